This is an optimization exercise on Yosys and OpenROAD, whose aim is small area, not a production implementation.
Function was checked by simulation only, so behaviour that the tests miss may differ from the original.
Order is by start time. A run may have started before the one above it ended, and the first run may already hold edits.
Some runs may be left out. An edit can pass the tests and still lose a function that they never use.

==> design/flow/design.v <==
module gwct_uart #(
    parameter CLK_HZ  = 50_000_000,
    parameter BAUD    = 115_200
)(
    input            clk,
    input            rstn,
    input            rx,
    output reg       tx,
    output reg [7:0] rx_data,
    output reg       rx_valid,
    input      [7:0] tx_data,
    input            tx_valid,
    output           tx_ready
);
    localparam integer DIVISOR = CLK_HZ / BAUD;           
    localparam integer HALF    = DIVISOR / 2;
    reg rx_s0, rx_s1, rx_s2;
    always @(posedge clk) begin
        rx_s0 <= rx;
        rx_s1 <= rx_s0;
        rx_s2 <= rx_s1;
    end
    wire rx_in = rx_s2;
    localparam RX_IDLE  = 2'd0,
               RX_START = 2'd1,
               RX_DATA  = 2'd2,
               RX_STOP  = 2'd3;
    reg [1:0]  rx_state;
    reg [15:0] rx_cnt;
    reg [2:0]  rx_bit;
    reg [7:0]  rx_shift;
    always @(posedge clk or negedge rstn) begin
        if (!rstn) begin
            rx_state <= RX_IDLE;
            rx_cnt   <= 0;
            rx_bit   <= 0;
            rx_shift <= 0;
            rx_data  <= 0;
            rx_valid <= 0;
        end else begin
            rx_valid <= 0;
            case (rx_state)
                RX_IDLE: begin
                    if (!rx_in) begin
                        rx_state <= RX_START;
                        rx_cnt   <= HALF;
                    end
                end
                RX_START: begin
                    if (rx_cnt == 0) begin
                        rx_cnt   <= DIVISOR - 1;
                        rx_state <= RX_DATA;
                        rx_bit   <= 0;
                    end else begin
                        rx_cnt <= rx_cnt - 1;
                    end
                end
                RX_DATA: begin
                    if (rx_cnt == 0) begin
                        rx_shift <= {rx_in, rx_shift[7:1]};
                        rx_cnt   <= DIVISOR - 1;
                        if (rx_bit == 7)
                            rx_state <= RX_STOP;
                        else
                            rx_bit <= rx_bit + 1;
                    end else begin
                        rx_cnt <= rx_cnt - 1;
                    end
                end
                RX_STOP: begin
                    if (rx_cnt == 0) begin
                        if (rx_in) begin
                            rx_data  <= rx_shift;
                            rx_valid <= 1;
                        end
                        rx_state <= RX_IDLE;
                    end else begin
                        rx_cnt <= rx_cnt - 1;
                    end
                end
            endcase
        end
    end
    localparam TX_IDLE  = 2'd0,
               TX_START = 2'd1,
               TX_DATA  = 2'd2,
               TX_STOP  = 2'd3;
    reg [1:0]  tx_state;
    reg [15:0] tx_cnt;
    reg [2:0]  tx_bit;
    reg [7:0]  tx_shift;
    assign tx_ready = (tx_state == TX_IDLE);
    always @(posedge clk or negedge rstn) begin
        if (!rstn) begin
            tx_state <= TX_IDLE;
            tx_cnt   <= 0;
            tx_bit   <= 0;
            tx_shift <= 0;
            tx       <= 1'b1;
        end else begin
            case (tx_state)
                TX_IDLE: begin
                    tx <= 1'b1;
                    if (tx_valid) begin
                        tx_shift <= tx_data;
                        tx_state <= TX_START;
                        tx_cnt   <= DIVISOR - 1;
                        tx       <= 1'b0;
                    end
                end
                TX_START: begin
                    if (tx_cnt == 0) begin
                        tx       <= tx_shift[0];
                        tx_shift <= {1'b1, tx_shift[7:1]};
                        tx_bit   <= 0;
                        tx_cnt   <= DIVISOR - 1;
                        tx_state <= TX_DATA;
                    end else begin
                        tx_cnt <= tx_cnt - 1;
                    end
                end
                TX_DATA: begin
                    if (tx_cnt == 0) begin
                        if (tx_bit == 7) begin
                            tx       <= 1'b1;
                            tx_state <= TX_STOP;
                            tx_cnt   <= DIVISOR - 1;
                        end else begin
                            tx_bit   <= tx_bit + 1;
                            tx       <= tx_shift[0];
                            tx_shift <= {1'b1, tx_shift[7:1]};
                            tx_cnt   <= DIVISOR - 1;
                        end
                    end else begin
                        tx_cnt <= tx_cnt - 1;
                    end
                end
                TX_STOP: begin
                    if (tx_cnt == 0)
                        tx_state <= TX_IDLE;
                    else
                        tx_cnt <= tx_cnt - 1;
                end
            endcase
        end
    end
endmodule
module gwct_packet (
    input            clk,
    input            rstn,
    input      [7:0] rx_data,
    input            rx_valid,
    output reg [7:0] tx_data,
    output reg       tx_valid,
    input            tx_ready,
    output reg [31:0] cmd_addr,
    output reg [31:0] cmd_wdata,
    output reg        cmd_write,
    output reg        cmd_valid,
    input             cmd_ready,
    input      [31:0] cmd_rdata,
    input             cmd_error
);
    localparam RX_MAGIC  = 4'd0,
               RX_CMD    = 4'd1,
               RX_ADDR0  = 4'd2,
               RX_ADDR1  = 4'd3,
               RX_ADDR2  = 4'd4,
               RX_ADDR3  = 4'd5,
               RX_DATA0  = 4'd6,
               RX_DATA1  = 4'd7,
               RX_DATA2  = 4'd8,
               RX_DATA3  = 4'd9,
               RX_CHK    = 4'd10,
               RX_WAIT   = 4'd11;
    reg [3:0]  rx_state;
    reg [7:0]  rx_cmd;
    reg [31:0] rx_addr;
    reg [31:0] rx_wdata;
    reg [7:0]  rx_chk_acc;
    always @(posedge clk or negedge rstn) begin
        if (!rstn) begin
            rx_state   <= RX_MAGIC;
            rx_cmd     <= 0;
            rx_addr    <= 0;
            rx_wdata   <= 0;
            rx_chk_acc <= 0;
            cmd_addr   <= 0;
            cmd_wdata  <= 0;
            cmd_write  <= 0;
            cmd_valid  <= 0;
        end else begin
            cmd_valid <= 0;
            if (rx_state == RX_WAIT) begin
                if (tx_done)
                    rx_state <= RX_MAGIC;
            end else if (rx_valid) begin
                case (rx_state)
                    RX_MAGIC: begin
                        if (rx_data == 8'h47) begin
                            rx_chk_acc <= 8'h47;
                            rx_state   <= RX_CMD;
                        end
                    end
                    RX_CMD: begin
                        rx_cmd     <= rx_data;
                        rx_chk_acc <= rx_chk_acc ^ rx_data;
                        if (rx_data == 8'h01 || rx_data == 8'h02)
                            rx_state <= RX_ADDR0;
                        else
                            rx_state <= RX_MAGIC;
                    end
                    RX_ADDR0: begin rx_addr[ 7: 0] <= rx_data; rx_chk_acc <= rx_chk_acc ^ rx_data; rx_state <= RX_ADDR1; end
                    RX_ADDR1: begin rx_addr[15: 8] <= rx_data; rx_chk_acc <= rx_chk_acc ^ rx_data; rx_state <= RX_ADDR2; end
                    RX_ADDR2: begin rx_addr[23:16] <= rx_data; rx_chk_acc <= rx_chk_acc ^ rx_data; rx_state <= RX_ADDR3; end
                    RX_ADDR3: begin rx_addr[31:24] <= rx_data; rx_chk_acc <= rx_chk_acc ^ rx_data; rx_state <= RX_DATA0; end
                    RX_DATA0: begin rx_wdata[ 7: 0] <= rx_data; rx_chk_acc <= rx_chk_acc ^ rx_data; rx_state <= RX_DATA1; end
                    RX_DATA1: begin rx_wdata[15: 8] <= rx_data; rx_chk_acc <= rx_chk_acc ^ rx_data; rx_state <= RX_DATA2; end
                    RX_DATA2: begin rx_wdata[23:16] <= rx_data; rx_chk_acc <= rx_chk_acc ^ rx_data; rx_state <= RX_DATA3; end
                    RX_DATA3: begin rx_wdata[31:24] <= rx_data; rx_chk_acc <= rx_chk_acc ^ rx_data; rx_state <= RX_CHK;   end
                    RX_CHK: begin
                        if ((rx_chk_acc ^ rx_data) == 8'h00) begin
                            cmd_addr  <= rx_addr;
                            cmd_wdata <= rx_wdata;
                            cmd_write <= (rx_cmd == 8'h02);
                            cmd_valid <= 1;
                            rx_state  <= RX_WAIT;
                        end else begin
                            rx_state <= RX_MAGIC;
                        end
                    end
                    default: rx_state <= RX_MAGIC;
                endcase
            end
        end
    end
    localparam TX_IDLE = 3'd0,
               TX_LOAD = 3'd1,
               TX_SEND = 3'd2,
               TX_WAIT = 3'd3,    
               TX_DONE = 3'd4;
    reg [2:0]  tx_state;
    reg [2:0]  tx_idx;
    reg        tx_done;
    reg [7:0]  tx_buf0, tx_buf1, tx_buf2, tx_buf3;
    reg [7:0]  tx_buf4, tx_buf5, tx_buf6;
    reg [31:0] tx_rdata;
    reg        tx_error;
    reg [7:0]  tx_cmd;
    always @(posedge clk or negedge rstn) begin
        if (!rstn) begin
            tx_state <= TX_IDLE;
            tx_valid <= 0;
            tx_data  <= 0;
            tx_idx   <= 0;
            tx_done  <= 0;
            tx_rdata <= 0;
            tx_error <= 0;
            tx_cmd   <= 0;
            tx_buf0  <= 0; tx_buf1 <= 0; tx_buf2 <= 0; tx_buf3 <= 0;
            tx_buf4  <= 0; tx_buf5 <= 0; tx_buf6 <= 0;
        end else begin
            tx_valid <= 0;
            tx_done  <= 0;
            case (tx_state)
                TX_IDLE: begin
                    if (cmd_ready) begin
                        tx_rdata <= cmd_rdata;
                        tx_error <= cmd_error;
                        tx_cmd   <= rx_cmd;
                        tx_state <= TX_LOAD;
                    end
                end
                TX_LOAD: begin
                    tx_buf0 <= 8'h47;
                    tx_buf1 <= tx_error ? 8'hFF : tx_cmd;
                    tx_buf2 <= tx_error ? 8'h00 : tx_rdata[ 7: 0];
                    tx_buf3 <= tx_error ? 8'h00 : tx_rdata[15: 8];
                    tx_buf4 <= tx_error ? 8'h00 : tx_rdata[23:16];
                    tx_buf5 <= tx_error ? 8'h00 : tx_rdata[31:24];
                    tx_buf6 <= 8'h47
                               ^ (tx_error ? 8'hFF : tx_cmd)
                               ^ (tx_error ? 8'h00 : tx_rdata[ 7: 0])
                               ^ (tx_error ? 8'h00 : tx_rdata[15: 8])
                               ^ (tx_error ? 8'h00 : tx_rdata[23:16])
                               ^ (tx_error ? 8'h00 : tx_rdata[31:24]);
                    tx_idx   <= 0;
                    tx_state <= TX_SEND;
                end
                TX_SEND: begin
                    if (tx_ready) begin
                        case (tx_idx)
                            3'd0: tx_data <= tx_buf0;
                            3'd1: tx_data <= tx_buf1;
                            3'd2: tx_data <= tx_buf2;
                            3'd3: tx_data <= tx_buf3;
                            3'd4: tx_data <= tx_buf4;
                            3'd5: tx_data <= tx_buf5;
                            3'd6: tx_data <= tx_buf6;
                            default: tx_data <= 8'h00;
                        endcase
                        tx_valid <= 1;
                        tx_state <= TX_WAIT;
                    end
                end
                TX_WAIT: begin
                    if (!tx_ready) begin
                        if (tx_idx == 3'd6)
                            tx_state <= TX_DONE;
                        else begin
                            tx_idx   <= tx_idx + 3'd1;
                            tx_state <= TX_SEND;
                        end
                    end
                end
                TX_DONE: begin
                    tx_done  <= 1;
                    tx_state <= TX_IDLE;
                end
            endcase
        end
    end
endmodule
module gwct_apb_master (
    input            clk,
    input            rstn,
    input  [31:0]    cmd_addr,
    input  [31:0]    cmd_wdata,
    input            cmd_write,
    input            cmd_valid,      
    output reg       cmd_ready,      
    output reg [31:0] cmd_rdata,     
    output reg       cmd_error,      
    output reg [31:0] PADDR,
    output reg        PSEL,
    output reg        PENABLE,
    output reg        PWRITE,
    output reg [31:0] PWDATA,
    output reg [3:0]  PSTRB,
    output reg [2:0]  PPROT,
    input  [31:0]    PRDATA,
    input            PREADY,
    input            PSLVERR
);
    localparam ST_IDLE   = 2'd0,
               ST_SETUP  = 2'd1,    
               ST_ACCESS = 2'd2,    
               ST_DONE   = 2'd3;    
    reg [1:0] state;
    always @(posedge clk or negedge rstn) begin
        if (!rstn) begin
            state      <= ST_IDLE;
            PADDR      <= 0;
            PSEL       <= 0;
            PENABLE    <= 0;
            PWRITE     <= 0;
            PWDATA     <= 0;
            PSTRB      <= 4'hF;      
            PPROT      <= 3'b000;    
            cmd_ready  <= 0;
            cmd_rdata  <= 0;
            cmd_error  <= 0;
        end else begin
            cmd_ready <= 0;
            case (state)
                ST_IDLE: begin
                    PSEL    <= 0;
                    PENABLE <= 0;
                    if (cmd_valid) begin
                        PADDR   <= cmd_addr;
                        PWRITE  <= cmd_write;
                        PWDATA  <= cmd_wdata;
                        PSTRB   <= 4'hF;
                        PSEL    <= 1;
                        PENABLE <= 0;
                        state   <= ST_SETUP;
                    end
                end
                ST_SETUP: begin
                    PENABLE <= 1;
                    state   <= ST_ACCESS;
                end
                ST_ACCESS: begin
                    if (PREADY) begin
                        cmd_rdata <= PRDATA;
                        cmd_error <= PSLVERR;
                        PSEL      <= 0;
                        PENABLE   <= 0;
                        state     <= ST_DONE;
                    end
                end
                ST_DONE: begin
                    cmd_ready <= 1;
                    state     <= ST_IDLE;
                end
            endcase
        end
    end
endmodule
module gwct_top #(
    parameter CLK_HZ = 50_000_000,
    parameter BAUD   = 115_200
)(
    input        clk,
    input        rstn,
    input        gwct_rx,
    output       gwct_tx,
    output [31:0] PADDR,
    output        PSEL,
    output        PENABLE,
    output        PWRITE,
    output [31:0] PWDATA,
    output [3:0]  PSTRB,
    output [2:0]  PPROT,
    input  [31:0] PRDATA,
    input         PREADY,
    input         PSLVERR
);
    wire [7:0] uart_rx_data;
    wire       uart_rx_valid;
    wire [7:0] uart_tx_data;
    wire       uart_tx_valid;
    wire       uart_tx_ready;
    wire [31:0] cmd_addr;
    wire [31:0] cmd_wdata;
    wire        cmd_write;
    wire        cmd_valid;
    wire        cmd_ready;
    wire [31:0] cmd_rdata;
    wire        cmd_error;
    gwct_uart #(
        .CLK_HZ (CLK_HZ),
        .BAUD   (BAUD)
    ) u_uart (
        .clk      (clk),
        .rstn     (rstn),
        .rx       (gwct_rx),
        .tx       (gwct_tx),
        .rx_data  (uart_rx_data),
        .rx_valid (uart_rx_valid),
        .tx_data  (uart_tx_data),
        .tx_valid (uart_tx_valid),
        .tx_ready (uart_tx_ready)
    );
    gwct_packet u_packet (
        .clk       (clk),
        .rstn      (rstn),
        .rx_data   (uart_rx_data),
        .rx_valid  (uart_rx_valid),
        .tx_data   (uart_tx_data),
        .tx_valid  (uart_tx_valid),
        .tx_ready  (uart_tx_ready),
        .cmd_addr  (cmd_addr),
        .cmd_wdata (cmd_wdata),
        .cmd_write (cmd_write),
        .cmd_valid (cmd_valid),
        .cmd_ready (cmd_ready),
        .cmd_rdata (cmd_rdata),
        .cmd_error (cmd_error)
    );
    gwct_apb_master u_apb (
        .clk       (clk),
        .rstn      (rstn),
        .cmd_addr  (cmd_addr),
        .cmd_wdata (cmd_wdata),
        .cmd_write (cmd_write),
        .cmd_valid (cmd_valid),
        .cmd_ready (cmd_ready),
        .cmd_rdata (cmd_rdata),
        .cmd_error (cmd_error),
        .PADDR     (PADDR),
        .PSEL      (PSEL),
        .PENABLE   (PENABLE),
        .PWRITE    (PWRITE),
        .PWDATA    (PWDATA),
        .PSTRB     (PSTRB),
        .PPROT     (PPROT),
        .PRDATA    (PRDATA),
        .PREADY    (PREADY),
        .PSLVERR   (PSLVERR)
    );
endmodule
==> design/flow/run.sh <==
#!/bin/bash
# synth_recipe.tcl (not shown) runs the flow's synth.tcl, then flattens the netlist and writes it again
# the make line also repeats each setting of config.mk as NAME=value (left out here)
make -C /OpenROAD-flow-scripts/flow DESIGN_CONFIG=/design/flow/config.mk WORK_HOME=/design/flow/orfs CLKGATE_MAP_FILE= SYNTH_SCRIPT=/design/flow/synth_recipe.tcl finish
==> design/flow/config.mk <==
export PLATFORM = sky130hd
export DESIGN_NAME = gwct_top
export DESIGN_NICKNAME = gwct_top
export VERILOG_FILES = /design/flow/design.v
export SDC_FILE = /design/flow/constraint.sdc
export NUM_CORES = 4
export LEC_CHECK = 0
export CAP_MARGIN = 20
export CORE_MARGIN = 2
export CORE_UTILIZATION = 40
export SLEW_MARGIN = 20
==> design/flow/constraint.sdc <==
create_clock -name core_clock -period 20.0 [get_ports {clk}]
set_input_delay 4.0000 -clock core_clock [delete_from_list [all_inputs] [get_ports {clk}]]
set_output_delay 4.0000 -clock core_clock [all_outputs]
set_load 0.01 [all_outputs]
==> impl_metrics.yaml, run 1 <==
outcome:
  status: "no timing/DRC/antenna violations"
setup_path:
  critPathMaxFanout: 169
  endpoint_kind: "async pin"
  startpoint: "rstn"
  path_buf_inv: 3
  crit_arrival_ns: 6.36
  startpoint_type: "input port"
  r2r_cells: 7
  cp.depth: 3
  required_ns: 20.56
  crit_family: "buffers and inverters"
  cpPeakStageDelay_ns: 0.88
  slowest_stage: "buf_4"
  crit_chain: "buf_8 -> buf_12 -> buf_4"
  crit_type: "input port to async pin"
  r2r-start: "u_uart.tx_cnt[0]"
floorplanning:
  die_x_um: 218.6
  top_level_ports: 112
  die_area_um2: 47790
  die_y_um: 218.6
  coreArea_um2: 45380
  start_util_pct: 40.59
  std_cell_rows: 78
sta:
  final-hold-violation-count: 0
  relSlewSlack_pct: 35.04
  setup_viol: 0
  max_clock_freq_ghz: 0.1724
  worst_pin_slew_ns: 0.9745
  report.final.slew_viol_count: 0
  fin_skew_ns: 0.01700
  grt_setup_unrepaired: "no"
  period_minus_slack_ns: 5.799
  fin_crit_sh_pct: 28.99
  worst_slack_ns: 14.20
  tns_ns: 0
synth:
  yosys-top-cells-area: "dfrtp_1 58%, mux2_2 19%, o21ai_0 2.6%"
  synth_area_um2: 18420
  synth_top_area_share_pct: 57.87
  synth-adder-area-share_pct: 1.630
  synth_edf_count: 0
  avgSynthCellArea_um2: 12.77
  yosys.area.top_type: "dfrtp_1"
  synthMuxAreaShare_pct: 19.66
  synthFlopType: "dfrtp_1"
  ys_types: 66
  yosys.area_share.simple_pct: 7.872
  synth_top_family_by_area: "multiplexers"
  async_flop_share_pct: 99.30
  synth_cells: 1442
  yosysWarnings: 3
  synth-xor-area-share_pct: 2.377
  synth.yosys.seq_area_share_pct: 58.34
  synth_compound_area_share_pct: 7.621
  ys_seq_elements: 430
route:
  vias: 11310
  drt_pass1_iterations: 7
  final_antenna_net_count: 0
  drc: 0
  vias_per_cell: 5.233
  wire_per_inst_um: 18.02
  first_iter_violations: 609
  routed_wl_um: 38950
clock_network:
  numCtsBuffers: 46
  htreeDepth: 2
  post_cts_buffers: 0
  tritoncts: "yes"
  clkTransAtPathRegs_ns: 0.06
  clkSinkCount: 430
  hold_buffers: 0
  cts-root-buf: "clkbuf_16"
  clockBufferDepth: 3
  insertion_delay_ns: 0.59
  cts-resized-gates: 0
place:
  hpwlAfterDp_um: 24580
  place.gp.congestion: 0.8142
  pre_cts_slack_ns: 13.43
  io_buffers: 104
global_route:
  grt_pass1_vias: 11630
  met1_usage_pct: 23.12
  grt_overflow: 0
  use_met3_pct: 2.965
  top_usage_layer: "met2"
  antenna_found_initial: 0
  use_met2_pct: 27.05
  grt.total_usage_pct: 16.80
  grt_pass1_wl_um: 63770
  grt_start_max_net_pins: 170
worst_hold_path:
  whs_path_depth: 0
  hold_start: "u_uart.rx_s1"
  hp-class: "register to register"
run:
  cap_violations: 0
cells_and_area:
  finalNetCount: 1587
  diodes: 0
  fillers: 4052
  area_growth_pct: 17.06
  drive_gt1_share_pct: 26.44
-- per-layer routing --
| layer | share of wire (%) | wire length (um) |
|---|---|---|
| met4 | 2.2 | 838 |
| met2 | 48 | 18510 |
| met5 | 0 | 0 |
| met1 | 46 | 18070 |
| met3 | 3.9 | 1538 |
-- cell usage in the layout (no fill, tap or decap), types with 11 or more instances in the layout --
master           instances
clkbuf_16               46
ha_1                    24
nor3_1                  11
a21oi_1                 46
mux2_2                 307
a22o_1                  11
clkdlybuf4s50_1        103
xor2_1                  17
xnor2_1                 33
o21ai_0                 94
nand2_1                 81
inv_1                   25
clkbuf_8                11
nor2_1                  66
or4_1                   11
nand2b_1                46
dfrtp_1                426
-- final cells by class --
type	instances	area (um^2)	share of cell area [%]
Timing Repair Buffer	115	1141	5.292
Tap cell	600	750.7	3.481
Inverter	25	93.84	0.4352
Clock buffer	67	1340	6.214
Multi-Input combinational cell	908	7256	33.65
Sequential cell	430	10750	49.84
Clock inverter	17	235.2	1.091
-- state kept, by name, summed over array words and instances (netlist names), 16 cells and up --
signal / cells
u_packet.rx_addr: 32
u_packet.tx_rdata: 32
u_apb.cmd_rdata: 32
u_packet.cmd_addr: 32
u_packet.cmd_wdata: 32
u_apb.PWDATA: 32
u_uart.rx_cnt: 16
u_apb.PADDR: 32
u_uart.tx_cnt: 16
u_packet.rx_wdata: 32
-- worst paths after layout --
check,endpoint,slack (ns)
max,u_packet.rx_addr[8],14.20
min,u_uart.rx_s2,0.32
max reg2reg,u_uart.tx_shift[5],16.73
min reg2reg,u_uart.rx_s2,0.32
max in group core_clock,gwct_tx,14.37
min in group asynchronous,u_apb.cmd_rdata[18],3.45
-- logic make-up (layout without fill, tap and decap cells) --
| logic type | count (synthesis) | after routing |
|---|---|---|
| compound gates | 223 | 223 |
| xor+xnor | 50 | 50 |
| fa+ha+maj | 24 | 24 |
| buf+inv | 109 | 224 |
| flops | 430 | 430 |
| mux | 320 | 320 |
| other cells | 2 | 7 |
| simple gates | 284 | 284 |
-- synth_stat cells (4+ instances only) --
library cell	number
buf_2	5
buf_1	6
a222oi_1	7
nor2b_1	9
dfrtp_1	426
nor4_1	8
nor3b_1	5
clkbuf_1	64
or2_2	4
ha_1	24
mux2_2	307
xor2_1	17
a211oi_1	6
or3_1	10
nand2_1	82
a21oi_1	46
a22oi_1	6
o41ai_1	4
mux2i_1	6
xnor2_1	33
nor3_1	12
or4_1	11
o31ai_1	6
mux2_4	7
buf_4	8
a221oi_1	6
o21ai_0	94
inv_1	25
a22o_1	11
nor2_1	67
nand4_1	5
a31oi_1	4
nand3_1	10
nand2b_1	46
o22a_1	10
-- stage by stage --
step	area (um^2)	utilization (%)	hold slack [ns]	std cells
2_1_floorplan	18440	-	0.3096	1447
3_5_place_dp	19990	44.04	0.3121	2078
5_1_grt	21560	47.52	0.3313	2162
6_report	21560	47.52	0.3224	2162
4_1_cts	21560	47.52	0.3284	2162
3_3_place_gp	19990	44.04	0.3256	2078
Power of run 1 is not shown: the default activity estimate is doubtful for this run.
==> run 2, diff against run 1 <==
==> design/flow/design.v (replaced) <==
module gwct_top #(
    parameter CLK_HZ = 50_000_000,
    parameter BAUD   = 115_200
)(
    input         clk,
    input         rstn,
    input         gwct_rx,
    output        gwct_tx,
    output [31:0] PADDR,
    output        PSEL,
    output        PENABLE,
    output        PWRITE,
    output [31:0] PWDATA,
    output [3:0]  PSTRB,
    output [2:0]  PPROT,
    input  [31:0] PRDATA,
    input         PREADY,
    input         PSLVERR
);
    localparam integer DIV  = CLK_HZ / BAUD;
    localparam integer HALF = DIV / 2;
    reg s0, s1, s2;
    always @(posedge clk) begin
        s0 <= gwct_rx; s1 <= s0; s2 <= s1;
    end
    wire rxi = s2;
    reg [1:0] rst;             
    reg [8:0] rcnt;
    reg [2:0] rbit;
    reg [7:0] rsh;
    wire rz = (rcnt == 9'd0);
    wire byte_ok = (rst == 2'd3) & rz & rxi;
    always @(posedge clk or negedge rstn)
        if (!rstn) rst <= 2'd0;
        else case (rst)
            2'd0: if (!rxi) rst <= 2'd1;
            2'd1: if (rz) rst <= 2'd2;
            2'd2: if (rz && rbit == 3'd7) rst <= 2'd3;
            2'd3: if (rz) rst <= 2'd0;
        endcase
    always @(posedge clk) begin
        if (rst == 2'd0)   rcnt <= HALF;
        else if (rz)       rcnt <= DIV - 1;
        else               rcnt <= rcnt - 9'd1;
        if (rst == 2'd1)   rbit <= 3'd0;
        else if (rst == 2'd2 && rz) rbit <= rbit + 3'd1;
        if (rst == 2'd2 && rz) rsh <= {rxi, rsh[7:1]};
    end
    localparam M0 = 4'd0, M1 = 4'd1, M9 = 4'd9, M10 = 4'd10,
               V1 = 4'd11, V2 = 4'd12, SETUP = 4'd13, ACCESS = 4'd14, WAIT = 4'd15;
    reg [3:0] ms;
    reg [31:0] A, D;
    reg [7:0] acc;
    reg wr, err;
    localparam T_START = 4'd8, T_STOP = 4'd9;    
    reg [3:0] tph;
    reg [2:0] tby;
    reg [8:0] tcnt;
    wire tz = (tcnt == 9'd0);
    wire t_idle = (tph == T_STOP) && (tby == 3'd6);
    wire t_exit = (tby == 3'd6) && (tph == T_START) && (tcnt == DIV - 2);
    wire done_apb = (ms == ACCESS) && PREADY;
    wire t_shift = tz && (tph == 4'd7) && (tby >= 3'd2) && (tby <= 3'd5);
    always @(posedge clk or negedge rstn)
        if (!rstn) ms <= M0;
        else case (ms)
            M0:     if (byte_ok && rsh == 8'h47) ms <= M1;
            M1:     if (byte_ok) ms <= (rsh == 8'h01 || rsh == 8'h02) ? 4'd2 : M0;
            M10:    if (byte_ok) ms <= (acc == rsh) ? V1 : M0;
            V1:     ms <= V2;
            V2:     ms <= SETUP;
            SETUP:  ms <= ACCESS;
            ACCESS: if (PREADY) ms <= WAIT;
            WAIT:   if (t_exit) ms <= M0;
            default: if (byte_ok) ms <= ms + 4'd1;
        endcase
    wire store = byte_ok && ms >= 4'd2 && ms <= M9;
    always @(posedge clk) begin
        if (store || t_shift) begin
            A <= {D[7:0], A[31:8]};
            D <= {rsh, D[31:8]};
        end else if (done_apb)
            D <= PRDATA;
        if (done_apb) err <= PSLVERR;
        if (byte_ok && ms == M1) wr <= rsh[1];
        if (byte_ok && ms == M1)
            acc <= 8'h47 ^ rsh;
        else if (store)
            acc <= acc ^ rsh;
        else if (done_apb)
            acc <= wr ? 8'h45 : 8'h46;
        else if (t_shift)
            acc <= acc ^ D[7:0];
    end
    always @(posedge clk or negedge rstn)
        if (!rstn) begin
            tph <= T_STOP;
            tby <= 3'd6;
        end else if (done_apb) begin
            tph <= T_STOP;
            tby <= 3'd7;
        end else if (tz && !t_idle) begin
            if (tph == T_STOP) begin
                tph <= T_START;
                tby <= tby + 3'd1;
            end else if (tph == T_START)
                tph <= 4'd0;
            else if (tph == 4'd7)
                tph <= T_STOP;
            else
                tph <= tph + 4'd1;
        end
    always @(posedge clk)
        if (done_apb)
            tcnt <= 9'd4;
        else if (tz)
            tcnt <= (tph == 4'd7) ? DIV + 1 : DIV - 1;
        else
            tcnt <= tcnt - 9'd1;
    reg [7:0] tv;
    always @(*) begin
        case (tby)
            3'd0: tv = 8'h47;
            3'd1: tv = err ? 8'hFF : (wr ? 8'h02 : 8'h01);
            3'd6: tv = err ? 8'hB8 : acc;
            default: tv = err ? 8'h00 : D[7:0];
        endcase
    end
    assign gwct_tx = (tph == T_START) ? 1'b0 : (tph == T_STOP) ? 1'b1 : tv[tph[2:0]];
    assign PADDR   = A;
    assign PWDATA  = D;
    assign PWRITE  = wr;
    assign PSEL    = (ms == SETUP) || (ms == ACCESS);
    assign PENABLE = (ms == ACCESS);
    assign PSTRB   = 4'hF;
    assign PPROT   = 3'b000;
endmodule
==> run 2 against run 1 <==
  * Sequential cell count down 311
  * Non-clock buffer count down 7
  * Synthesized area down 67%
  * Design area down 64%
  * Utilization up 5.7 points
  * Critical path type is now register to output port
  * Critical endpoint is now gwct_tx
==> impl_metrics.yaml, run 2 <==
floorplanning:
  die_x_um: 126.8
  std_cell_rows: 44
  die_area_um2: 16080
  top_level_ports: 112
  start_util_pct: 41.20
  die_y_um: 126.8
  coreArea_um2: 14640
synth:
  synth_top_area_share_pct: 40.81
  synth.most_common_cell: "edfxtp_1"
  yosysWarnings: 1
  ys_types: 66
  synth_area_um2: 6033
  yosys-top-cells-area: "edfxtp_1 41%, dfxtp_1 8.0%, mux2_2 6.3%"
  async_flop_share_pct: 10.92
  ys_seq_elements: 119
  synthFlopType: "edfxtp_1"
  synth.yosys.seq_area_share_pct: 54.25
  avgSynthCellArea_um2: 11.56
  synth_common_cells: "82 x edfxtp_1, 34 x mux2_2, 32 x nor2_1, 28 x nand2_1, 26 x a21oi_1"
  synth_cells: 522
  synth_edf_count: 82
  yosys.area.top_type: "edfxtp_1"
setup_path:
  cp.depth: 8
  required_ns: 16.00
  crit_family: "compound AO/OA/AOI/OAI gates"
  crit_arrival_ns: 3.30
  critPathMaxFanout: 6
  r2r_cells: 8
  startpoint_type: "register"
  endpoint_kind: "output port"
  cpPeakStageDelay_ns: 0.56
  crit_type: "register to output port"
  slowest_stage: "dfstp_2"
  path_buf_inv: 2
  crit_chain: "inv_1 -> ha_1 -> or3_1 -> a21oi_1 -> a221oi_1 -> o311ai_0 -> o221a_2 -> clkdlybuf4s50_1"
route:
  vias_per_cell: 5.480
  wire_per_inst_um: 17.52
  final_antenna_net_count: 0
  routed_wl_um: 14390
  vias: 4499
  drt_pass1_iterations: 4
  first_iter_violations: 316
  drc: 0
clock_network:
  post_cts_buffers: 0
  cts-resized-gates: 0
  cts-root-buf: "clkbuf_16"
  tritoncts: "yes"
  htreeDepth: 4
  clockBufferDepth: 2
  clkSinkCount: 119
  numCtsBuffers: 17
  hold_buffers: 0
  clkTransAtPathRegs_ns: 0.05
  insertion_delay_ns: 0.42
place:
  place.gp.congestion: 0.8501
  postPlaceCellArea_um2: 7172
  io_buffers: 104
  hpwlAfterDp_um: 10180
sta:
  fin_skew_ns: 0.01074
  grt_setup_unrepaired: "no"
  period_minus_slack_ns: 7.300
  fin_crit_sh_pct: 36.50
  max_clock_freq_ghz: 0.1370
  tns_ns: 0
  setup_viol: 0
  worst_pin_slew_ns: 0.9029
  report.final.slew_viol_count: 0
  relSlewSlack_pct: 39.48
  final-hold-violation-count: 0
run:
  cap_violations: 0
cells_and_area:
  multi_input_comb_area_um2: 2511
  reg.largest.list: "A x32, D x32"
  regArea_um2: 3273
  area_growth_pct: 29.10
  fillers: 1258
  final_cell_mix: "104 x clkdlybuf4s50_1, 82 x edfxtp_1, 34 x mux2_2"
  diodes: 0
  finalNetCount: 683
  final_common_cell: "clkdlybuf4s50_1"
  fin_area_um2: 7789
  drive_gt1_share_pct: 13.81
global_route:
  grt.total_usage_pct: 18.17
  grt_pass1_wl_um: 22830
  antenna_found_initial: 0
  grt_overflow: 0
  grt_start_max_net_pins: 35
  grt_pass1_vias: 4393
outcome:
  status: "no timing/DRC/antenna violations"
worst_hold_path:
  hp-class: "register to register"
  whs_path_depth: 0
-- run 2: worst paths after layout --
check,from,endpoint,slack [ns]
max in group asynchronous,rstn,ms[3],15.54
worst min-delay path,s1,s2,0.32
min in group asynchronous,rstn,tph[1],4.01
worst min register to register,s1,s2,0.32
worst max-delay path,tby[1],gwct_tx,12.70
worst max register to register,ms[0],D[26],16.29
-- run 2: cell type report --
type | instances | share of cell area [%]
Multi-Input combinational cell | 353 | 32.24
Sequential cell | 119 | 42.02
Clock buffer | 19 | 5.558
Clock inverter | 13 | 2.008
Inverter | 25 | 1.205
Tap cell | 184 | 2.956
Timing Repair Buffer | 108 | 14.01
-- run 2: metrics by stage --
stage | instances | setup WS, ns | utilization (%) | hold slack, ns
detailed placement | 788 | 13.15 | 48.97 | 0.3132
finish | 821 | 12.70 | 53.19 | 0.3228
global placement | 788 | 13.19 | 48.97 | 0.3100
floorplan | 527 | 13.84 | - | 0.3096
global route | 821 | 12.47 | 53.19 | 0.3323
CTS | 820 | 12.69 | 53.00 | 0.3253
-- run 2: logic make-up after synthesis --
family | count (synthesis) | synth area share, %
flip-flops | 119 | 54.25
buffers and inverters | 55 | 4.500
AO/OA/AOI/OAI | 104 | 12.03
multiplexers | 43 | 7.881
adder cells (fa/ha/maj) | 22 | 4.562
XOR/XNOR | 20 | 2.903
AND/OR/NAND/NOR | 157 | 13.75
other | 2 | 0.1245
-- run 2: worst register-to-register path, cell delays in order (launching register included) --
cell and delay, ns:
dfrtp_1 0.43, inv_1 0.13, ha_1 0.33, nor3_1 0.13
o22ai_1 0.68, nand4_1 0.63, o21ai_4 0.43, nand2b_1 0.19
buf_4 0.39
-- run 2: per-layer routing --
metal / up-vias / routed length, um / track usage [%]
li1: 2144 / - / -
met1: 2168 / 6283 / 22.65
met2: 162 / 7043 / 30.08
met3: 25 / 766 / 4.597
met4: 0 / 291 / 7.757
met5: - / 0 / 0
Power of run 2 is not shown: the default activity estimate is doubtful for this run.
==> run 3, diff against run 2 <==
==> design/flow/design.v (replaced) <==
module gwct_top #(
    parameter CLK_HZ = 50_000_000,
    parameter BAUD   = 115_200
)(
    input         clk,
    input         rstn,
    input         gwct_rx,
    output        gwct_tx,
    output [31:0] PADDR,
    output        PSEL,
    output        PENABLE,
    output        PWRITE,
    output [31:0] PWDATA,
    output [3:0]  PSTRB,
    output [2:0]  PPROT,
    input  [31:0] PRDATA,
    input         PREADY,
    input         PSLVERR
);
    localparam integer DIV  = CLK_HZ / BAUD;
    localparam integer HALF = DIV / 2;
    function [8:0] lstep(input [8:0] c);
        lstep = {c[7:0], ~(c[8] ^ c[4])};
    endfunction
    function [8:0] LB(input integer n);
        integer i;
        reg [8:0] s;
        begin
            s = 9'd0;
            for (i = 0; i < n; i = i + 1)
                s = {~s[0] ^ s[5], s[8:1]};
            LB = s;
        end
    endfunction
    reg s0, s1, s2;
    always @(posedge clk) begin
        s0 <= gwct_rx; s1 <= s0; s2 <= s1;
    end
    wire rxi = s2;
    reg [3:0] rph;
    reg [8:0] rcnt;
    wire rz = (rcnt == 9'd0);
    wire sample = rph[3] & rz;
    wire [2:0] k = rph[2:0];
    wire byte_ok = (rph == 4'd2) & rz & rxi;
    always @(posedge clk or negedge rstn)
        if (!rstn) rph <= 4'd0;
        else if (rph == 4'd0) begin
            if (!rxi) rph <= 4'd1;
        end else if (rz) begin
            if (rph == 4'd1)       rph <= 4'd8;
            else if (rph == 4'd15) rph <= 4'd2;
            else if (rph == 4'd2)  rph <= 4'd0;
            else                   rph <= rph + 4'd1;
        end
    always @(posedge clk) begin
        if (rph == 4'd0)   rcnt <= LB(HALF);
        else if (rz)       rcnt <= LB(DIV - 1);
        else               rcnt <= lstep(rcnt);
    end
    localparam M0 = 4'd0, M1 = 4'd1, M9 = 4'd9, M10 = 4'd10,
               V1 = 4'd11, V2 = 4'd12, SETUP = 4'd13, ACCESS = 4'd14, WAIT = 4'd15;
    reg [3:0] ms;
    reg [31:0] A, D;
    reg [7:0] acc;
    reg wr, err, ok;
    reg [3:0] tph;
    reg [2:0] tb;
    reg [8:0] tcnt;
    wire tz = (tcnt == 9'd0);
    wire t_idle = (tph == 4'd0) && (tb == 3'd0);
    wire t_exit = (tb == 3'd0) && (tph == 4'd1) && (tcnt == LB(DIV - 2));
    wire done_apb = (ms == ACCESS) && PREADY;
    wire t_shift = tz && (tph == 4'd15) && (tb >= 3'd1) && (tb <= 3'd4);
    wire [7:0] magic = 8'h47;
    reg m;
    always @(*) begin
        if (ms == M1)
            m = (k == 3'd0) ? 1'b1 : (k == 3'd1) ? (rxi != wr) : !rxi;
        else if (ms == M10)
            m = (rxi == acc[k]);
        else
            m = (rxi == magic[k]);
    end
    always @(posedge clk or negedge rstn)
        if (!rstn) ms <= M0;
        else case (ms)
            M0:     if (byte_ok && ok) ms <= M1;
            M1:     if (byte_ok) ms <= ok ? 4'd2 : M0;
            M10:    if (byte_ok) ms <= ok ? V1 : M0;
            V1:     ms <= V2;
            V2:     ms <= SETUP;
            SETUP:  ms <= ACCESS;
            ACCESS: if (PREADY) ms <= WAIT;
            WAIT:   if (t_exit) ms <= M0;
            default: if (byte_ok) ms <= ms + 4'd1;
        endcase
    wire stor = (ms >= 4'd2) && (ms <= M9);
    always @(posedge clk) begin
        if (sample) ok <= (k == 3'd0 ? 1'b1 : ok) & m;
        if (sample && ms == M1 && k <= 3'd1) wr <= rxi;
        if ((byte_ok && stor && ms != M9) || t_shift) begin
            A <= {D[7:0], A[31:8]};
            D[23:0] <= D[31:8];
        end else if (done_apb)
            D[23:0] <= PRDATA[23:0];
        if (sample && stor)
            D[31:24] <= {rxi, D[31:25]};
        else if (done_apb)
            D[31:24] <= PRDATA[31:24];
        if (done_apb) err <= PSLVERR;
        if ((byte_ok && ms == M1) || done_apb)
            acc <= wr ? 8'h45 : 8'h46;
        else if (byte_ok && stor)
            acc <= acc ^ D[31:24];
        else if (t_shift)
            acc <= acc ^ D[7:0];
    end
    always @(posedge clk or negedge rstn)
        if (!rstn) begin
            tph <= 4'd0;
            tb  <= 3'd0;
        end else if (done_apb) begin
            tph <= 4'd0;
            tb  <= 3'd7;
        end else if (tz && !t_idle) begin
            if (tph == 4'd1) tph <= 4'd8;
            else             tph <= tph + 4'd1;
            if (tph == 4'd0) tb <= tb - 3'd1;
        end
    always @(posedge clk)
        if (done_apb)
            tcnt <= LB(4);
        else if (tz)
            tcnt <= (tph == 4'd15) ? LB(DIV + 1) : LB(DIV - 1);
        else
            tcnt <= lstep(tcnt);
    reg [7:0] tv;
    always @(*) begin
        case (tb)
            3'd6: tv = 8'h47;
            3'd5: tv = err ? 8'hFF : (wr ? 8'h02 : 8'h01);
            3'd0: tv = err ? 8'hB8 : acc;
            default: tv = err ? 8'h00 : D[7:0];
        endcase
    end
    assign gwct_tx = tph[3] ? tv[tph[2:0]] : ~tph[0];
    assign PADDR   = A;
    assign PWDATA  = D;
    assign PWRITE  = wr;
    assign PSEL    = (ms == SETUP) || (ms == ACCESS);
    assign PENABLE = (ms == ACCESS);
    assign PSTRB   = 4'hF;
    assign PPROT   = 3'b000;
endmodule
==> design/flow/flow/run.sh (new file) <==
#!/bin/bash
# Layout flow: the standard ORFS flow (standard.sh), with two changes to how
# the layout is built:
#  - port buffers use sky130_fd_sc_hd__buf_1 (every input and output port still
#    gets its own buffer, as in the standard flow);
#  - clock tree synthesis uses clkbuf_8 buffers, larger sink clusters and no
#    dummy load cells.
# The full output of the make run goes to flow_make.log in this folder; ORFS
# keeps each tool's own log under orfs/logs/.
set -euo pipefail
export BUFFER_PORTS_ARGS="-buffer_cell sky130_fd_sc_hd__buf_1"
export CTS_ARGS="-sink_clustering_enable -repair_clock_nets -dont_use_dummy_load -buf_list sky130_fd_sc_hd__clkbuf_8 -sink_clustering_size 60 -sink_clustering_max_diameter 200"
bash standard.sh > flow_make.log 2>&1
==> design/flow/standard.sh (new file) <==
#!/bin/bash
# synth_recipe.tcl (not shown) runs the flow's synth.tcl, then flattens the netlist and writes it again
# the make line also repeats each setting of config.mk as NAME=value (left out here)
make -C /OpenROAD-flow-scripts/flow DESIGN_CONFIG=/design/flow/config.mk WORK_HOME=/design/flow/orfs CLKGATE_MAP_FILE= SYNTH_SCRIPT=/design/flow/synth_recipe.tcl "${@:-finish}"
removed: design/flow/run.sh
==> run 3 against run 2 <==
  * Still clean
  * Maximum frequency rose by 13%
  * Utilization down 7.8 points
  * Global-route usage down 1.2 points
  * Synthesized area fell by 12%
  * Cell count fell by 12%
  * Clock skew grew 0.019 ns
  * Critical path depth down 3
  * Synthesized cell count shrank 13%
  * Setup slack improved by 0.83 ns
  * Register-to-register slack got worse by 0.47 ns
  * First-iteration DRC count up 40%
  * Die area decreased by 12%
  * Highest routed layer unchanged
==> impl_metrics.yaml, run 3 <==
place:
  place.gp.congestion: 0.8452
  dpl.cell_count: 710
  io_buffers: 104
  pre_cts_slack_ns: 13.95
  hpwlAfterDp_um: 8772
floorplanning:
  top_level_ports: 112
  die_area_um2: 14200
  coreArea_um2: 13090
  start_util_pct: 40.55
  die_x_um: 119.2
  std_cell_rows: 42
  die_y_um: 119.2
cells_and_area:
  final_common_cell: "buf_1"
  diodes: 0
  drive_gt1_share_pct: 10.68
  final_cell_mix: "104 x buf_1, 75 x edfxtp_1, 30 x mux2_2"
  reg.largest.list: "A x32, D x32"
  finalNetCount: 591
  finalNonFillerCells: 719
  area_growth_pct: 11.81
clock_network:
  clkSinkCount: 111
  clkTransAtPathRegs_ns: 0.09
  hold_buffers: 0
  cts-root-buf: "clkbuf_8"
  cts-resized-gates: 0
  htreeDepth: 3
  post_cts_buffers: 0
  insertion_delay_ns: 0.37
  clockBufferDepth: 2
  numCtsBuffers: 9
  tritoncts: "yes"
route:
  vias_per_cell: 5.449
  drc: 0
  first_iter_violations: 442
  final_antenna_net_count: 0
  drt_pass1_iterations: 5
  routed_wl_um: 11970
  wire_per_inst_um: 16.65
  vias: 3918
synth:
  yosys.area.top_type: "edfxtp_1"
  synth_top_area_share_pct: 42.44
  synth_cells: 455
  yosys-top-cells-area: "edfxtp_1 42%, dfxtp_1 7.9%, dfrtp_1 7.1%"
  ys_types: 67
  synth_common_cells: "75 x edfxtp_1, 30 x mux2_2, 28 x nor2_1, 26 x o21ai_0"
  synthFlopType: "edfxtp_1"
  yosysWarnings: 1
  synth.most_common_cell: "edfxtp_1"
  synth_area_um2: 5306
  async_flop_share_pct: 13.51
  synth_edf_count: 75
  synth.yosys.seq_area_share_pct: 57.44
  avgSynthCellArea_um2: 11.66
  ys_seq_elements: 111
sta:
  report.final.slew_viol_count: 0
  fin_crit_sh_pct: 32.36
  max_clock_freq_ghz: 0.1545
  worst_pin_slew_ns: 1.094
  hold-worst-slack_ns: 0.3207
  fin_skew_ns: 0.02981
  final-hold-violation-count: 0
  grt_setup_unrepaired: "no"
  period_minus_slack_ns: 6.473
  tns_ns: 0
  worst_slack_ns: 13.53
  setup_viol: 0
  relSlewSlack_pct: 27.06
global_route:
  grt_start_max_net_pins: 33
  grt_overflow: 0
  antenna_found_initial: 0
  grt_pass1_vias: 3729
  grt_pass1_wl_um: 19130
  grt.total_usage_pct: 17.01
setup_path:
  critPathMaxFanout: 16
  startpoint_type: "register"
  crit_arrival_ns: 2.47
  crit_type: "register to output port"
  endpoint_kind: "output port"
  required_ns: 16.00
outcome:
  status: "no timing/DRC/antenna violations"
worst_hold_path:
  hp-class: "register to register"
run:
  cap_violations: 0
-- run 3: cell types whose count changed in the layout (fill, tap and decap cells not counted), moves of 8 or more --
cell             delta
clkbuf_8            +9
buf_1             +104
clkbuf_16          -17
o21ai_0            +12
xnor2_1             -8
a21oi_1            -12
clkdlybuf4s50_1   -104
nor3_1             -10
ha_1               -13
-- run 3: area by class of cell --
cell class | count | area [um^2]
Fill cell | 1215 | 7152
Tap cell | 176 | 220.2
Inverter | 17 | 63.81
Clock buffer | 9 | 123.9
Timing Repair Buffer | 108 | 417.9
Multi-Input combinational cell | 298 | 2059
Sequential cell | 111 | 3048
-- run 3: cells by family (layout without fill, tap and decap cells) --
group | after synthesis | count (layout) | share of synthesized area [%]
mux | 41 | 41 | 8.984
fa+ha+maj | 9 | 9 | 2.122
flops | 111 | 111 | 57.44
buf+inv | 51 | 134 | 4.268
xor+xnor | 7 | 7 | 1.155
compound gates | 83 | 83 | 10.02
other cells | 2 | 7 | 0.1415
simple gates | 151 | 151 | 15.87
-- run 3: path summary, 6_finish.rpt --
| check | slack [ns] | endpoint | cells after the start | from |
|---|---|---|---|---|
| worst max-delay path | 13.53 | gwct_tx | 5 | tph[1] |
| worst min-delay path | 0.32 | s2 | 0 | s1 |
| worst max register to register | 15.82 | D[16] | 7 | ms[0] |
| worst min register to register | 0.32 | s2 | 0 | s1 |
| max in group asynchronous | 15.71 | ms[1] | 1 | rstn |
| min in group asynchronous | 3.73 | tph[2] | 1 | rstn |
-- run 3: layer usage --
| metal | GRT usage, % | up-vias | routed length [um] |
|---|---|---|---|
| li1 | - | 1851 | - |
| met1 | 22.65 | 1924 | 5272 |
| met2 | 28.27 | 131 | 5855 |
| met3 | 3.784 | 12 | 725 |
| met4 | 4.241 | 0 | 116 |
| met5 | 0 | - | 0 |
-- run 3: worst max-delay path, stage by stage, from the launching register on --
cell,delay (ns)
dfrtp_1,0.64
mux4_2,0.56
and4b_1,0.19
a2111oi_0,0.33
o221ai_1,0.21
buf_1,0.17
-- run 3: per-stage QoR --
step | utilization [%] | area [um^2]
3_5_place_dp | 44.36 | 5804
4_1_cts | 45.31 | 5928
6_report | 45.34 | 5933
5_1_grt | 45.34 | 5933
3_3_place_gp | 44.32 | 5799
2_1_floorplan | - | 5325
Power of run 3 is not shown: the default activity estimate is doubtful for this run.
==> run 4, diff against run 3 <==
--- a/design/flow/design.v
+++ b/design/flow/design.v
@@ -84,16 +84,12 @@
     end
+    wire stor = (ms >= 4'd2) && (ms <= M9);
+    wire ms_chk = (ms == M0) || (ms == M1) || (ms == M10);
+    wire ms_inc = (byte_ok && (stor || ok)) && (stor || ms_chk) ||
+                  (ms == V1) || (ms == V2) || (ms == SETUP) ||
+                  (ms == ACCESS && PREADY) || (ms == WAIT && t_exit);
+    wire ms_clr = byte_ok && !ok && ((ms == M1) || (ms == M10));
     always @(posedge clk or negedge rstn)
         if (!rstn) ms <= M0;
-        else case (ms)
-            M0:     if (byte_ok && ok) ms <= M1;
-            M1:     if (byte_ok) ms <= ok ? 4'd2 : M0;
-            M10:    if (byte_ok) ms <= ok ? V1 : M0;
-            V1:     ms <= V2;
-            V2:     ms <= SETUP;
-            SETUP:  ms <= ACCESS;
-            ACCESS: if (PREADY) ms <= WAIT;
-            WAIT:   if (t_exit) ms <= M0;
-            default: if (byte_ok) ms <= ms + 4'd1;
-        endcase
-    wire stor = (ms >= 4'd2) && (ms <= M9);
+        else if (ms_clr) ms <= M0;
+        else if (ms_inc) ms <= ms + 4'd1;
     always @(posedge clk) begin
@@ -137,12 +133,16 @@
             tcnt <= lstep(tcnt);
-    reg [7:0] tv;
+    wire [2:0] kt = tph[2:0];
+    wire [7:0] errchk = 8'hB8;
+    wire bd = D[kt];
+    wire ba = acc[kt];
+    reg tbit;
     always @(*) begin
         case (tb)
-            3'd6: tv = 8'h47;
-            3'd5: tv = err ? 8'hFF : (wr ? 8'h02 : 8'h01);
-            3'd0: tv = err ? 8'hB8 : acc;
-            default: tv = err ? 8'h00 : D[7:0];
+            3'd6: tbit = magic[kt];
+            3'd5: tbit = err | (wr ? (kt == 3'd1) : (kt == 3'd0));
+            3'd0: tbit = err ? errchk[kt] : ba;
+            default: tbit = ~err & bd;
         endcase
     end
-    assign gwct_tx = tph[3] ? tv[tph[2:0]] : ~tph[0];
+    assign gwct_tx = tph[3] ? tbit : ~tph[0];
     assign PADDR   = A;
==> design/flow/flow/run.sh (replaced) <==
#!/bin/bash
# Layout flow: the standard ORFS flow (standard.sh) with these changes to
# how the layout is made:
#  1. after the standard synthesis, its combinational logic is mapped again by
#     yosys/ABC with area-oriented scripts (flip-flops untouched: same
#     instances, names and cell types); the smallest result that a SAT
#     equivalence check proves equal to the standard netlist replaces it;
#  2. port buffers are sky130_fd_sc_hd__buf_1 (every port still gets one);
#  3. CTS uses clkbuf_8, larger sink clusters and no dummy loads;
#  4. non-critical gates are downsized after global routing (RECOVER_POWER).
# Each tool writes its full output to its own log file in this folder.
set -uo pipefail
HERE=$(pwd)
F=$HERE/flow
R=$HERE/orfs/results/$FLOW_PLATFORM/gwct_top/base
LIB=$FLOW_HOME/platforms/$FLOW_PLATFORM/lib/sky130_fd_sc_hd__tt_025C_1v80.lib
DONTUSE=$(grep -o 'sky130_fd_sc_hd__\(probe\|lpflow\)[a-z0-9_]*' $FLOW_HOME/platforms/$FLOW_PLATFORM/config.mk | sort -u | sed 's/^/-dont_use /' | tr '\n' ' ')

export BUFFER_PORTS_ARGS="-buffer_cell sky130_fd_sc_hd__buf_1"
export CTS_ARGS="-sink_clustering_enable -repair_clock_nets -dont_use_dummy_load -buf_list sky130_fd_sc_hd__clkbuf_8 -sink_clustering_size 60 -sink_clustering_max_diameter 200"
export RECOVER_POWER=100

bash standard.sh synth > flow_synth.log 2>&1 || exit 1

cp $R/1_2_yosys.v std_synth.v
python3 $F/mkcomb.py $LIB comb_cells.v > mkcomb.log 2>&1
python3 $F/cutff.py std_synth.v std_cut.v > cut_std.log 2>&1
best=""
bestarea=""
for s in a b c; do
  sed -e "s#@LIB@#$LIB#g" -e "s#@DONTUSE@#$DONTUSE#" -e "s#@SCRIPT@#$F/abc_$s.script#" \
      -e "s#@OUT@#resynth_$s.v#g" $F/resynth.ys > resynth_$s.ys
  timeout 900 yosys -s resynth_$s.ys > resynth_$s.log 2>&1 || continue
  python3 $F/cutff.py resynth_$s.v resynth_$s.cut.v > cut_$s.log 2>&1 || continue
  sed -e "s#@GOLD@#std_cut.v#" -e "s#@GATE@#resynth_$s.cut.v#" $F/cec.ys > cec_$s.ys
  timeout 900 yosys -s cec_$s.ys > cec_$s.log 2>&1 || continue
  area=$(grep 'Chip area' resynth_$s.v.stat | awk '{print $NF}')
  echo "script $s: area $area, equivalent" >> resynth_summary.log
  if [[ -z "$best" ]] || python3 -c "import sys; sys.exit(0 if $area < $bestarea else 1)"; then
    best=resynth_$s.v; bestarea=$area
  fi
done
if [[ -n "$best" ]]; then
  echo "using $best ($bestarea)" >> resynth_summary.log
  cp $best $R/1_2_yosys.v
  touch $R/1_2_yosys.v
else
  echo "no re-mapped netlist passed; keeping the standard one" >> resynth_summary.log
fi

bash standard.sh > flow_make.log 2>&1
==> design/flow/flow/abc_a.script (new file) <==
strash
&get -n
&st
&deepsyn -T 20
&dch -f
&nf -R 1000
&put
topo
dnsize
==> design/flow/flow/abc_b.script (new file) <==
strash
&get -n
&st
&deepsyn -T 20 -S 7
&dch -f
&nf -R 1000
&put
strash
&get -n
&st
&deepsyn -T 20
&dch -f
&nf -R 1000
&put
topo
dnsize
==> design/flow/flow/abc_c.script (new file) <==
strash
&get -n
&st
&syn2
&dch -f
&nf -R 1000
&put
topo
dnsize
==> design/flow/flow/cec.ys (new file) <==
# Combinational equivalence of two netlists whose flip-flops were cut into
# inputs (Q) and outputs (D, DE, RESET_B, SET_B) by cutff.py.
read_verilog comb_cells.v
read_verilog @GOLD@
rename gwct_top gold
read_verilog @GATE@
rename gwct_top gate
hierarchy -check
flatten gold gate
techmap
opt_clean
miter -equiv -flatten -make_assert gold gate miter
hierarchy -top miter
sat -verify -prove-asserts miter
==> design/flow/flow/cutff.py (new file) <==
# cutff.py IN OUT: turn a mapped netlist into a purely combinational module:
# every flip-flop instance is removed, its Q net becomes an input named
# ffq_<n> and its data/control nets become outputs named ffi_<n>_<pin>.
import re,sys
src=open(sys.argv[1]).read()
mod=re.search(r'module\s+gwct_top\s*\((.*?)\);(.*?)endmodule',src,re.S)
ports,body=mod.group(1),mod.group(2)
inst_re=re.compile(r'\s*(sky130_fd_sc_hd__(?:df|edf)\w*)\s+(\\\S+|\S+)\s*\((.*?)\);',re.S)
newports=[];decl=[];assigns=[]
def key(n):
    return re.sub(r'[^A-Za-z0-9_]','_',n)
ffs=[]
def repl(m):
    typ,name,pins=m.groups()
    k=key(name)
    ffs.append(name)
    for pn,net in re.findall(r'\.(\w+)\(([^()]*)\)',pins):
        net=net.strip()
        if net.startswith('\\'): net=net+' '
        if pn=='Q':
            newports.append('ffq_'+k); decl.append('  input ffq_%s;'%k); assigns.append('  assign %s = ffq_%s;'%(net,k))
        elif pn in ('CLK',):
            continue
        else:
            newports.append('ffi_%s_%s'%(k,pn)); decl.append('  output ffi_%s_%s;'%(k,pn)); assigns.append('  assign ffi_%s_%s = %s;'%(k,pn,net))
    return '\n'
body2=inst_re.sub(repl,body)
# drop 'reg' style declarations not needed; flop Q nets may be declared as output/wire already
out='module gwct_top(%s, %s);\n%s\n%s\n%s\nendmodule\n'%(ports,', '.join(newports),'\n'.join(decl),body2,'\n'.join(assigns))
open(sys.argv[2],'w').write(out)
print(len(ffs),'flops cut')
==> design/flow/flow/mkcomb.py (new file) <==
# mkcomb.py LIB OUT: write a Verilog model of every combinational cell of the
# liberty file LIB (from its pin functions) to OUT.
import re,sys
lib=open(sys.argv[1]).read()
out=[]
# split into cells
for m in re.finditer(r'\n    cell \("(sky130_fd_sc_hd__\w+)"\) \{(.*?)\n    \}',lib,re.S):
    name,body=m.groups()
    if re.search(r'\b(ff|latch|statetable)\s*\(',body): continue
    pins=[]
    for pm in re.finditer(r'pin \("(\w+)"\) \{(.*?)\n        \}',body,re.S):
        pn,pb=pm.groups()
        d=re.search(r'direction : "(\w+)"',pb)
        f=re.search(r'function : "([^"]*)"',pb)
        pins.append((pn,d.group(1) if d else None,f.group(1) if f else None))
    outs=[p for p in pins if p[1]=='output' and p[2]]
    ins=[p for p in pins if p[1]=='input']
    if not outs: continue
    if any(p[1]=='output' and not p[2] for p in pins): continue
    ports=[p[0] for p in ins]+[p[0] for p in outs]
    s='module %s(%s);\n'%(name,', '.join(ports))
    for p in ins: s+='  input %s;\n'%p[0]
    for p in outs:
        f=p[2].replace('!','~')
        f=re.sub(r'(\w|\))\s+(\w|\(|~)',r'\1 & \2',f)
        s+='  output %s;\n  assign %s = %s;\n'%(p[0],p[0],f)
    s+='endmodule\n'
    out.append(s)
open(sys.argv[2],'w').write('\n'.join(out))
print(len(out))
==> design/flow/flow/resynth.ys (new file) <==
# Re-map the combinational logic of the standard synthesis netlist; every
# flip-flop instance (a blackbox here) keeps its name, cell type and nets.
read_verilog comb_cells.v
read_liberty -lib -ignore_redef @LIB@
read_verilog std_synth.v
hierarchy -check -top gwct_top
flatten
opt -purge
techmap
opt -purge
abc -liberty @LIB@ @DONTUSE@ -script @SCRIPT@
read_liberty -lib -ignore_redef @LIB@
hierarchy -check -top gwct_top
opt_clean -purge
setundef -zero
splitnets
opt_clean -purge
hilomap -singleton -hicell sky130_fd_sc_hd__conb_1 HI -locell sky130_fd_sc_hd__conb_1 LO
rename -hide w:* i:* o:* %u %d
opt_clean -purge
check -assert
tee -o @OUT@.stat stat -liberty @LIB@
write_verilog -noattr -nohex -nodec @OUT@
==> run 4 against run 3 <==
  * Highest routed layer unchanged
  * Sequential share of layout area rose by 5.9 points
  * Synthesized cell count is 22% lower
  * Via count down 17%
  * Count of clock-buffer cells in the layout unchanged
  * Register-to-register slack worse by 1.0 ns
  * First-iteration DRC count decreased by 40%
  * Critical path depth rose by 4
  * Clock skew is 0.0030 ns higher
  * Design area down 10%
  * Die area fell by 13%
==> impl_metrics.yaml, run 4 <==
clock_network:
  cts-resized-gates: 0
  clkTransAtPathRegs_ns: 0.08
  hold_buffers: 0
  htreeDepth: 3
  numCtsBuffers: 9
  clockBufferDepth: 2
  post_cts_buffers: 0
  insertion_delay_ns: 0.38
  clkSinkCount: 111
  tritoncts: "yes"
  cts-root-buf: "clkbuf_8"
setup_path:
  r2r_cells: 11
  r2r-end: "A[30]"
  crit_type: "register to output port"
  reg2reg_slack_ns: 14.78
  slowest_stage: "dfrtp_1"
  r2r-start: "rcnt[8]"
  startpoint: "tph[0]"
  required_ns: 16.00
  startpoint_type: "register"
  crit_chain: "clkinv_1 -> nand2_1 -> o22ai_1 -> nor4_1 -> a21oi_1 -> o2bb2ai_1 -> nand2_1 -> o21ai_0 -> buf_1"
  cpPeakStageDelay_ns: 0.56
  crit_arrival_ns: 2.16
  endpoint_kind: "output port"
  critPathMaxFanout: 12
  crit_top_cell: "nand2_1"
route:
  routed_wl_um: 9817
  first_iter_violations: 263
  wire_per_inst_um: 15.91
  vias: 3238
  vias_per_cell: 5.248
  final_antenna_net_count: 0
  drt_pass1_iterations: 4
  drc: 0
place:
  hpwlAfterDp_um: 7127
  pre_cts_slack_ns: 14.25
  dpl.cell_count: 607
  place.gp.congestion: 0.8497
  io_buffers: 104
sta:
  report.final.slew_viol_count: 0
  max_clock_freq_ghz: 0.1623
  setup_viol: 0
  worst_slack_ns: 13.84
  fin_crit_sh_pct: 30.80
  fin_skew_ns: 0.03279
  relSlewSlack_pct: 10.54
  final-hold-violation-count: 0
  grt_setup_unrepaired: "no"
  period_minus_slack_ns: 6.160
  worst_pin_slew_ns: 1.337
  tns_ns: 0
cells_and_area:
  postLayoutCoreUtil_pct: 46.99
  drive_gt1_share_pct: 1.899
  finalNetCount: 513
  fillers: 1100
  final_common_cell: "buf_1"
  reg.largest.list: "A x32, D x32"
  area_growth_pct: 15.73
  diodes: 0
  finalNonFillerCells: 617
  final_cell_mix: "103 x buf_1, 75 x edfxtp_1, 32 x mux2_1"
synth:
  synth_cells: 353
  yosysWarnings: 1
  avgSynthCellArea_um2: 13.02
  synth_area_um2: 4597
worst_hold_path:
  hold_start: "s0"
  hold-path-endpoint: "s1"
  hp-class: "register to register"
  whs_path_depth: 0
run:
  cap_violations: 0
floorplanning:
  die_y_um: 111.2
  top_level_ports: 112
  die_x_um: 111.2
  std_cell_rows: 39
  die_area_um2: 12370
  coreArea_um2: 11320
  start_util_pct: 40.61
global_route:
  antenna_found_initial: 0
  grt_start_max_net_pins: 33
  grt_overflow: 0
  grt_pass1_vias: 3169
  grt.total_usage_pct: 16.01
  grt_pass1_wl_um: 15790
outcome:
  status: "no timing/DRC/antenna violations"
[run 4: cell type report]
class	count	area (um^2)	share of cell area (%)
Clock buffer	9	123.9	2.328
Inverter	7	26.28	0.4939
Multi-Input combinational cell	240	1541	28.97
Sequential cell	111	3048	57.29
Tap cell	143	178.9	3.363
Timing Repair Buffer	107	401.6	7.549
[run 4: per-stage QoR]
stage / hold WS [ns] / area, um^2
after global placement: 0.3108 / 5206
after floorplan: 0.3096 / 4616
after CTS: 0.3361 / 5330
after detailed placement: 0.3164 / 5206
final: 0.3318 / 5320
after global routing: 0.3387 / 5320
[run 4: metal layers]
metal | vias up | track usage (%) | part of all wire (%)
met5 | - | 0 | 0
met4 | 0 | 5.103 | 1.4
met3 | 12 | 4.374 | 6.6
met2 | 105 | 25.53 | 48
met1 | 1556 | 21.35 | 44
li1 | 1565 | - | -
[run 4: how the worst max path moves through the flow]
stage / end / slack, ns / cells past startpoint
2_1_floorplan: gwct_tx / 14.61 / 7
3_3_place_gp: gwct_tx / 14.31 / 8
3_5_place_dp: gwct_tx / 14.25 / 9
4_1_cts: gwct_tx / 13.85 / 9
5_1_grt: gwct_tx / 13.64 / 9
6_report: gwct_tx / 13.84 / 9
[run 4: critical path, delay by kind of cell (launching register included)]
family / cells / cell delay (ns)
AND/OR/NAND/NOR: 3 / 0.38
flip-flops: 1 / 0.56
AO/OA/AOI/OAI: 4 / 0.47
buffers and inverters: 2 / 0.39
Power of run 4 is not shown: the default activity estimate is doubtful for this run.
==> run 5, diff against run 4 <==
--- a/design/flow/design.v
+++ b/design/flow/design.v
@@ -107,3 +107,5 @@
         if (done_apb) err <= PSLVERR;
-        if ((byte_ok && ms == M1) || done_apb)
+        if (done_apb && PSLVERR)
+            acc <= 8'hB8;
+        else if ((byte_ok && ms == M1) || done_apb)
             acc <= wr ? 8'h45 : 8'h46;
@@ -111,3 +113,3 @@
             acc <= acc ^ D[31:24];
-        else if (t_shift)
+        else if (t_shift && !err)
             acc <= acc ^ D[7:0];
@@ -142,3 +144,3 @@
             3'd5: tbit = err | (wr ? (kt == 3'd1) : (kt == 3'd0));
-            3'd0: tbit = err ? errchk[kt] : ba;
+            3'd0: tbit = ba;
             default: tbit = ~err & bd;
--- a/design/flow/flow/run.sh
+++ b/design/flow/flow/run.sh
@@ -29,3 +29,3 @@
 bestarea=""
-for s in a b c; do
+for s in a b c d e; do
   sed -e "s#@LIB@#$LIB#g" -e "s#@DONTUSE@#$DONTUSE#" -e "s#@SCRIPT@#$F/abc_$s.script#" \
==> design/flow/flow/abc_d.script (new file) <==
strash
&get -n
&st
&deepsyn -T 30 -S 3
&dch -f
&nf -R 1000
&put
strash
&get -n
&st
&deepsyn -T 15 -S 5
&dch -f
&nf -R 1000
&put
topo
dnsize
==> design/flow/flow/abc_e.script (new file) <==
strash
&get -n
&st
&deepsyn -T 20 -S 11
&dch -f
&nf -R 1000
&put
strash
&get -n
&st
&deepsyn -T 20 -S 13
&dch -f
&nf -R 1000
&put
topo
dnsize
==> run 5 against run 4 <==
  * Count of clock-buffer cells in the layout unchanged
  * The layout now fails its checks (capacitance limit, slew limit)
  * Routed wire length increased by 2.6%
  * Maximum frequency decreased by 4.3%
  * Synthesized cell count decreased by 0.28%
  * Die area decreased by 2.9%
  * Cell count decreased by 0.49%
  * Register-to-register slack got worse by 0.47 ns
  * Design area decreased by 2.6%
  * Hold slack improved by 0.0022 ns
  * Setup slack got worse by 0.27 ns
  * Sequential share of layout area about the same
==> impl_metrics.yaml, run 5 <==
outcome:
  status: "failed layout checks"
  so.violations: "capacitance limit, slew limit"
synth:
  synth_cells: 352
  avgSynthCellArea_um2: 12.66
  yosysWarnings: 1
  synth_area_um2: 4458
clock_network:
  post_cts_buffers: 0
  htreeDepth: 3
  hold_buffers: 0
  clkSinkCount: 111
  clkTransAtPathRegs_ns: 0.09
  tritoncts: "yes"
  clockBufferDepth: 2
  cts-root-buf: "clkbuf_8"
  numCtsBuffers: 9
  insertion_delay_ns: 0.37
  cts-resized-gates: 0
worst_hold_path:
  hp-class: "register to register"
run:
  cap_violations: 1
sta:
  tns_ns: 0
  report.final.slew_viol_count: 57
  relSlewSlack_pct: -108.0
  fin_skew_ns: 0.03124
  fin_crit_sh_pct: 32.17
  grt_setup_unrepaired: "no"
  max_clock_freq_ghz: 0.1554
  worst_pin_slew_ns: 3.120
  final-hold-violation-count: 0
  period_minus_slack_ns: 6.433
  setup_viol: 0
cells_and_area:
  drive_gt1_share_pct: 2.110
  finalNetCount: 513
  fin_area_um2: 5184
  diodes: 0
  final_common_cell: "buf_1"
  final_cell_mix: "103 x buf_1, 67 x edfxtp_1, 36 x nor2_1"
  reg.largest.list: "A x32, D x32"
  finalNonFillerCells: 614
  area_growth_pct: 16.28
place:
  hpwlAfterDp_um: 7149
  io_buffers: 104
  place.gp.congestion: 0.8395
  dpl.cell_count: 605
  postPlaceCellArea_um2: 5081
route:
  first_iter_violations: 222
  wire_per_inst_um: 16.41
  vias_per_cell: 5.384
  vias: 3306
  drc: 0
  final_antenna_net_count: 0
  drt_pass1_iterations: 4
  routed_wl_um: 10080
floorplanning:
  start_util_pct: 41.12
  die_x_um: 109.6
  die_area_um2: 12010
  top_level_ports: 112
  std_cell_rows: 38
  die_y_um: 109.6
  coreArea_um2: 10840
global_route:
  grt_start_max_net_pins: 57
  antenna_found_initial: 0
  grt.total_usage_pct: 17.62
  grt_pass1_vias: 3193
  grt_pass1_wl_um: 16120
  grt_overflow: 0
setup_path:
  required_ns: 16.00
  crit_arrival_ns: 2.43
  endpoint_kind: "output port"
  startpoint_type: "register"
  crit_type: "register to output port"
  critPathMaxFanout: 7
-- run 5: cell count changes in the layout (fill, tap and decap cells not counted), sizes merged, moves of 5 or more --
cell | previous run | this run
nor3 | 25 | 13
xnor2 | 10 | 1
dfxtp | 21 | 29
edfxtp | 75 | 67
nand2 | 19 | 26
nand3 | 4 | 9
nor2 | 31 | 36
-- run 5: per-layer routing --
layer,routed length [um],share of wire [%],global-route usage [%],vias up
met5,0,0,0,-
met3,485,4.8,3.438,9
met4,145,1.4,7.414,0
li1,-,-,-,1578
met2,5024,50,29.32,96
met1,4420,44,22.47,1623
-- run 5: final cells by class --
type | instances | area [um^2]
inverters | 6 | 22.52
repair buffers | 108 | 405.4
clock buffers | 9 | 123.9
fillers | 1036 | 5657
multi-input cells | 240 | 1489
flip-flops and latches | 111 | 2968
well taps | 140 | 175.2
-- run 5: metrics by stage --
stage	util, %	hold WS, ns	setup slack [ns]
2_1_floorplan	-	0.3096	14.49
3_3_place_gp	46.81	0.3103	14.07
3_5_place_dp	46.87	0.3161	13.90
4_1_cts	48.01	0.3388	13.61
5_1_grt	47.82	0.3463	13.31
6_report	47.82	0.3339	13.57
-- run 5: worst paths after layout --
path,to,cells after the start,start,slack [ns]
min in group asynchronous,tph[1],1,rstn,3.74
hold reg to reg,s2,0,s1,0.33
setup / recovery,gwct_tx,11,tb[1],13.57
setup reg to reg,D[2],9,tcnt[7],14.31
hold / removal,s2,0,s1,0.33
max in group asynchronous,tph[3],1,rstn,15.65
-- run 5: critical path, cell delays in order (launching register included) --
cell and delay [ns]:
dfrtp_1 0.45, nor3_1 0.52, clkinv_1 0.19, nand2_1 0.10, a21oi_1 0.08, o221ai_1 0.07
o21ai_0 0.10, nand2_1 0.07, o21ai_0 0.08, nand2_1 0.08, o21ai_0 0.16, buf_1 0.18
Power of run 5 is not shown: the default activity estimate is doubtful for this run.
==> run 6, diff against run 5 <==
--- a/design/flow/flow/run.sh
+++ b/design/flow/flow/run.sh
@@ -9,3 +9,3 @@
 #  3. CTS uses clkbuf_8, larger sink clusters and no dummy loads;
-#  4. non-critical gates are downsized after global routing (RECOVER_POWER).
+
 # Each tool writes its full output to its own log file in this folder.
@@ -20,3 +20,2 @@
 export CTS_ARGS="-sink_clustering_enable -repair_clock_nets -dont_use_dummy_load -buf_list sky130_fd_sc_hd__clkbuf_8 -sink_clustering_size 60 -sink_clustering_max_diameter 200"
-export RECOVER_POWER=100
 
==> run 6 against run 5 <==
  * The run now finishes clean
  * Synthesized cell count increased by 0.28%
  * Die area is essentially flat
  * Via count is 0.42% lower
  * First-iteration DRC count down 25%
  * Utilization rose by 0.092 points
  * Maximum frequency rose by 4.1%
  * Largest cell class unchanged
==> impl_metrics.yaml, run 6 <==
clock_network:
  htreeDepth: 3
  post_cts_buffers: 0
  cts-resized-gates: 0
  clkSinkCount: 111
  numCtsBuffers: 9
  clkTransAtPathRegs_ns: 0.10
  insertion_delay_ns: 0.37
  tritoncts: "yes"
  clockBufferDepth: 2
  cts-root-buf: "clkbuf_8"
  hold_buffers: 0
cells_and_area:
  fin_area_um2: 5194
  fillers: 1034
  reg.largest.list: "A x32, D x32"
  drive_gt1_share_pct: 2.954
  multi_input_comb_area_um2: 1484
  area_growth_pct: 16.60
  final_common_cell: "buf_1"
  regArea_um2: 2968
  final_cell_mix: "104 x buf_1, 67 x edfxtp_1, 44 x nor2_1"
  diodes: 0
  finalNetCount: 513
sta:
  tns_ns: 0
  fin_crit_sh_pct: 30.90
  max_clock_freq_ghz: 0.1618
  worst_pin_slew_ns: 0.9309
  fin_skew_ns: 0.02795
  relSlewSlack_pct: 37.37
  grt_setup_unrepaired: "no"
  final-hold-violation-count: 0
  setup_viol: 0
  report.final.slew_viol_count: 0
  period_minus_slack_ns: 6.180
floorplanning:
  coreArea_um2: 10840
  std_cell_rows: 38
  top_level_ports: 112
  die_area_um2: 12000
  die_y_um: 109.5
  die_x_um: 109.5
  start_util_pct: 41.09
global_route:
  grt_pass1_wl_um: 15820
  grt_pass1_vias: 3278
  grt_overflow: 0
  grt_start_max_net_pins: 57
  antenna_found_initial: 0
  grt.total_usage_pct: 17.04
route:
  drt_pass1_iterations: 4
  vias_per_cell: 5.362
  vias: 3292
  final_antenna_net_count: 0
  wire_per_inst_um: 15.76
  routed_wl_um: 9679
  first_iter_violations: 167
  drc: 0
place:
  hpwlAfterDp_um: 7009
  place.gp.congestion: 0.8625
  postPlaceCellArea_um2: 5070
  io_buffers: 104
run:
  cap_violations: 0
setup_path:
  crit_arrival_ns: 2.18
  endpoint_kind: "output port"
  startpoint_type: "register"
  crit_type: "register to output port"
  required_ns: 16.00
  critPathMaxFanout: 7
synth:
  avgSynthCellArea_um2: 12.62
  yosysWarnings: 1
  synth_area_um2: 4454
  synth_cells: 353
worst_hold_path:
  hp-class: "register to register"
outcome:
  status: "no timing/DRC/antenna violations"
-- run 6: critical path, stage by stage (launching register included) --
cell and delay (ns):
dfrtp_1 0.45, nor3_1 0.43, nor2_1 0.11, a21oi_1 0.13, nor2_1 0.07, o221ai_1 0.07, o21ai_0 0.10, a22o_1 0.18
nand2_1 0.06, o21ai_0 0.07, buf_1 0.16
-- run 6: final cells by class --
cell class | instances | share of cell area (%)
sequential | 111 | 57.14
multi-input combinational | 239 | 28.57
tap | 140 | 3.373
clock buffer | 9 | 2.385
inverter | 8 | 0.5782
timing repair buffer | 107 | 7.950
-- run 6: per-layer routing --
metal	routed length, um	track usage (%)	up-vias
li1	-	-	1568
met1	4000	21.12	1600
met2	4760	29.41	114
met3	782	4.268	10
met4	134	4.973	0
met5	0	0	-
-- run 6: path summary, 6_finish.rpt --
kind	to	slack, ns	depth (start not counted)	from
setup / recovery	gwct_tx	13.82	10	tb[1]
setup reg to reg	D[20]	15.66	10	rcnt[8]
min in group asynchronous	rph[3]	3.74	1	rstn
hold reg to reg	s1	0.34	0	s0
hold / removal	s1	0.34	0	s0
max in group asynchronous	tb[0]	15.68	1	rstn
-- run 6: through the flow --
step | utilization [%] | setup WS, ns | hold WS (ns) | cells
3_5_place_dp | 46.77 | 13.94 | 0.3157 | 605
6_report | 47.91 | 13.82 | 0.3377 | 614
4_1_cts | 47.91 | 13.79 | 0.3399 | 614
3_3_place_gp | 46.71 | 14.10 | 0.3114 | 605
5_1_grt | 47.91 | 13.61 | 0.3494 | 614
2_1_floorplan | - | 14.51 | 0.3096 | 358
Power of run 6 is not shown: the default activity estimate is doubtful for this run.
==> run 7, diff against run 6 <==
--- a/design/flow/flow/run.sh
+++ b/design/flow/flow/run.sh
@@ -9,2 +9,4 @@
 #  3. CTS uses clkbuf_8, larger sink clusters and no dummy loads;
+#  4. the constant outputs (PSTRB, PPROT) share one tie cell (conb_1 has a
+#     HI and a LO pin) instead of one tie cell per port.
 
@@ -19,2 +21,3 @@
 export BUFFER_PORTS_ARGS="-buffer_cell sky130_fd_sc_hd__buf_1"
+export SKIP_REPAIR_TIE_FANOUT=1
 export CTS_ARGS="-sink_clustering_enable -repair_clock_nets -dont_use_dummy_load -buf_list sky130_fd_sc_hd__clkbuf_8 -sink_clustering_size 60 -sink_clustering_max_diameter 200"
@@ -43,2 +46,3 @@
   echo "using $best ($bestarea)" >> resynth_summary.log
+  python3 $F/mergetie.py $best > mergetie.log 2>&1
   cp $best $R/1_2_yosys.v
==> design/flow/flow/mergetie.py (new file) <==
# mergetie.py FILE: if the netlist has one conb_1 used only for HI and one
# used only for LO, drive both nets from a single conb_1 (it has both pins).
import re,sys
s=open(sys.argv[1]).read()
ties=list(re.finditer(r'  sky130_fd_sc_hd__conb_1 (\S+) \(\s*\.(HI|LO)\(([^()]*)\)\s*\);\n',s))
his=[m for m in ties if m.group(2)=='HI']; los=[m for m in ties if m.group(2)=='LO']
if len(ties)==2 and len(his)==1 and len(los)==1:
    h,l=his[0],los[0]
    merged='  sky130_fd_sc_hd__conb_1 %s (\n    .HI(%s),\n    .LO(%s)\n  );\n'%(h.group(1),h.group(3),l.group(3))
    s=s.replace(l.group(0),'').replace(h.group(0),merged)
    open(sys.argv[1],'w').write(s)
    print('merged')
else:
    print('left as is: %d tie cells'%len(ties))
==> run 7 against run 6 <==
  * Still clean on timing, DRC and antenna
  * Design area is 0.53% lower
  * Sequential cell count is the same
  * Hold slack worse by 0.0067 ns
  * Maximum frequency is 0.87% lower
  * Cell count down 1.1%
  * Clock skew is 0.0058 ns higher
  * Sequential share of layout area grew 0.30 points
==> impl_metrics.yaml, run 7 <==
sta:
  tns_ns: 0
  setup_viol: 0
  grt_setup_unrepaired: "no"
  report.final.slew_viol_count: 0
  max_clock_freq_ghz: 0.1604
  final-hold-violation-count: 0
  fin_skew_ns: 0.03373
  fin_crit_sh_pct: 31.17
  relSlewSlack_pct: 36.09
  period_minus_slack_ns: 6.235
  worst_pin_slew_ns: 0.9499
run:
  cap_violations: 0
clock_network:
  insertion_delay_ns: 0.39
  cts-root-buf: "clkbuf_8"
  tritoncts: "yes"
  cts-resized-gates: 0
  clkSinkCount: 111
  clkTransAtPathRegs_ns: 0.09
  htreeDepth: 3
  numCtsBuffers: 9
  post_cts_buffers: 0
  hold_buffers: 0
  clockBufferDepth: 2
setup_path:
  crit_type: "register to output port"
  startpoint_type: "register"
  required_ns: 16.00
  crit_arrival_ns: 2.23
  critPathMaxFanout: 7
  endpoint_kind: "output port"
floorplanning:
  start_util_pct: 41.05
  coreArea_um2: 10840
  die_x_um: 109.5
  std_cell_rows: 38
  die_area_um2: 11990
  die_y_um: 109.5
  top_level_ports: 112
worst_hold_path:
  hp-class: "register to register"
route:
  drc: 0
  final_antenna_net_count: 0
  dr_wl_met2_um: 4371
  first_iter_violations: 154
  wl_met3_um: 513
  drt_pass1_iterations: 4
  wl_met1_um: 4492
  vias: 3172
  routed.top_layer: "met4"
  vias_per_cell: 5.226
  wire_per_inst_um: 15.74
  routed_wl_um: 9553
cells_and_area:
  drive_gt1_share_pct: 2.998
  diodes: 0
  finalNetCount: 507
  area_growth_pct: 16.08
  final_cell_mix: "104 x buf_1, 67 x edfxtp_1, 44 x nor2_1"
  reg.largest.list: "A x32, D x32"
  final_common_cell: "buf_1"
synth:
  yosysWarnings: 1
  avgSynthCellArea_um2: 12.64
  synth_area_um2: 4451
  synth_cells: 352
place:
  io_buffers: 104
  place.gp.congestion: 0.8272
  hpwlAfterDp_um: 6951
global_route:
  grt.total_usage_pct: 16.51
  antenna_found_initial: 0
  grt_pass1_wl_um: 15100
  grt_pass1_vias: 3016
  grt_start_max_net_pins: 57
  grt_overflow: 0
outcome:
  status: "no timing/DRC/antenna violations"
[run 7: per-stage QoR]
stage / hold slack (ns) / setup slack, ns / util (%) / cell area, um^2 / instances
2_1_floorplan: 0.3096 / 14.51 / - / 4451 / 352
3_3_place_gp: 0.3113 / 14.11 / 46.36 / 5026 / 597
3_5_place_dp: 0.3121 / 13.95 / 46.47 / 5037 / 598
4_1_cts: 0.3312 / 13.77 / 47.61 / 5161 / 607
5_1_grt: 0.3528 / 13.61 / 47.66 / 5166 / 607
6_report: 0.3309 / 13.77 / 47.66 / 5166 / 607
[run 7: layout make-up]
type	instances	area, um^2
fill	1021	5674
sequential	111	2968
multi-input combinational	233	1466
timing repair buffer	106	402.9
tap	140	175.2
clock buffer	9	123.9
inverter	8	30.03
[run 7: worst paths after layout]
| check | startpoint | endpoint | slack [ns] | cells past startpoint |
|---|---|---|---|---|
| max in group asynchronous | rstn | ms[0] | 15.72 | 1 |
| max reg2reg | rcnt[5] | D[12] | 15.73 | 10 |
| min | s0 | s1 | 0.33 | 0 |
| min reg2reg | s0 | s1 | 0.33 | 0 |
| min in group asynchronous | rstn | tb[2] | 3.72 | 1 |
| max | tb[1] | gwct_tx | 13.77 | 10 |
[run 7: critical path: stages, from the launching register on]
cell	delay, ns
dfrtp_1	0.45
nor3_1	0.41
nor2_1	0.11
a21oi_1	0.14
nor2_1	0.07
o221ai_1	0.07
o21ai_0	0.12
a22o_1	0.19
nand2_1	0.05
o21ai_0	0.09
buf_1	0.17
[run 7: layer usage]
layer | vias up | GRT usage, %
met3 | 11 | 3.023
met1 | 1515 | 23.32
met4 | 0 | 6.239
li1 | 1557 | -
met2 | 89 | 25.35
met5 | - | 0
Power of run 7 is not shown: the default activity estimate is doubtful for this run.
==> run 8, diff against run 7 <==
--- a/design/flow/flow/run.sh
+++ b/design/flow/flow/run.sh
@@ -31,3 +31,3 @@
 bestarea=""
-for s in a b c d e; do
+for s in a b c d e f g h i j; do
   sed -e "s#@LIB@#$LIB#g" -e "s#@DONTUSE@#$DONTUSE#" -e "s#@SCRIPT@#$F/abc_$s.script#" \
==> design/flow/flow/abc_f.script (new file) <==
strash
&get -n
&st
&deepsyn -T 20 -S 4
&dch -f
&nf -R 1000
&put
topo
dnsize
==> design/flow/flow/abc_g.script (new file) <==
strash
&get -n
&st
&deepsyn -T 20 -S 8
&dch -f
&nf -R 1000
&put
topo
dnsize
==> design/flow/flow/abc_h.script (new file) <==
strash
&get -n
&st
&deepsyn -T 20 -S 21
&dch -f
&nf -R 1000
&put
topo
dnsize
==> design/flow/flow/abc_i.script (new file) <==
strash
&get -n
&st
&deepsyn -T 20 -S 33
&dch -f
&nf -R 1000
&put
topo
dnsize
==> design/flow/flow/abc_j.script (new file) <==
strash
&get -n
&st
&deepsyn -T 20 -S 4
&dch -f
&nf -R 1000
&put
strash
&get -n
&st
&deepsyn -T 20 -S 17
&dch -f
&nf -R 1000
&put
topo
dnsize
==> run 8 against run 7 <==
  * Utilization about the same
  * Non-clock buffer count up 1
  * Critical endpoint unchanged
  * Highest routed layer unchanged
  * Via count up 2.3%
  * Critical path type unchanged
==> impl_metrics.yaml, run 8 <==
outcome:
  status: "no timing/DRC/antenna violations"
sta:
  final-hold-violation-count: 0
  tns_ns: 0
  grt_setup_unrepaired: "no"
  fin_skew_ns: 0.03847
  worst_pin_slew_ns: 0.8952
  period_minus_slack_ns: 6.283
  setup_viol: 0
  report.final.slew_viol_count: 0
  relSlewSlack_pct: 40.32
  max_clock_freq_ghz: 0.1592
  fin_crit_sh_pct: 31.41
floorplanning:
  die_x_um: 109.5
  coreArea_um2: 10840
  die_y_um: 109.5
  start_util_pct: 41.04
  die_area_um2: 11980
  top_level_ports: 112
  std_cell_rows: 38
synth:
  synth_cells: 346
  yosysWarnings: 1
  avgSynthCellArea_um2: 12.86
  synth_area_um2: 4449
worst_hold_path:
  hp-class: "register to register"
  whs_path_depth: 0
  hold-path-endpoint: "s2"
  hold_start: "s1"
run:
  cap_violations: 0
global_route:
  grt_pass1_wl_um: 15750
  grt_pass1_vias: 3208
  grt.total_usage_pct: 17.41
  antenna_found_initial: 0
  grt_start_max_net_pins: 33
  grt_overflow: 0
setup_path:
  endpoint_kind: "output port"
  r2r_cells: 14
  required_ns: 16.00
  crit_arrival_ns: 2.28
  r2r-start: "rcnt[5]"
  crit_type: "register to output port"
  r2r-end: "A[17]"
  critPathMaxFanout: 6
  startpoint_type: "register"
  reg2reg_slack_ns: 15.65
clock_network:
  insertion_delay_ns: 0.38
  clockBufferDepth: 2
  clkSinkCount: 111
  cts-root-buf: "clkbuf_8"
  post_cts_buffers: 0
  clkTransAtPathRegs_ns: 0.08
  cts-resized-gates: 0
  tritoncts: "yes"
  numCtsBuffers: 9
  hold_buffers: 0
  htreeDepth: 3
cells_and_area:
  fin_area_um2: 5170
  finalNetCount: 502
  reg.largest.list: "A x32, D x32"
  drive_gt1_share_pct: 3.247
  fillers: 1044
  diodes: 0
  final_common_cell: "buf_1"
  final_cell_mix: "104 x buf_1, 67 x edfxtp_1, 35 x nor2_1"
  area_growth_pct: 16.20
route:
  wire_per_inst_um: 16.56
  first_iter_violations: 191
  drt_pass1_iterations: 4
  routed_wl_um: 9970
  final_antenna_net_count: 0
  vias: 3244
  drc: 0
  vias_per_cell: 5.389
place:
  place.gp.congestion: 0.9004
  hpwlAfterDp_um: 7279
  io_buffers: 104
  postPlaceCellArea_um2: 5044
[run 8: area by class of cell]
cell class                 count  area (um^2)  area share (%)
timing repair buffer         107        412.9           7.986
clock buffer                   9        123.9           2.396
inverter                       5        18.77          0.3630
multi-input combinational    230         1471           28.46
tap                          140        175.2           3.388
sequential                   111         2968           57.41
[run 8: critical path, cell delays in order (launching register included)]
cell and delay [ns]:
dfrtp_1 0.44, nor3_1 0.43, clkinv_1 0.20, nand2_1 0.10
a21oi_1 0.07, o221ai_1 0.07, nor2_1 0.06, o21ai_0 0.13
o21ai_0 0.10, nand2_1 0.07, o21ai_0 0.10, buf_1 0.15
[run 8: stage by stage]
| step | instances | setup WS (ns) | utilization [%] | hold WS (ns) |
|---|---|---|---|---|
| after global routing | 602 | 13.36 | 47.69 | 0.3507 |
| after detailed placement | 593 | 13.73 | 46.53 | 0.3175 |
| after floorplan | 346 | 14.43 | - | 0.3096 |
| after CTS | 602 | 13.67 | 47.67 | 0.3354 |
| after global placement | 593 | 13.95 | 46.47 | 0.3218 |
| final | 602 | 13.72 | 47.69 | 0.3328 |
[run 8: worst max path at each step]
| stage | end | slack, ns | start | cells after the start |
|---|---|---|---|---|
| floorplan | acc[2] | 14.43 | PREADY | 7 |
| detailed placement | acc[5] | 13.73 | PREADY | 8 |
| finish | gwct_tx | 13.72 | tb[1] | 11 |
| global route | gwct_tx | 13.36 | tb[1] | 11 |
| CTS | gwct_tx | 13.67 | tb[1] | 11 |
| global placement | acc[5] | 13.95 | PREADY | 8 |
[run 8: routing by layer]
layer	up-vias	wire length [um]	track usage [%]
met2	109	4760	28.17
met5	-	0	0
met1	1565	4294	21.73
met4	0	251	9.222
met3	21	663	3.912
li1	1549	-	-
Power of run 8 is not shown: the default activity estimate is doubtful for this run.
==> run 9, diff against run 8 <==
--- a/design/flow/design.v
+++ b/design/flow/design.v
@@ -85,2 +85,4 @@
     wire stor = (ms >= 4'd2) && (ms <= M9);
+    wire chain = (byte_ok && stor && ms != M9) || t_shift;
+    wire rx_sh = sample && stor;
     wire ms_chk = (ms == M0) || (ms == M1) || (ms == M10);
@@ -97,11 +99,8 @@
         if (sample && ms == M1 && k <= 3'd1) wr <= rxi;
-        if ((byte_ok && stor && ms != M9) || t_shift) begin
+        if (chain)
             A <= {D[7:0], A[31:8]};
-            D[23:0] <= D[31:8];
-        end else if (done_apb)
-            D[23:0] <= PRDATA[23:0];
-        if (sample && stor)
-            D[31:24] <= {rxi, D[31:25]};
-        else if (done_apb)
-            D[31:24] <= PRDATA[31:24];
+        if (chain || done_apb)
+            D[23:0] <= ({24{chain}} & D[31:8]) | ({24{done_apb}} & PRDATA[23:0]);
+        if (rx_sh || done_apb)
+            D[31:24] <= ({8{rx_sh}} & {rxi, D[31:25]}) | ({8{done_apb}} & PRDATA[31:24]);
         if (done_apb) err <= PSLVERR;
--- a/design/flow/config.mk
+++ b/design/flow/config.mk
@@ -9,3 +9,3 @@
 export CORE_MARGIN = 2
-export CORE_UTILIZATION = 40
+export CORE_UTILIZATION = 75
 export SLEW_MARGIN = 20
==> run 9 against run 8 <==
  * Still clean
  * Count of clock-buffer cells in the layout did not move
  * Via count rose by 20%
  * Register-to-register slack better by 0.70 ns
  * Synthesized area decreased by 1.4%
  * Sequential cell count did not move
  * Synthesized cell count is 1.7% higher
  * Die area fell by 46%
  * Setup slack worse by 0.45 ns
  * Routed wire length increased by 27%
  * Utilization is 43 points higher
  * Non-clock buffer count did not move
  * Critical path depth shrank 4
  * Critical endpoint unchanged
  * Largest cell class unchanged
==> impl_metrics.yaml, run 9 <==
place:
  hpwlAfterDp_um: 8057
  place.gp.congestion: 1.108
  io_buffers: 104
cells_and_area:
  drive_gt1_share_pct: 3.205
  reg.largest.list: "A x32, D x32"
  fillers: 236
  area_growth_pct: 14.72
  final_cell_mix: "104 x buf_1, 67 x edfxtp_1, 36 x a22o_1"
  postLayoutCoreUtil_pct: 90.26
  diodes: 0
  final_common_cell: "buf_1"
  finalNetCount: 508
clock_network:
  clkSinkCount: 111
  insertion_delay_ns: 0.38
  clkTransAtPathRegs_ns: 0.09
  numCtsBuffers: 9
  tritoncts: "yes"
  cts-root-buf: "clkbuf_8"
  htreeDepth: 3
  hold_buffers: 0
  cts-resized-gates: 0
  clockBufferDepth: 2
  post_cts_buffers: 0
floorplanning:
  start_util_pct: 78.68
  std_cell_rows: 27
  die_y_um: 80.47
  coreArea_um2: 5574
  die_x_um: 80.47
  die_area_um2: 6475
  top_level_ports: 112
route:
  routed.top_layer: "met5"
  drt_pass1_iterations: 17
  first_iter_violations: 1028
  wl_met3_um: 1798
  routed_wl_um: 12630
  final_antenna_net_count: 0
  vias_per_cell: 7.237
  wire_per_inst_um: 23.40
  drc: 0
  dr_wl_met2_um: 5905
  vias: 3908
  wl_met1_um: 3901
setup_path:
  r2r-start: "rcnt[4]"
  critPathMaxFanout: 8
  slowest_stage: "nor3_1"
  crit_family: "compound AO/OA/AOI/OAI gates"
  startpoint_type: "register"
  crit_arrival_ns: 2.73
  cpPeakStageDelay_ns: 0.52
  crit_type: "register to output port"
  required_ns: 16.00
  crit_top_cell: "o21ai_0"
  endpoint_kind: "output port"
  crit_chain: "nor3_1 -> o21ai_0 -> o31ai_1 -> a22o_1 -> nand2_1 -> o21ai_0 -> buf_1"
  path_buf_inv: 1
  startpoint: "tb[0]"
sta:
  worst_pin_slew_ns: 0.8589
  final-hold-violation-count: 0
  grt_setup_unrepaired: "no"
  fin_crit_sh_pct: 33.66
  tns_ns: 0
  relSlewSlack_pct: 42.35
  period_minus_slack_ns: 6.733
  setup_viol: 0
  fin_skew_ns: 0.02491
  max_clock_freq_ghz: 0.1485
  report.final.slew_viol_count: 0
global_route:
  grt_start_max_net_pins: 57
  grt_overflow: 0
  grt_pass1_vias: 3589
  antenna_found_initial: 0
  grt.total_usage_pct: 40.40
  grt_pass1_wl_um: 18660
outcome:
  status: "no timing/DRC/antenna violations"
synth:
  yosysWarnings: 1
  avgSynthCellArea_um2: 12.46
  synth_cells: 352
  synth_area_um2: 4385
worst_hold_path:
  hold_start: "s1"
  hp-class: "register to register"
run:
  cap_violations: 0
==> run 9: area by class of cell <==
type	instances	area, um^2	share of cell area, %
Timing Repair Buffer	107	412.9	8.207
Tap cell	72	90.09	1.791
Sequential cell	111	2968	58.99
Clock buffer	9	123.9	2.462
Inverter	7	26.28	0.5223
Multi-Input combinational cell	234	1410	28.03
==> run 9: stage by stage <==
| stage | instances | instance area [um^2] | hold slack [ns] | setup slack [ns] |
|---|---|---|---|---|
| 2_1_floorplan | 352 | 4385 | 0.3096 | 14.05 |
| 3_3_place_gp | 531 | 4891 | 0.3101 | 14.13 |
| 3_5_place_dp | 531 | 4896 | 0.3367 | 13.79 |
| 4_1_cts | 540 | 5020 | 0.3535 | 13.48 |
| 5_1_grt | 540 | 5031 | 0.3609 | 13.20 |
| 6_report | 540 | 5031 | 0.3493 | 13.27 |
==> run 9: worst paths after layout <==
kind                       slack, ns  cells past startpoint      end
setup / recovery               13.27                      7  gwct_tx
hold / removal                  0.35                      0       s2
setup reg to reg               16.35                     12   acc[6]
hold reg to reg                 0.35                      0       s2
max in group asynchronous      15.77                      1   tph[3]
min in group asynchronous       3.69                      1   rph[3]
==> run 9: metal layers <==
| metal | track usage, % | vias to the layer above |
|---|---|---|
| li1 | - | 1589 |
| met1 | 48.29 | 1740 |
| met2 | 64.92 | 426 |
| met3 | 13.26 | 151 |
| met4 | 22.20 | 2 |
| met5 | 0 | - |
Power of run 9 is not shown: the default activity estimate is doubtful for this run.
==> run 10, diff against run 9 <==
--- a/design/flow/config.mk
+++ b/design/flow/config.mk
@@ -9,3 +9,3 @@
 export CORE_MARGIN = 2
-export CORE_UTILIZATION = 75
+export CORE_UTILIZATION = 60
 export SLEW_MARGIN = 20
==> run 10 against run 9 <==
  * Design area up 1.0%
  * Sequential share of layout area down 0.61 points
  * Hold slack worse by 0.038 ns
  * Critical path depth up 3
  * Maximum frequency up 5.0%
==> impl_metrics.yaml, run 10 <==
global_route:
  grt_pass1_vias: 2985
  grt_start_max_net_pins: 47
  grt_overflow: 0
  grt_pass1_wl_um: 14660
  grt.total_usage_pct: 24.40
  antenna_found_initial: 0
cells_and_area:
  drive_gt1_share_pct: 3.397
  fillers: 553
  final_common_cell: "buf_1"
  multi_input_comb_area_um2: 1394
  regArea_um2: 2968
  area_growth_pct: 15.92
  finalNetCount: 511
  diodes: 0
  final_cell_mix: "104 x buf_1, 67 x edfxtp_1, 36 x a22o_1"
  reg.largest.list: "A x32, D x32"
setup_path:
  crit_type: "register to output port"
  crit_chain: "nor3_1 -> nor2_1 -> a21oi_1 -> nor2_1 -> nand2_1 -> o31ai_1 -> a22o_1 -> nand2_1 -> o21ai_0 -> buf_1"
  r2r_cells: 11
  required_ns: 16.00
  reg2reg_slack_ns: 16.49
  critPathMaxFanout: 8
  r2r-start: "tcnt[4]"
  r2r-end: "acc[6]"
  path_buf_inv: 1
  crit_arrival_ns: 2.41
  endpoint_kind: "output port"
  slowest_stage: "nor3_1"
  cpPeakStageDelay_ns: 0.52
  crit_family: "simple AND/OR/NAND/NOR gates"
  startpoint_type: "register"
sta:
  tns_ns: 0
  grt_setup_unrepaired: "no"
  fin_crit_sh_pct: 32.05
  fin_skew_ns: 0.02793
  setup_viol: 0
  report.final.slew_viol_count: 0
  final-hold-violation-count: 0
  relSlewSlack_pct: 32.81
  period_minus_slack_ns: 6.410
  max_clock_freq_ghz: 0.1560
  worst_pin_slew_ns: 0.9986
floorplanning:
  die_x_um: 89.50
  start_util_pct: 61.12
  die_area_um2: 8009
  die_y_um: 89.50
  std_cell_rows: 31
  top_level_ports: 112
  coreArea_um2: 7176
route:
  final_antenna_net_count: 0
  drt_pass1_iterations: 7
  wire_per_inst_um: 16.57
  routed_wl_um: 9447
  vias: 3328
  drc: 0
  first_iter_violations: 194
  vias_per_cell: 5.839
clock_network:
  cts-resized-gates: 0
  hold_buffers: 0
  numCtsBuffers: 9
  clkTransAtPathRegs_ns: 0.10
  tritoncts: "yes"
  htreeDepth: 3
  cts-root-buf: "clkbuf_8"
  post_cts_buffers: 0
  clockBufferDepth: 2
  insertion_delay_ns: 0.36
  clkSinkCount: 111
worst_hold_path:
  hp-class: "register to register"
  hold-path-endpoint: "s2"
  whs_path_depth: 0
  hold_start: "s1"
place:
  hpwlAfterDp_um: 6753
  io_buffers: 104
  place.gp.congestion: 0.9980
synth:
  avgSynthCellArea_um2: 12.46
  yosysWarnings: 1
  synth_cells: 352
  synth_area_um2: 4385
outcome:
  status: "no timing/DRC/antenna violations"
run:
  cap_violations: 0
-- run 10: worst max path at each step --
stage / endpoint / start / depth (start not counted)
after detailed placement: acc[6] / PREADY / 8
after global routing: gwct_tx / tb[0] / 10
final: gwct_tx / tb[0] / 10
after floorplan: ms[3] / PREADY / 8
after CTS: gwct_tx / tb[0] / 10
after global placement: acc[6] / PREADY / 8
-- run 10: layer usage --
metal	vias to the layer above	routed length, um	track usage (%)
li1	1602	-	-
met5	-	0	0
met2	154	4477	35.69
met3	18	802	7.202
met4	0	148	8.412
met1	1554	4017	35.07
-- run 10: area by class of cell --
class                      count  area share (%)
sequential                   111           58.38
multi-input combinational    234           27.42
timing repair buffer         110           8.811
clock buffer                   9           2.437
tap                           99           2.437
inverter                       7          0.5169
-- run 10: through the flow --
step	instance area, um^2	cells	utilization [%]	setup WS, ns	hold WS (ns)
2_1_floorplan	4385	352	-	14.05	0.3096
3_3_place_gp	4940	560	68.84	14.04	0.3135
3_5_place_dp	4960	561	69.12	13.90	0.3215
4_1_cts	5084	570	70.85	13.61	0.3213
5_1_grt	5084	570	70.85	13.45	0.3305
6_report	5084	570	70.85	13.59	0.3111
Power of run 10 is not shown: the default activity estimate is doubtful for this run.

static timing again, ports no longer ideal:
No port has a modelled driver above. Below, the same layouts with a new extraction and two added sets of constraints. Step 1 sets driving cells, clkbuf_16 on the clock port and buf_2 on the other inputs (assumed; they add their load-dependent delay and slew). Step 2 moves the port delays by t, midway between the first and last clock arrival at a register: inputs arrive t later, outputs are due t later. That takes back most of the time a late clock gives input paths. a / b / c = no drivers / after step 1 / after step 2; a / b = the first two.
run	t, ns	setup WS [ns]	latest minus earliest clock arrival (ns)
run 1	0.633	14.201 / 14.207 / 13.574	0.017 / 0.017
run 2	0.455	12.700 / 12.656 / 13.111	0.011 / 0.010
run 3	0.394	13.527 / 13.493 / 13.887	0.030 / 0.030
run 4	0.400	13.840 / 13.808 / 14.209	0.033 / 0.033
run 5	0.383	13.567 / 13.534 / 13.887	0.031 / 0.032
run 6	0.386	13.820 / 13.786 / 13.940	0.028 / 0.028
run 7	0.403	13.765 / 13.733 / 13.943	0.034 / 0.034
run 8	0.392	13.717 / 13.684 / 13.736	0.039 / 0.038
run 9	0.397	13.267 / 13.233 / 13.631	0.025 / 0.025
run 10	0.376	13.590 / 13.557 / 13.864	0.028 / 0.028
For run 1, which loses most, drivers alone change the setup slack by +0.006 ns; drivers and shift together by -0.627 ns. Setup slack includes reset recovery checks.
